Context: an optimization exercise on an open-source flow, tuned for small area and a short achievable clock period. The choices shown serve that exercise and are no tape-out recipe. The RTL was checked by simulation tests, not by an equivalence proof against the original design. Runs are listed by start time; runs that overlapped did not see each other's results, and the first one shown may already differ from the original design. The series may have gaps, and a smaller design here may also do less where the tests do not look. Power is estimated from default activity; no workload was simulated.

<file path="run.sh">
#!/bin/bash
# synth_recipe.tcl (not shown) runs the flow's synth.tcl, then flattens the netlist and writes it again
# the make line also repeats each setting of config.mk as NAME=value (left out here)
make -C /OpenROAD-flow-scripts/flow DESIGN_CONFIG=/design/flow/config.mk WORK_HOME=/design/flow/orfs CLKGATE_MAP_FILE= SYNTH_SCRIPT=/design/flow/synth_recipe.tcl finish
</file>
<file path="config.mk">
export PLATFORM = sky130hd
export DESIGN_NAME = LEGLiteComputer
export DESIGN_NICKNAME = LEGLiteComputer
export VERILOG_FILES = /design/flow/design.v
export SDC_FILE = /design/flow/constraint.sdc
export NUM_CORES = 4
export LEC_CHECK = 0
export CAP_MARGIN = 20
export CORE_MARGIN = 2
export CORE_UTILIZATION = 40
export SLEW_MARGIN = 20
</file>
<file path="constraint.sdc">
create_clock -name core_clock -period 12.5 [get_ports {clock}]
set_input_delay 2.5000 -clock core_clock [delete_from_list [all_inputs] [get_ports {clock}]]
set_output_delay 2.5000 -clock core_clock [all_outputs]
set_load 0.01 [all_outputs]
</file>
<file path="design.v">
module DMemory_IO(
     output logic [15:0] rdata,   
     output logic [6:0] io_display,  
     input logic clock,   
     input logic [15:0] addr,    
     input logic [15:0] wdata,   
     input logic write,   
     input logic read,    
     input logic io_sw0,  
     input logic io_sw1   
     );
reg [15:0] memcell[0:127];  
always_comb
	begin
	if (read == 0) rdata = 0;
	else  
		begin
		if (addr >= 0 && addr < 256)
               rdata = memcell[addr[7:1]];
		else if (addr == 16'hfff0)
               rdata = {14'd0,io_sw1,io_sw0};
		else rdata = 0;  
		end
	end
always_ff @(posedge clock)
	if (write == 1 && addr == 16'hfffa)
         io_display <= wdata[6:0];
always_ff @(posedge clock)
     if (write == 1 && addr>= 0 && addr < 256)
          memcell[addr[7:1]] <= wdata;
endmodule
module RegFile(
     output logic [15:0] rdata1,   
     output logic [15:0] rdata2,   
     input logic clock,
     input logic [15:0] wdata,    
     input logic [2:0] waddr,    
     input logic [2:0] raddr1,   
     input logic [2:0] raddr2,   
     input logic write     
     );
reg [15:0] regcell[0:7];
always_ff @(posedge clock)
     if (write==1) regcell[waddr]<=wdata;
always_comb
     begin
     if (raddr1 == 7) 	rdata1 = 0;
     else rdata1 = regcell[raddr1];
     end
always_comb
     begin
     if (raddr2 == 7) 	rdata2 = 0;
     else rdata2 = regcell[raddr2];
     end
endmodule
module ALU(
     output logic [15:0] result,  
     output logic zero_result,  
     input logic [15:0] indata0,      
     input logic [15:0] indata1,      
     input logic [2:0] select        
     );
always_comb
	case(select)
	0: result = indata0 + indata1;
	1: result = indata0 - indata1;
	2: result = indata0;
	3: result = indata0 | indata1;
	4: result = indata0 & indata1;
	default: result = 0;
	endcase
always_comb  
	if (result == 0) 	zero_result = 1;
	else 			  	zero_result = 0;
endmodule
module MUX2(
     output logic [15:0] result,
     input logic [15:0] indata0,
     input logic [15:0] indata1,
     input logic select
     );
always_comb
	case(select)
	0: result = indata0;
	1: result = indata1;
	endcase
endmodule
module MUX4(
     output logic [15:0] result,
     input logic [15:0] indata0,
     input logic [15:0] indata1,
     input logic [15:0] indata2,
     input logic [15:0] indata3,
     input logic [1:0] select
     );
always_comb
	case(select)
	0: result = indata0;
	1: result = indata1;
	2: result = indata2;
	3: result = indata3;
	endcase
endmodule
module Control(
     output logic reg2loc,
     output logic uncondbranch,
     output logic branch,
     output logic memread,
     output logic memtoreg,
     output logic [2:0] alu_select,
     output logic memwrite,
     output logic alusrc,
     output logic regwrite,
     input logic [3:0] opcode
     );
always_comb
	case(opcode)
	0:			 
		begin
		reg2loc = 0;    
		branch = 0;     
    uncondbranch = 0;
		memread = 0;    
		memtoreg = 0;   
		alu_select = 0;  
		memwrite = 0;   
		alusrc = 0;     
		regwrite = 1;   
		end
	5:			 
		begin
		reg2loc = 0;    
		branch = 0;     
    uncondbranch = 0;
		memread = 1;    
		memtoreg = 1;   
		alu_select = 0;  
		memwrite = 0;   
		alusrc = 1;     
		regwrite = 1;   
		end
	6:			 
		begin
		reg2loc = 1;    
		branch = 0;     
    uncondbranch = 0;
		memread = 0;    
		memtoreg = 0;   
		alu_select = 0;  
		memwrite = 1;   
		alusrc = 1;     
		regwrite = 0;   
		end
	7:			 
		begin
		reg2loc = 1;    
		branch = 1;     
    uncondbranch = 0;
		memread = 0;    
		memtoreg = 0;   
		alu_select = 2;  
		memwrite = 0;   
		alusrc = 0;     
		regwrite = 0;   
		end
	8:			 
		begin
		reg2loc = 0;    
		branch = 0;     
    uncondbranch = 0;
		memread = 0;    
		memtoreg = 0;   
		alu_select = 0;  
		memwrite = 0;   
		alusrc = 1;     
		regwrite = 1;   
		end
	9:			 
		begin
		reg2loc = 0;    
		branch = 0;     
    uncondbranch = 0;
		memread = 0;    
		memtoreg = 0;   
		alu_select = 4;  
		memwrite = 0;   
		alusrc = 1;     
		regwrite = 1;   
		end
  default:
		begin
		reg2loc = 0;
		uncondbranch = 0;
		branch = 0;
		memread = 0;
		memtoreg = 0;
		alu_select = 0;
		memwrite = 0;
		alusrc = 0;
		regwrite = 0;
		end
	endcase
endmodule
module PCLogic(
     output logic [15:0] pc,   
     input logic clock,  
     input logic [15:0] signext,	 
     input logic uncondbranch,
     input logic branch,
     input logic alu_zero,
     input logic reset
     );
always_ff @(posedge clock)
	begin
	if (reset==1) pc <= 0;
  else if (branch == 1 && alu_zero == 1) pc <= pc + (signext << 1);
  else if(uncondbranch == 1) pc <= pc + (signext << 1);
	else pc <= pc+2;  
	end
endmodule
module LEGLiteSingle(
	iaddr,		 
	daddr,		 
	dwrite,		 
	dread,		 
	dwdata,		 
	alu_out,	 
	clock,
	idata,		 
	ddata,		 
	reset
	);
output [15:0] iaddr;
output [15:0] daddr;
output dwrite;
output dread;
output [15:0] dwdata;
output [15:0] alu_out;
input clock;
input [15:0] idata;  
input [15:0] ddata;
input reset;
wire reg2loc;
wire memread;
wire memtoreg;
wire[2:0] alu_select;
wire memwrite;
wire alusrc;
wire[15:0] pcout;  
wire[15:0] signext;
wire[15:0] alumuxout;
wire[15:0] iaddr;   
wire[15:0] readreg2;
wire[15:0] rdata1;
wire[15:0] rdata2;
wire[15:0] wdata;
wire[2:0] waddr;
assign alu_out = daddr;
assign dwdata = rdata2;
assign dwrite = memwrite;
assign dread = memread;
assign signext = {{10{idata[11]}}, idata[11:6]};
Control control(
	reg2loc,
	uncondbranch,
	branch,
	memread,
	memtoreg,
	alu_select,
	memwrite,
	alusrc,
	regwrite,
	{idata[15:12]}
	);
MUX2 regfilemux(
	readreg2,
	{{13'b0},idata [11:9]},
	{{13'b0},idata [2:0]},
	reg2loc
	);
RegFile regfile(
	rdata1,
	rdata2,
	clock,
	wdata,
	{idata[2:0]},
	{idata[5:3]},
	readreg2[2:0],
	regwrite
	);
MUX2 alumux(
	alumuxout,
	rdata2,
	signext,
	alusrc
	);
MUX2 datamux(
	wdata,
	daddr,
	ddata,
	memtoreg
	);
ALU alu(
	daddr,
	zero_result,
	rdata1,
	alumuxout,
	alu_select
	);
PCLogic PC(
	iaddr,
	clock,
	signext,
	uncondbranch,
	branch,
	zero_result,
	reset
	);
endmodule
module LEGLiteComputer(
	output logic [15:0] iaddr,       
	output logic [15:0] alu_out,     
	output logic [6:0]  io_display,  
	input  logic        clock,
	input  logic [15:0] idata,       
	input  logic        io_sw0,      
	input  logic        io_sw1,
	input  logic        reset
	);
wire [15:0] daddr;
wire [15:0] dwdata;
wire [15:0] drdata;
wire dwrite;
wire dread;
LEGLiteSingle cpu(
	iaddr,
	daddr,
	dwrite,
	dread,
	dwdata,
	alu_out,
	clock,
	idata,
	drdata,
	reset
	);
DMemory_IO DMemoryIO_Circ(
	drdata,
	io_display,
	clock,
	daddr,
	dwdata,
	dwrite,
	dread,
	io_sw0,
	io_sw1
	);
endmodule
</file>
==> results.txt, run 1 <==
* CP startpoint kind: input pin
* Via density at 6.34
* Later-pin clock latency in the skew report at 890 ps
* Final Instance Area at 100000 µm²
* Fmax at 84.3 MHz
* Routed via count at 58627
* Total GRT Usage at 28.3%
* Sequential area share after synthesis at 74.8%
* Die Width at 472 µm
* Worst Hold Path EP: cpu.PC.pc[1]
* VDD IR-drop max at 0.000355 V
* Top FF cell, synth: edfxtp_1
* Fin. Hold Viols at 0
* Syn Area/Cell at 14.7 µm²
* Final period util at 94.9%
* Minimum clock period at 11860 ps
* First-pass GRT wire length at 444000 µm
* R2R setup slack at 4200 ps
* Setup TNS at 0 ps
* RSZ-0062 raised after global routing: false
* Drt first pass iters at 8
* HP Start: cpu.PC.pc[1]
* Max-slew violations at 0
* Post-DP HPWL at 196000 µm
* CP Capture Type: primary output
* Layout area overhead at 14.3%
* Critical Path RT at 10000 ps
* Asr flop ratio synth at 0%
* Share of layout cells above drive strength 1 at 13.9%
* CTS Sinks at 2186
* Post-CTS setup buffer count at 0
* Synthesis-stage register bit count at 2186
* Initial Utilization at 40.3%
* Reg2reg start: cpu.regfile.regcell[0][1]
* IO Pins at 59
* # DRC at 0
* WHS at 599 ps
* Clock-pin slew on the worst setup and hold paths at 60 ps
* Area share of the largest cell type after synthesis at 74.4%
* Vias in the first global route at 54417
* CTS Root Cell: clkbuf_16
* Most common cell after layout, fill and taps aside: edfxtp_1
* Cell Area, Synth at 87600 µm²
* H-Tree Depth at 4
* Max clock buf depth at 3
* Placed inst area at 93200 µm²
* P_leak at 0.0324 µW
* Port Buffer Count at 57
* Final Non-Filler Cells at 9246
* FP Rows at 171
* Kind of critical path: in2out
* Routed wire length per instance at 34.8 µm
* Synth area leaders: edfxtp_1, nand2_1, o22ai_1, nor2_1, mux2i_1
* Placed Instances at 8829
* Worst EP arrival at 9360 ps
* Syn Inst Count at 5971
* Unique masters post-synth at 110
* Initial antenna violation count at 15
* CTS Hold Bufs at 0
* Worst reg-to-reg path cell count at 20
* Synthesis warning total at 10
* Remaining antenna violation count at 0
* Maxcap violations at 0
* CTS buffer count at 217
* Max_slew headroom at 3.35%
* Syn Nets at 6024
* Worst reg2reg path endpoint: cpu.regfile.regcell[1][1]
* Core area at 217000 µm²
* Dominant cell type by area after synthesis: edfxtp_1
* Post_cts resized at 0
* Placer Congestion at 0.977
* CTS tree: yes
* # nets final at 6249
* Finish-stage setup viols at 0
* Largest net degree at the start of global routing at 98
* Max FO, Critical Path at 20
* Count of flip-flops with a built-in enable after synthesis at 2171
* Slew at the pin with the worst max-slew slack at 1430 ps
* Die area at 223000 µm²
* Worst hold path type: reg2reg
* PD cells at 243 nW/µm²
* Drt total wl at 322000 µm
* Clock Skew at 49.7 ps
* Commonest cells after routing, fill and taps aside: edfxtp_1, nand2_1, nor2_1
* Hold path cells at 2
* Initial DRC count at 9513
* Grt ovf at 0
* Die Ht at 472 µm
* Status: timing/DRC/antenna clean
## cell usage after synthesis, drive strengths merged, types with 12 or more instances
cell     count
o31ai       16
nand2b      24
a21oi      207
dfxtp       15
o22a        20
a22oi       62
o32ai       28
xnor2       20
a32o        13
a31oi       49
and3        32
a2bb2oi     13
edfxtp    2171
o21ai      164
a32oi       16
buf        246
mux4        23
nand3      191
mux2i      155
ha          31
nor4        47
a221oi      42
o221ai      45
inv         42
clkbuf     133
nand4       17
nand2      667
a211oi      58
o211ai      56
xor2        12
or3         14
mux2        49
o22ai      386
nor3        92
nor2b       12
nor2       602
## layout make-up
| class | count | area, µm² |
|---|---|---|
| timing repair buffer | 385 | 3320 |
| multi-input combinational | 3363 | 20700 |
| clock buffer | 269 | 5690 |
| antenna | 9 | 22.5 |
| sequential | 2186 | 65500 |
| clock inverter | 137 | 1190 |
| inverter | 43 | 194 |
| tap | 2854 | 3570 |
| fill | 18881 | 117000 |
## critical path: stages
cell and delay [ps]:
clkdlybuf4s50_1 540, and3b_1 660, buf_4 280, o21ai_2 70, buf_4 260, a211oi_1 300
a21oi_1 120, and2_4 200, mux2i_1 290, ha_1 220, inv_1 60, nor3_1 280
and2_1 240, nand2_1 80, xor2_1 160, a21oi_1 190, ha_1 260, o21a_1 110
o21a_1 200, nand2b_1 180, a31oi_1 310, a21oi_1 170, nor2_1 110, o21ai_0 100
xnor3_1 480, nand2b_1 200, nand2_1 180, clkdlybuf4s50_1 580
## worst max path at each step
| stage | start | to | slack (ps) |
|---|---|---|---|
| after floorplan | idata[15] | cpu.PC.pc[14] | 450 |
| after global placement | idata[15] | cpu.PC.pc[14] | 440 |
| after detailed placement | idata[15] | cpu.PC.pc[14] | 620 |
| after CTS | idata[15] | alu_out[15] | 690 |
| after global routing | idata[15] | alu_out[15] | 180 |
| final | idata[15] | alu_out[15] | 640 |
## cells by family after synthesis
family / after synthesis / synth area share (%)
other cells: 1 / 0.00428
xor+xnor: 34 / 0.373
fa+ha+maj: 34 / 0.500
simple gates: 1756 / 8.98
buf+inv: 422 / 2.27
mux: 227 / 3.00
compound gates: 1311 / 10.1
flops: 2186 / 74.8
## routing by layer
| layer | track usage (%) | wire length (µm) | vias up |
|---|---|---|---|
| li1 | - | - | 23824 |
| met1 | 37.5 | 120000 | 29878 |
| met2 | 42.3 | 142000 | 4165 |
| met3 | 7.87 | 40200 | 752 |
| met4 | 14.8 | 19200 | 8 |
| met5 | 0 | 43 | - |
## stage by stage
step           util [%]  total power [µW]  setup WS, ps
2_1_floorplan         -             12800           452
3_3_place_gp       42.8             17600           444
3_5_place_dp       42.9             17700           623
4_1_cts            46.0             24000           688
5_1_grt            46.1             24700           183
6_report           46.1             24300           638
## where the power goes
part	switching, µW	internal (µW)
Clock	2850	3560
Sequential	7.91	8320
Combinational	7270	2320
Total	10100	14200
## registers in the layout, indices dropped and copies added, names as in the netlist
signal	count
DMemoryIO_Circ.memcell	2048
cpu.PC.pc	15
cpu.regfile.regcell	116
DMemoryIO_Circ.io_display	7
==> inputs of run 2 (changes only) <==
==> design.v (replaced) <==
module LEGLiteComputer(
	output logic [15:0] iaddr,       
	output logic [15:0] alu_out,     
	output logic [6:0]  io_display,  
	input  logic        clock,
	input  logic [15:0] idata,       
	input  logic        io_sw0,      
	input  logic        io_sw1,
	input  logic        reset
	);
wire [3:0]  op  = idata[15:12];
wire [2:0]  rm  = idata[11:9];
wire [2:0]  rn  = idata[5:3];
wire [2:0]  rd  = idata[2:0];
wire [15:0] imm = {{10{idata[11]}}, idata[11:6]};
wire is_ld   = (op == 4'd5);
wire is_st   = (op == 4'd6);
wire is_cbz  = (op == 4'd7);
wire is_addi = (op == 4'd8);
wire is_andi = (op == 4'd9);
wire use_imm = is_ld | is_st | is_addi | is_andi;
wire regwr   = (op == 4'd0) | is_ld | is_addi | is_andi;
logic [15:0] regs [0:6];
wire [15:0] ra = (rn == 3'd7) ? 16'd0 : regs[rn];
wire [15:0] rb = (rm == 3'd7) ? 16'd0 : regs[rm];
wire [15:0] rt = (rd == 3'd7) ? 16'd0 : regs[rd];
wire [15:0] opb = is_cbz ? 16'd0 : (use_imm ? imm : rb);
wire [15:0] sum = ra + opb;
wire [15:0] alu = is_andi ? (ra & imm) : sum;
assign alu_out = alu;
logic [15:1] pc;
wire         take = is_cbz & (ra == 16'd0);
wire [15:1]  pc_inc = pc + 15'd1;
wire [15:1]  pc_br  = pc + imm[14:0];
always_ff @(posedge clock)
	if (reset) pc <= 15'd0;
	else       pc <= take ? pc_br : pc_inc;
assign iaddr = {pc, 1'b0};
logic [15:0] mem [0:127];
logic [6:0]  disp;
wire in_range = (alu[15:8] == 8'd0);
wire [6:0] widx = alu[7:1];
wire is_sw   = (alu == 16'hfff0);
wire is_disp = (alu == 16'hfffa);
always_ff @(posedge clock)
	if (is_st & in_range) mem[widx] <= rt;
always_ff @(posedge clock)
	if (is_st & is_disp) disp <= rt[6:0];
assign io_display = disp;
wire [15:0] ld_data = in_range ? mem[widx] : (is_sw ? {14'd0, io_sw1, io_sw0} : 16'd0);
wire [15:0] wdata = is_ld ? ld_data : alu;
always_ff @(posedge clock)
	if (regwr && rd != 3'd7) regs[rd] <= wdata;
endmodule
==> results.txt, run 2 <==
* Count of flip-flops with a built-in enable after synthesis at 2167 (-0.18%)
* Total GRT Usage at 26.5% (-1.8 points)
* CTS buffer count at 217 (unchanged)
* Die Width at 462 µm (-2.1%)
* Setup TNS at 0 ps (unchanged)
* CP Capture Type: primary output
* # DRC at 0 (unchanged)
* Max FFs per register at 2048 (unchanged)
* Via density at 6.26 (-1.3%)
* Met1 Wirelength at 108000 µm (-10%)
* Routed wl met3 at 35100 µm (-13%)
* Fmax at 98.0 MHz (+16%)
* Final period util at 81.7% (-13 points)
* Synthesis-stage register bit count at 2182 (-0.18%)
* Initial antenna violation count at 24 (+9)
* Top Metal Used: met5
* PD cells at 194 nW/µm² (-20%)
* Grt ovf at 0 (unchanged)
* H-Tree Depth at 4 (unchanged)
* Max_slew headroom at 12.7% (+9.4 points)
* IO Pins at 59 (unchanged)
* Synth cell count leaders: edfxtp_1, nor2_1, o22ai_1
* Drt total wl at 286000 µm (-11%)
* Vias in the first global route at 50300 (-7.6%)
* Routed via count at 53266 (-9.1%)
* CTS Root Cell: clkbuf_16
* # nets final at 5558 (-11%)
* First-pass GRT wire length at 398000 µm (-10%)
* Layout area overhead at 15.2%
* Cell Area, Synth at 83900 µm² (-4.3%)
* Remaining antenna violation count at 0 (unchanged)
* Worst hold path type: reg2reg
* Synthesis warning total at 1 (-9)
* Max clock buf depth at 3 (unchanged)
* Area share of the largest cell type after synthesis at 77.6% (+3.2 points)
* CTS Sinks at 2182 (-0.18%)
* Asr flop ratio synth at 0% (unchanged)
* Synth area leaders: edfxtp_1, o22ai_1, nor2_1, o221ai_1, a21oi_1
* Initial DRC count at 7822 (-18%)
* Most common cell after layout, fill and taps aside: edfxtp_1
* Largest net degree at the start of global routing at 110 (+12%)
* Die area at 213000 µm² (-4.2%)
* Post-DP HPWL at 175000 µm (-11%)
* Worst EP arrival at 7710 ps (-1650 ps)
* Critical Path RT at 10000 ps (about the same)
* Later-pin clock latency in the skew report at 910 ps (+20 ps)
* Most common cell in the netlist: edfxtp_1
* Routed wire length per instance at 33.6 µm (-3.5%)
* Clock Skew at 66.7 ps (+17.0 ps)
* Max-slew violations at 0 (unchanged)
* Routed length on met2 at 127000 µm (-11%)
* Dominant cell type by area after synthesis: edfxtp_1
* Post-CTS setup buffer count at 0 (unchanged)
* Max FO, Critical Path at 12 (-40%)
* Status: timing/DRC/antenna clean
* VDD IR-drop max at 0.000145 V (-59%)
* Finish-stage setup viols at 0 (unchanged)
* Syn Area/Cell at 16.1 µm² (+9.5%)
* Die Ht at 462 µm (-2.1%)
* Share of layout cells above drive strength 1 at 13.9% (about the same)
* Kind of critical path: in2out
* Top FF cell, synth: edfxtp_1
* CTS tree: yes
* P_leak at 0.0306 µW (-5.3%)
* Syn Nets at 5271 (-13%)
* Port Buffer Count at 57 (unchanged)
* Overall power at 18800 µW (-23%)
* Post_cts resized at 0 (unchanged)
* Placer Congestion at 1.05 (+7.2%)
* CTS Hold Bufs at 0 (unchanged)
* Minimum clock period at 10210 ps (-1650 ps)
* Core area at 209000 µm² (-3.9%)
* Sequential area share after synthesis at 77.9% (+3.2 points)
* FP Rows at 168 (-1.8%)
* Syn Inst Count at 5220 (-13%)
* Maxcap violations at 0 (unchanged)
* Clock-pin slew on the worst setup and hold paths at 60 ps (about the same)
* Drt first pass iters at 8 (unchanged)
* Initial Utilization at 40.1% (-0.16 points)
* Commonest cells after routing, fill and taps aside: edfxtp_1, o22ai_1, nor2_1
* CP startpoint kind: input pin
* RSZ-0062 raised after global routing: false
* Slew at the pin with the worst max-slew slack at 1310 ps (-125 ps)
* Unique masters post-synth at 92 (-16%)
* Fin. Hold Viols at 0 (unchanged)
run 2: changes by cell type after synthesis, moves of 58 or more:
cell | previous run | this run
nand2_1 | 658 | 142
nand3_1 | 191 | 31
o22ai_1 | 386 | 529
mux2i_1 | 154 | 56
nor2_2 | 78 | 1
or3_1 | 13 | 81
o221ai_1 | 45 | 103
run 2: power by group:
part	internal, µW	switching (µW)
clock	3450	2840
combinational	1110	3150
sequential	8200	6.43
total	12800	5990
run 2: critical path: stages:
cell and delay, ps:
clkdlybuf4s50_1 930, buf_4 340, mux4_2 250, nor2_1 40, a21oi_1 390, ha_1 300, inv_1 80, fa_1 470
nor2b_1 190, o31a_1 230, o22ai_1 140, a31oi_1 230, nor3_1 70, o32ai_1 820, clkdlybuf4s50_1 710
run 2: worst paths after layout:
check / startpoint / to / slack [ps] / cells past startpoint
max: idata[3] / alu_out[12] / 2290 / 15
min: pc[1] / pc[1] / 640 / 2
max reg2reg: regs[0][1] / regs[6][11] / 4540 / 19
min reg2reg: pc[1] / pc[1] / 640 / 2
run 2: metal layers:
layer | vias up | track usage [%]
met4 | 10 | 13.4
met2 | 3585 | 39.6
met3 | 667 | 7.49
li1 | 21821 | -
met5 | - | 0.0226
met1 | 27183 | 35.3
run 2: final cells by class:
class,count,area (µm²)
antenna,14,35.0
clock buffer,264,5630
tap,2805,3510
fill,17998,112000
sequential,2182,65400
timing repair buffer,390,3350
clock inverter,140,1220
inverter,57,214
multi-input combinational,2659,17300
run 2: cell families after synthesis:
family / synth area share [%]
buf+inv: 2.00
mux: 1.95
compound gates: 11.4
xor+xnor: 0.177
other cells: 0.00447
simple gates: 6.08
flops: 77.9
fa+ha+maj: 0.480
run 2: through the flow:
step	std cells	setup slack, ps	hold slack, ps	instance area [µm²]	util [%]
finish	8511	2290	640	96600	46.2
global route	8501	2020	684	96600	46.2
CTS	8495	2330	651	96500	46.2
detailed placement	8091	1710	638	89700	42.9
global placement	8089	1220	579	89600	42.9
floorplan	5220	2530	629	83900	-
==> inputs of run 3 (changes only) <==
--- a/config.mk
+++ b/config.mk
@@ -8,4 +8,8 @@
 export CAP_MARGIN = 20
 export CORE_MARGIN = 2
 export CORE_UTILIZATION = 40
+export CTS_BUF_LIST = sky130_fd_sc_hd__clkbuf_4 sky130_fd_sc_hd__clkbuf_8
+export CTS_CLUSTER_DIAMETER = 45
+export CTS_CLUSTER_SIZE = 20
+export SETUP_SLACK_MARGIN = 5
 export SLEW_MARGIN = 20
==> results.txt, run 3 <==
* Commonest cells after routing, fill and taps aside: edfxtp_1, o22ai_1, nor2_1
* Critical Path RT at 10000 ps (about the same)
* Initial DRC count at 8541 (+9.2%)
* Maxcap violations at 0 (unchanged)
* Max-slew violations at 0 (unchanged)
* Worst EP arrival at 5590 ps (-2120 ps)
* Fin. Hold Viols at 0 (unchanged)
* Drt first pass iters at 6 (-2)
* Syn Area/Cell at 16.1 µm² (unchanged)
* Final period util at 64.7% (-17 points)
* Post-DP HPWL at 181000 µm (+3.4%)
* Grt ovf at 0 (unchanged)
* Routed wire length per instance at 33.9 µm (+0.85%)
* Worst path max stage delay at 330 ps (-600 ps)
* Worst hold path type: reg2reg
* Most common cell after layout, fill and taps aside: edfxtp_1
* Drt total wl at 293000 µm (+2.5%)
* Core area at 209000 µm² (unchanged)
* Max FFs per register at 2048 (unchanged)
* Crit-path leading delay family: simple AND/OR/NAND/NOR gates
* H-Tree Depth at 4 (unchanged)
* CP Capture Point: alu_out[15]
* First-pass GRT wire length at 403000 µm (+1.4%)
* Simple-gate share of the synthesized area at 6.08% (unchanged)
* Synth Area in Adders at 0.480% (unchanged)
* Status: timing/DRC/antenna clean
* Worst reg2reg path endpoint: regs[6][0]
* Total GRT Usage at 26.9% (+0.40 points)
* Mux share of post-synthesis cell area at 1.95% (unchanged)
* Synthesis-stage register bit count at 2182 (unchanged)
* Minimum clock period at 8090 ps (-2120 ps)
* Syn Nets at 5271 (unchanged)
* Die Ht at 462 µm (unchanged)
* Synth Area in XOR/XNOR at 0.177% (unchanged)
* CP startpoint kind: input pin
* CP bufs+invs at 4 (unchanged)
* Dominant cell type by area after synthesis: edfxtp_1
* CTS buffer count at 221 (+1.8%)
* Finish-stage setup viols at 0 (unchanged)
* Later-pin clock latency in the skew report at 1090 ps (+180 ps)
* Levels on crit path at 19 (+4)
* Sequential area share after synthesis at 77.9% (unchanged)
* Asr flop ratio synth at 0% (unchanged)
* Synth area leaders: edfxtp_1, o22ai_1, nor2_1, o221ai_1, a21oi_1
* Clock-pin slew on the worst setup and hold paths at 70 ps (about the same)
* Port Buffer Count at 57 (unchanged)
* Initial antenna violation count at 23 (-4.2%)
* Critical-path cell list: buf_8 > nor2b_4 > and3b_2 > nor2_4 > buf_8 > nand2_2 > nor2_1 > a21oi_1 > nor2_1 > ha_1 > and3_4 > a22oi_2 > buf_6 > a211o_4 > nand3_4 > and3_4 > nor3_4 > mux2_4 > buf_6
* RSZ-0062 raised after global routing: true
* Syn Inst Count at 5220 (unchanged)
* # DRC at 0 (unchanged)
* FP Rows at 168 (unchanged)
* Largest family of logic cells by synthesized area: compound AO/OA/AOI/OAI gates
* Unique masters post-synth at 92 (unchanged)
* Top FF cell, synth: edfxtp_1
* Highest-delay cell along the critical path: mux2_4
* # nets final at 5690 (+2.4%)
* Remaining antenna violation count at 0 (unchanged)
* Count of flip-flops with a built-in enable after synthesis at 2167 (unchanged)
* Compound-Gate Fraction of Synth Area at 11.4% (unchanged)
* Final Instance Area at 97800 µm² (+1.2%)
* IO Pins at 59 (unchanged)
* Kind of critical path: in2out
* CTS tree: yes
* CTS Sinks at 2182 (unchanged)
* Max_slew headroom at 19.4% (+6.6 points)
* Via density at 6.29 (+0.51%)
* Vias in the first global route at 50992 (+1.4%)
* Layout area overhead at 16.6%
* Largest net degree at the start of global routing at 93 (-15%)
* CP Capture Type: primary output
* P_leak at 0.0310 µW (+1.1%)
* Synth cell count leaders: edfxtp_1, nor2_1, o22ai_1
* Slew at the pin with the worst max-slew slack at 1200 ps (-106 ps)
* CTS Root Cell: clkbuf_8
* R2R setup slack at 6210 ps (+1670 ps)
* Routed via count at 54418 (+2.2%)
* CP startpoint: idata[14]
* Max FO, Critical Path at 5 (-7)
* PD cells at 185 nW/µm² (-4.5%)
* Clock Skew at 86.8 ps (+20.2 ps)
* Die area at 213000 µm² (unchanged)
* Synthesis warning total at 1 (unchanged)
* Worst reg-to-reg path cell count at 18 (-1)
* Placer Congestion at 1.02 (-2.3%)
* Share of layout cells above drive strength 1 at 21.1% (+7.2 points)
* Placed inst area at 89600 µm² (about the same)
* CTS Hold Bufs at 0 (unchanged)
* WHS at 623 ps (-16.8 ps)
* Setup TNS at 0 ps (unchanged)
* Initial Utilization at 40.1% (unchanged)
* Max clock buf depth at 3 (unchanged)
* Cell Area, Synth at 83900 µm² (unchanged)
* VDD IR-drop max at 0.000132 V (-8.8%)
* Area share of the largest cell type after synthesis at 77.6% (unchanged)
* Reg2reg start: regs[2][1]
* Fmax at 124 MHz (+26%)
* Die Width at 462 µm (unchanged)
* Most common cell in the netlist: edfxtp_1
run 3: through the flow:
stage | setup WS (ps) | power [µW] | util, % | std cells
after floorplan | 2720 | 10300 | - | 5220
after global placement | 1730 | 12400 | 42.8 | 8084
after detailed placement | 1810 | 12400 | 42.9 | 8088
after CTS | 4480 | 17800 | 46.3 | 8592
after global routing | 4300 | 18500 | 46.8 | 8643
final | 4410 | 18100 | 46.8 | 8651
run 3: metal layers:
layer	global-route usage (%)	part of all wire (%)	vias to the layer above
met4	14.5	6.1	10
met2	39.6	44	3842
met1	36.1	37	27792
li1	-	-	22066
met5	0	0.033	-
met3	7.46	13	708
run 3: what timing repair did:
item / 4_1_cts / 5_1_grt
gates resized for setup: 335 / 129
endpoints found under the setup margin: 2183 / 515
gates cloned: 7 / 4
pin swaps: 55 / 47
setup buffers: 77 / 42
run 3: layout make-up:
cell class	count	area [µm²]
fillers	17840	111000
flip-flops and latches	2182	65400
multi-input cells	2666	18500
repair buffers	511	4720
well taps	2805	3510
clock buffers	230	3110
clock inverters	190	2230
inverters	57	278
diodes	10	25.0
run 3: worst min path at each step:
stage / start / end / slack [ps] / depth (start not counted)
6_report: pc[1] / pc[1] / 620 / 2
5_1_grt: pc[1] / pc[1] / 650 / 2
4_1_cts: pc[1] / pc[1] / 620 / 2
3_5_place_dp: pc[1] / pc[1] / 600 / 2
3_3_place_gp: pc[1] / pc[1] / 580 / 2
2_1_floorplan: pc[1] / pc[1] / 630 / 2
run 3: report_power, final:
part	leakage [µW]	internal [µW]	switching, µW
Sequential	0.0197	8190	6.85
Clock	0.00266	2300	2960
Combinational	0.00869	1340	3330
Total	0.0310	11800	6300
run 3: worst reg2reg max path, delay by kind of cell, from the launching register on:
family | cells | cell delay (ps)
buffers and inverters | 2 | 830
muxes | 2 | 660
and+or+nand+nor | 8 | 1930
adders and majority gates | 1 | 320
AOI/OAI and AO/OA | 5 | 1800
DFF | 1 | 440
run 3: kinds of logic after synthesis:
family / after synthesis
flip-flops: 2182
AO/OA/AOI/OAI: 1385
AND/OR/NAND/NOR: 1107
buffers and inverters: 379
multiplexers: 118
adder cells (fa/ha/maj): 31
XOR/XNOR: 17
other: 1
==> inputs of run 4 (changes only) <==
==> design.v (replaced) <==
module LEGLiteComputer(
	output logic [15:0] iaddr,       
	output logic [15:0] alu_out,     
	output logic [6:0]  io_display,  
	input  logic        clock,
	input  logic [15:0] idata,       
	input  logic        io_sw0,      
	input  logic        io_sw1,
	input  logic        reset
	);
wire [3:0]  op  = idata[15:12];
wire [2:0]  rm  = idata[11:9];
wire [2:0]  rn  = idata[5:3];
wire [2:0]  rd  = idata[2:0];
wire [15:0] imm = {{10{idata[11]}}, idata[11:6]};
wire is_ld   = (op == 4'd5);
wire is_st   = (op == 4'd6);
wire is_cbz  = (op == 4'd7);
wire is_addi = (op == 4'd8);
wire is_andi = (op == 4'd9);
wire use_imm = is_ld | is_st | is_addi | is_andi;
wire regwr   = (op == 4'd0) | is_ld | is_addi | is_andi;
logic [15:0] regs [0:6];
wire use_rm = ~use_imm & ~is_cbz;
wire [6:0] asel, bsel;
for (genvar i = 0; i < 7; i++) begin : g_rsel
	assign asel[i] = (rn == 3'(i));
	assign bsel[i] = (rm == 3'(i)) & use_rm;
end
logic [15:0] ra, opb;
always_comb begin
	ra  = 16'd0;
	opb = imm & {16{use_imm}};
	for (int i = 0; i < 7; i++) begin
		ra  = ra  | (regs[i] & {16{asel[i]}});
		opb = opb | (regs[i] & {16{bsel[i]}});
	end
end
wire [6:0] tsel;
wire [15:0] rt;
genvar gi, gb, gk;
for (gi = 0; gi < 7; gi++) begin : g_tsel
	assign tsel[gi] = (rd == 3'(gi));
end
for (gb = 0; gb < 16; gb++) begin : g_rt
	wire y0, y1, y2;
	c_aoi222 u0(.a0(regs[0][gb]), .b0(tsel[0]), .a1(regs[1][gb]), .b1(tsel[1]),
	            .a2(regs[2][gb]), .b2(tsel[2]), .y(y0));
	c_aoi222 u1(.a0(regs[3][gb]), .b0(tsel[3]), .a1(regs[4][gb]), .b1(tsel[4]),
	            .a2(regs[5][gb]), .b2(tsel[5]), .y(y1));
	c_nand2  u2(.a(regs[6][gb]), .b(tsel[6]), .y(y2));
	c_nand3  u3(.a(y0), .b(y1), .c(y2), .y(rt[gb]));
end
wire [15:0] g0 = ra & opb;
wire [15:0] t0 = ra | opb;
wire [15:0] p0;
for (genvar i = 0; i < 16; i++) begin : g_p0
	c_xor2 x(.a(ra[i]), .b(opb[i]), .y(p0[i]));
end
logic [15:0] kg, kp;
always_comb begin
	kg = g0 & {16{~is_andi}};
	kp = t0;
	for (int d = 1; d < 16; d = d * 2)
		for (int i = 15; i >= d; i--) begin
			kg[i] = kg[i] | (kp[i] & kg[i-d]);
			kp[i] = kp[i] & kp[i-d];
		end
end
wire [15:0] half = is_andi ? g0 : p0;
wire [15:0] alu  = half ^ {kg[14:0], 1'b0};
wire [15:0] sum_i = alu;    
assign alu_out = alu;
logic [15:1] pc;
wire         take = is_cbz & (ra == 16'd0);
wire [15:1]  pc_inc = pc + 15'd1;
wire [15:1]  pc_br  = pc + imm[14:0];
always_ff @(posedge clock)
	if (reset) pc <= 15'd0;
	else       pc <= take ? pc_br : pc_inc;
assign iaddr = {pc, 1'b0};
wire in_range = (sum_i[15:8] == 8'd0);
wire is_sw    = (sum_i == 16'hfff0);
wire is_disp  = (sum_i == 16'hfffa);
wire [7:0]  lo;
wire [15:0] hi, whi;
for (gi = 0; gi < 8; gi++) begin : g_lo
	assign lo[gi] = (sum_i[3:1] == 3'(gi));
end
for (gi = 0; gi < 16; gi++) begin : g_hi
	assign hi[gi]  = (sum_i[7:4] == 4'(gi));
	assign whi[gi] = is_st & in_range & hi[gi];
end
wire [127:0] sel, wen;
for (gi = 0; gi < 128; gi++) begin : g_sel
	assign sel[gi] = lo[gi % 8] & hi[gi / 8];
	assign wen[gi] = lo[gi % 8] & whi[gi / 8];
end
logic [15:0] mem [0:127];
for (gi = 0; gi < 128; gi++) begin : g_mem
	always_ff @(posedge clock)
		if (wen[gi]) mem[gi] <= rt;
end
logic [6:0] disp;
always_ff @(posedge clock)
	if (is_st & is_disp) disp <= rt[6:0];
assign io_display = disp;
wire [15:0] mrd;
for (gb = 0; gb < 16; gb++) begin : g_rd
	wire [43:0] y;
	wire [10:0] z;
	wire [5:0]  u;
	wire [1:0]  v;
	for (gk = 0; gk < 42; gk++) begin : g_l1
		c_aoi222 a(.a0(mem[3*gk][gb]),   .b0(sel[3*gk]),
		           .a1(mem[3*gk+1][gb]), .b1(sel[3*gk+1]),
		           .a2(mem[3*gk+2][gb]), .b2(sel[3*gk+2]), .y(y[gk]));
	end
	c_nand2 n126(.a(mem[126][gb]), .b(sel[126]), .y(y[42]));
	c_nand2 n127(.a(mem[127][gb]), .b(sel[127]), .y(y[43]));
	for (gk = 0; gk < 11; gk++) begin : g_l2
		c_nand4 n(.a(y[4*gk]), .b(y[4*gk+1]), .c(y[4*gk+2]), .d(y[4*gk+3]), .y(z[gk]));
	end
	for (gk = 0; gk < 5; gk++) begin : g_l3
		c_nor2 n(.a(z[2*gk]), .b(z[2*gk+1]), .y(u[gk]));
	end
	c_inv i10(.a(z[10]), .y(u[5]));
	c_nand3 m0(.a(u[0]), .b(u[1]), .c(u[2]), .y(v[0]));
	c_nand3 m1(.a(u[3]), .b(u[4]), .c(u[5]), .y(v[1]));
	assign mrd[gb] = v[0] | v[1];
end
wire [15:0] ld_data = in_range ? mrd : (is_sw ? {14'd0, io_sw1, io_sw0} : 16'd0);
wire [15:0] wdata = is_ld ? ld_data : alu;
for (gi = 0; gi < 7; gi++) begin : g_regs
	always_ff @(posedge clock)
		if (regwr && rd == 3'(gi)) regs[gi] <= wdata;
end
endmodule
module c_aoi222(input a0, input b0, input a1, input b1, input a2, input b2, output y);
	assign y = ~((a0 & b0) | (a1 & b1) | (a2 & b2));
endmodule
module c_nand2(input a, input b, output y);
	assign y = ~(a & b);
endmodule
module c_nand3(input a, input b, input c, output y);
	assign y = ~(a & b & c);
endmodule
module c_nand4(input a, input b, input c, input d, output y);
	assign y = ~(a & b & c & d);
endmodule
module c_nor2(input a, input b, output y);
	assign y = ~(a | b);
endmodule
module c_inv(input a, output y);
	assign y = ~a;
endmodule
module c_xor2(input a, input b, output y);
	assign y = a ^ b;
endmodule
--- a/config.mk
+++ b/config.mk
@@ -13,3 +13,4 @@
 export CTS_CLUSTER_SIZE = 20
 export SETUP_SLACK_MARGIN = 5
 export SLEW_MARGIN = 20
+export SYNTH_HIERARCHICAL = 1
==> results.txt, run 4 <==
* Status: timing/DRC/antenna clean
* CTS tree: yes
* Largest net degree at the start of global routing at 99 (+6.5%)
* Critical-path cell list: buf_16 > bufbuf_16 > mux2i_1 > nor2_1 > a21oi_1 > o221ai_1 > maj3_2 > a21oi_2 > mux2i_2 > and2_4 > buf_6
* Initial DRC count at 9223 (+8.0%)
* Fin. Hold Viols at 0 (unchanged)
* Unique masters post-synth at 97 (+5.4%)
* Footprint of the multi-input gates at 16800 µm² (-9.3%)
* Grt ovf at 0 (unchanged)
* Most common cell in the netlist: edfxtp_1
* PD cells at 161 nW/µm² (-13%)
* Placed inst area at 87600 µm² (-2.3%)
* Highest-delay cell along the critical path: maj3_2
* CP startpoint kind: input pin
* Cell Area, Synth at 81000 µm² (-3.5%)
* Drt first pass iters at 13 (+7)
* Share of layout cells above drive strength 1 at 26.0% (+4.9 points)
* Fmax at 127 MHz (+3.0%)
* CP Capture Type: primary output
* Dpl ws at 1500 ps (-309 ps)
* Final Instance Area at 95400 µm² (-2.4%)
* CP bufs+invs at 3 (-1)
* Remaining antenna violation count at 0 (unchanged)
* Area share of the largest cell type after synthesis at 80.4% (+2.8 points)
* CTS Root Cell: clkbuf_8
* Clock-pin slew on the worst setup and hold paths at 100 ps (+30 ps)
* Kind of critical path: in2out
* Initial antenna violation count at 5 (-78%)
* Final period util at 62.9% (-1.9 points)
* RSZ-0062 raised after global routing: true
* Synthesis-stage register bit count at 2182 (unchanged)
* P_leak at 0.0303 µW (-2.4%)
* Synthesis warning total at 11 (+10)
* Routed wire length per instance at 30.8 µm (-9.2%)
* Vias in the first global route at 47105 (-7.6%)
* Initial Utilization at 40.1% (about the same)
* H-Tree Depth at 4 (unchanged)
* Worst hold path type: reg2reg
* Dominant cell type by area after synthesis: edfxtp_1
* Die area at 206000 µm² (-3.4%)
* Total GRT Usage at 22.7% (-4.2 points)
* Die Width at 454 µm (-1.7%)
* Top FF cell, synth: edfxtp_1
* Minimum clock period at 7860 ps (-233 ps)
* Routed via count at 49327 (-9.4%)
* Layout area overhead at 17.8%
* Port Buffer Count at 57 (unchanged)
* Sequential area share after synthesis at 80.7% (+2.8 points)
* First-pass GRT wire length at 339000 µm (-16%)
* Syn Nets at 4329 (-18%)
* CTS buffer count at 195 (-12%)
* Synth area leaders: edfxtp_1, a222oi_1, nand4_1, nor2_1, nor3_2
* # nets final at 4985 (-12%)
* Asr flop ratio synth at 0% (unchanged)
* Via density at 6.33 (+0.56%)
* IO Pins at 59 (unchanged)
* Max-slew violations at 0 (unchanged)
* Max_slew headroom at 24.1% (+4.7 points)
* Max FO, Critical Path at 12 (+7)
* Max FFs per register at 2048 (unchanged)
* CTS Sinks at 2182 (unchanged)
* FILL cells at 16597 (-7.0%)
* Post-DP HPWL at 147000 µm (-19%)
* Slew at the pin with the worst max-slew slack at 1140 ps (-61.6 ps)
* # DRC at 0 (unchanged)
* Finish-stage setup viols at 0 (unchanged)
* Overall power at 15300 µW (-15%)
* Most common cell after layout, fill and taps aside: edfxtp_1
* Synth cell count leaders: edfxtp_1, a222oi_1, nor2_1
* Core area at 202000 µm² (-3.5%)
* Syn Inst Count at 4294 (-18%)
* VDD IR-drop max at 0.000144 V (+8.9%)
* Worst path max stage delay at 500 ps (+170 ps)
* Die Ht at 454 µm (-1.7%)
* Worst EP arrival at 5360 ps (-230 ps)
* Maxcap violations at 0 (unchanged)
* Syn Area/Cell at 18.9 µm² (+17%)
* Register area at 65400 µm² (unchanged)
* Worst setup margin at 4640 ps (+233 ps)
* FP Rows at 165 (-1.8%)
* Later-pin clock latency in the skew report at 1030 ps (-60 ps)
* Clock Skew at 84.6 ps (-2.27 ps)
* Setup TNS at 0 ps (unchanged)
* Critical Path RT at 10000 ps (about the same)
* Max clock buf depth at 3 (unchanged)
* Commonest cells after routing, fill and taps aside: edfxtp_1, a222oi_1, buf_4
* Placer Congestion at 0.941 (-8.0%)
* Crit-path leading delay family: compound AO/OA/AOI/OAI gates
* Count of flip-flops with a built-in enable after synthesis at 2167 (unchanged)
* Drt total wl at 240000 µm (-18%)
* WHS at 603 ps (-20.8 ps)
## run 4: cell count changes after synthesis, moves of 62 or more
cell	before	now
a22oi_1	87	14
nor3_2	0	62
or3_1	81	4
a21oi_1	156	43
nor3_1	140	77
buf_2	138	17
nand4_1	18	186
nor2_1	544	277
o22ai_1	529	9
o221ai_1	103	5
clkbuf_1	125	49
a222oi_1	19	705
## run 4: modules after synthesis, one instance, submodules excluded
module | area [µm²] | copies in the design
LEGLiteComputer | 71900 | 1
c_nand4 | 6.26 | 176
c_nor2 | 3.75 | 80
c_nand3 | 5.00 | 48
c_inv | 3.75 | 16
c_xor2 | 8.76 | 16
c_aoi222 | 10.0 | 704
c_nand2 | 3.75 | 48
## run 4: final timing paths
path / start / end / slack [ps] / cells past startpoint
max: idata[5] / alu_out[15] / 4640 / 11
min: pc[1] / pc[1] / 600 / 2
max reg2reg: regs[5][2] / disp[3] / 5970 / 36
min reg2reg: pc[1] / pc[1] / 600 / 2
## run 4: layout make-up
class                   instances  area share, %
inverters                      60          0.268
clock inverters               164           1.98
multi-input cells            1956           17.6
repair buffers                555           5.18
flip-flops and latches       2182           68.5
diodes                          2        0.00525
well taps                    2672           3.50
clock buffers                 207           2.91
## run 4: through the flow
step           std cells  util [%]
6_report            7798      47.3
5_1_grt             7798      47.3
3_5_place_dp        7247      43.4
2_1_floorplan       4294         -
4_1_cts             7752      46.9
3_3_place_gp        7242      43.4
## run 4: logic make-up (layout without fill, tap and decap cells)
logic type                 count (synthesis)  after routing  share of synthesized area [%]
DFF                                     2182           2182                           80.7
AOI/OAI and AO/OA                        943            943                           10.8
and+or+nand+nor                          879            880                           5.75
buffers and inverters                    157            986                          0.926
muxes                                     70             70                          0.994
xor gates and xnor gates                  42             42                          0.473
adders and majority gates                 20             20                          0.307
other                                      1              3                        0.00463
## run 4: power breakdown
part | internal, µW | switching (µW) | leakage [µW]
Clock | 1950 | 2790 | 0.00232
Sequential | 8200 | 9.13 | 0.0198
Combinational | 642 | 1740 | 0.00817
Total | 10800 | 4530 | 0.0303
## run 4: layer usage
| layer | vias up | GRT usage (%) | share of wire, % |
|---|---|---|---|
| li1 | 20472 | - | - |
| met1 | 25230 | 31.3 | 39 |
| met2 | 3135 | 35.0 | 46 |
| met3 | 490 | 4.98 | 11 |
| met4 | 0 | 8.94 | 4.6 |
| met5 | - | 0 | 0 |
## run 4: tightest hold or removal path, stage by stage, from the launching register on
cell and delay, ps:
dfxtp_1 350, ha_1 120, nor2b_1 100
## run 4: repair_timing
action,in CTS,in global routing
gates resized for setup,364,136
gates cloned,12,2
pin swaps,74,52
hold buffers,0,0
endpoints found under the setup margin,1649,133
setup buffers,122,42
==> inputs of run 5 (changes only) <==
--- a/design.v
+++ b/design.v
@@ -27,15 +27,205 @@
 	assign asel[i] = (rn == 3'(i));
 	assign bsel[i] = (rm == 3'(i)) & use_rm;
 end
-logic [15:0] ra, opb;
-always_comb begin
-	ra  = 16'd0;
-	opb = imm & {16{use_imm}};
-	for (int i = 0; i < 7; i++) begin
-		ra  = ra  | (regs[i] & {16{asel[i]}});
-		opb = opb | (regs[i] & {16{bsel[i]}});
-	end
-end
+wire [15:0] ra, opb;
+for (genvar i = 0; i < 16; i++) begin : g_rd_ab
+	wire ya0, ya1, ya2, yb0, yb1, yb2;
+	c_aoi222 ua0(.a0(regs[0][i]), .b0(asel[0]), .a1(regs[1][i]), .b1(asel[1]), .a2(regs[2][i]), .b2(asel[2]), .y(ya0));
+	c_aoi222 ua1(.a0(regs[3][i]), .b0(asel[3]), .a1(regs[4][i]), .b1(asel[4]), .a2(regs[5][i]), .b2(asel[5]), .y(ya1));
+	c_nand2  ua2(.a(regs[6][i]), .b(asel[6]), .y(ya2));
+	c_nand3  ua3(.a(ya0), .b(ya1), .c(ya2), .y(ra[i]));
+	c_aoi222 ub0(.a0(regs[0][i]), .b0(bsel[0]), .a1(regs[1][i]), .b1(bsel[1]), .a2(regs[2][i]), .b2(bsel[2]), .y(yb0));
+	c_aoi222 ub1(.a0(regs[3][i]), .b0(bsel[3]), .a1(regs[4][i]), .b1(bsel[4]), .a2(regs[5][i]), .b2(bsel[5]), .y(yb1));
+	c_aoi22  ub2(.a0(regs[6][i]), .b0(bsel[6]), .a1(imm[i]), .b1(use_imm), .y(yb2));
+	c_nand3  ub3(.a(yb0), .b(yb1), .c(yb2), .y(opb[i]));
+end
+wire nandi = ~is_andi;
+wire [15:0] half;
+wire ng0_0, nt0_0;
+c_nand3 kg0_0(.a(ra[0]), .b(opb[0]), .c(nandi), .y(ng0_0));
+c_nor2  kt0_0(.a(ra[0]), .b(opb[0]), .y(nt0_0));
+wire na0; c_nand2 kn_0(.a(ra[0]), .b(opb[0]), .y(na0));
+c_half  kh_0(.ng(na0), .nt(nt0_0), .k(is_andi), .y(half[0]));
+wire ng0_1, nt0_1;
+c_nand3 kg0_1(.a(ra[1]), .b(opb[1]), .c(nandi), .y(ng0_1));
+c_nor2  kt0_1(.a(ra[1]), .b(opb[1]), .y(nt0_1));
+wire na1; c_nand2 kn_1(.a(ra[1]), .b(opb[1]), .y(na1));
+c_half  kh_1(.ng(na1), .nt(nt0_1), .k(is_andi), .y(half[1]));
+wire ng0_2, nt0_2;
+c_nand3 kg0_2(.a(ra[2]), .b(opb[2]), .c(nandi), .y(ng0_2));
+c_nor2  kt0_2(.a(ra[2]), .b(opb[2]), .y(nt0_2));
+wire na2; c_nand2 kn_2(.a(ra[2]), .b(opb[2]), .y(na2));
+c_half  kh_2(.ng(na2), .nt(nt0_2), .k(is_andi), .y(half[2]));
+wire ng0_3, nt0_3;
+c_nand3 kg0_3(.a(ra[3]), .b(opb[3]), .c(nandi), .y(ng0_3));
+c_nor2  kt0_3(.a(ra[3]), .b(opb[3]), .y(nt0_3));
+wire na3; c_nand2 kn_3(.a(ra[3]), .b(opb[3]), .y(na3));
+c_half  kh_3(.ng(na3), .nt(nt0_3), .k(is_andi), .y(half[3]));
+wire ng0_4, nt0_4;
+c_nand3 kg0_4(.a(ra[4]), .b(opb[4]), .c(nandi), .y(ng0_4));
+c_nor2  kt0_4(.a(ra[4]), .b(opb[4]), .y(nt0_4));
+wire na4; c_nand2 kn_4(.a(ra[4]), .b(opb[4]), .y(na4));
+c_half  kh_4(.ng(na4), .nt(nt0_4), .k(is_andi), .y(half[4]));
+wire ng0_5, nt0_5;
+c_nand3 kg0_5(.a(ra[5]), .b(opb[5]), .c(nandi), .y(ng0_5));
+c_nor2  kt0_5(.a(ra[5]), .b(opb[5]), .y(nt0_5));
+wire na5; c_nand2 kn_5(.a(ra[5]), .b(opb[5]), .y(na5));
+c_half  kh_5(.ng(na5), .nt(nt0_5), .k(is_andi), .y(half[5]));
+wire ng0_6, nt0_6;
+c_nand3 kg0_6(.a(ra[6]), .b(opb[6]), .c(nandi), .y(ng0_6));
+c_nor2  kt0_6(.a(ra[6]), .b(opb[6]), .y(nt0_6));
+wire na6; c_nand2 kn_6(.a(ra[6]), .b(opb[6]), .y(na6));
+c_half  kh_6(.ng(na6), .nt(nt0_6), .k(is_andi), .y(half[6]));
+wire ng0_7, nt0_7;
+c_nand3 kg0_7(.a(ra[7]), .b(opb[7]), .c(nandi), .y(ng0_7));
+c_nor2  kt0_7(.a(ra[7]), .b(opb[7]), .y(nt0_7));
+wire na7; c_nand2 kn_7(.a(ra[7]), .b(opb[7]), .y(na7));
+c_half  kh_7(.ng(na7), .nt(nt0_7), .k(is_andi), .y(half[7]));
+wire ng0_8, nt0_8;
+c_nand3 kg0_8(.a(ra[8]), .b(opb[8]), .c(nandi), .y(ng0_8));
+c_nor2  kt0_8(.a(ra[8]), .b(opb[8]), .y(nt0_8));
+wire na8; c_nand2 kn_8(.a(ra[8]), .b(opb[8]), .y(na8));
+c_half  kh_8(.ng(na8), .nt(nt0_8), .k(is_andi), .y(half[8]));
+wire ng0_9, nt0_9;
+c_nand3 kg0_9(.a(ra[9]), .b(opb[9]), .c(nandi), .y(ng0_9));
+c_nor2  kt0_9(.a(ra[9]), .b(opb[9]), .y(nt0_9));
+wire na9; c_nand2 kn_9(.a(ra[9]), .b(opb[9]), .y(na9));
+c_half  kh_9(.ng(na9), .nt(nt0_9), .k(is_andi), .y(half[9]));
+wire ng0_10, nt0_10;
+c_nand3 kg0_10(.a(ra[10]), .b(opb[10]), .c(nandi), .y(ng0_10));
+c_nor2  kt0_10(.a(ra[10]), .b(opb[10]), .y(nt0_10));
+wire na10; c_nand2 kn_10(.a(ra[10]), .b(opb[10]), .y(na10));
+c_half  kh_10(.ng(na10), .nt(nt0_10), .k(is_andi), .y(half[10]));
+wire ng0_11, nt0_11;
+c_nand3 kg0_11(.a(ra[11]), .b(opb[11]), .c(nandi), .y(ng0_11));
+c_nor2  kt0_11(.a(ra[11]), .b(opb[11]), .y(nt0_11));
+wire na11; c_nand2 kn_11(.a(ra[11]), .b(opb[11]), .y(na11));
+c_half  kh_11(.ng(na11), .nt(nt0_11), .k(is_andi), .y(half[11]));
+wire ng0_12, nt0_12;
+c_nand3 kg0_12(.a(ra[12]), .b(opb[12]), .c(nandi), .y(ng0_12));
+c_nor2  kt0_12(.a(ra[12]), .b(opb[12]), .y(nt0_12));
+wire na12; c_nand2 kn_12(.a(ra[12]), .b(opb[12]), .y(na12));
+c_half  kh_12(.ng(na12), .nt(nt0_12), .k(is_andi), .y(half[12]));
+wire ng0_13, nt0_13;
+c_nand3 kg0_13(.a(ra[13]), .b(opb[13]), .c(nandi), .y(ng0_13));
+c_nor2  kt0_13(.a(ra[13]), .b(opb[13]), .y(nt0_13));
+wire na13; c_nand2 kn_13(.a(ra[13]), .b(opb[13]), .y(na13));
+c_half  kh_13(.ng(na13), .nt(nt0_13), .k(is_andi), .y(half[13]));
+wire ng0_14, nt0_14;
+c_nand3 kg0_14(.a(ra[14]), .b(opb[14]), .c(nandi), .y(ng0_14));
+c_nor2  kt0_14(.a(ra[14]), .b(opb[14]), .y(nt0_14));
+wire na14; c_nand2 kn_14(.a(ra[14]), .b(opb[14]), .y(na14));
+c_half  kh_14(.ng(na14), .nt(nt0_14), .k(is_andi), .y(half[14]));
+wire ng0_15, nt0_15;
+c_nand3 kg0_15(.a(ra[15]), .b(opb[15]), .c(nandi), .y(ng0_15));
+c_nor2  kt0_15(.a(ra[15]), .b(opb[15]), .y(nt0_15));
+wire na15; c_nand2 kn_15(.a(ra[15]), .b(opb[15]), .y(na15));
+c_half  kh_15(.ng(na15), .nt(nt0_15), .k(is_andi), .y(half[15]));
+wire g1_15; c_oai21 ug1_15(.a1(nt0_15), .a2(ng0_14), .b(ng0_15), .y(g1_15));
+wire t1_15; c_nor2 ut1_15(.a(nt0_15), .b(nt0_14), .y(t1_15));
+wire g1_14; c_oai21 ug1_14(.a1(nt0_14), .a2(ng0_13), .b(ng0_14), .y(g1_14));
+wire t1_14; c_nor2 ut1_14(.a(nt0_14), .b(nt0_13), .y(t1_14));
+wire g1_13; c_oai21 ug1_13(.a1(nt0_13), .a2(ng0_12), .b(ng0_13), .y(g1_13));
+wire t1_13; c_nor2 ut1_13(.a(nt0_13), .b(nt0_12), .y(t1_13));
+wire g1_12; c_oai21 ug1_12(.a1(nt0_12), .a2(ng0_11), .b(ng0_12), .y(g1_12));
+wire t1_12; c_nor2 ut1_12(.a(nt0_12), .b(nt0_11), .y(t1_12));
+wire g1_11; c_oai21 ug1_11(.a1(nt0_11), .a2(ng0_10), .b(ng0_11), .y(g1_11));
+wire t1_11; c_nor2 ut1_11(.a(nt0_11), .b(nt0_10), .y(t1_11));
+wire g1_10; c_oai21 ug1_10(.a1(nt0_10), .a2(ng0_9), .b(ng0_10), .y(g1_10));
+wire t1_10; c_nor2 ut1_10(.a(nt0_10), .b(nt0_9), .y(t1_10));
+wire g1_9; c_oai21 ug1_9(.a1(nt0_9), .a2(ng0_8), .b(ng0_9), .y(g1_9));
+wire t1_9; c_nor2 ut1_9(.a(nt0_9), .b(nt0_8), .y(t1_9));
+wire g1_8; c_oai21 ug1_8(.a1(nt0_8), .a2(ng0_7), .b(ng0_8), .y(g1_8));
+wire t1_8; c_nor2 ut1_8(.a(nt0_8), .b(nt0_7), .y(t1_8));
+wire g1_7; c_oai21 ug1_7(.a1(nt0_7), .a2(ng0_6), .b(ng0_7), .y(g1_7));
+wire t1_7; c_nor2 ut1_7(.a(nt0_7), .b(nt0_6), .y(t1_7));
+wire g1_6; c_oai21 ug1_6(.a1(nt0_6), .a2(ng0_5), .b(ng0_6), .y(g1_6));
+wire t1_6; c_nor2 ut1_6(.a(nt0_6), .b(nt0_5), .y(t1_6));
+wire g1_5; c_oai21 ug1_5(.a1(nt0_5), .a2(ng0_4), .b(ng0_5), .y(g1_5));
+wire t1_5; c_nor2 ut1_5(.a(nt0_5), .b(nt0_4), .y(t1_5));
+wire g1_4; c_oai21 ug1_4(.a1(nt0_4), .a2(ng0_3), .b(ng0_4), .y(g1_4));
+wire t1_4; c_nor2 ut1_4(.a(nt0_4), .b(nt0_3), .y(t1_4));
+wire g1_3; c_oai21 ug1_3(.a1(nt0_3), .a2(ng0_2), .b(ng0_3), .y(g1_3));
+wire t1_3; c_nor2 ut1_3(.a(nt0_3), .b(nt0_2), .y(t1_3));
+wire g1_2; c_oai21 ug1_2(.a1(nt0_2), .a2(ng0_1), .b(ng0_2), .y(g1_2));
+wire t1_2; c_nor2 ut1_2(.a(nt0_2), .b(nt0_1), .y(t1_2));
+wire g1_1; c_oai21 ug1_1(.a1(nt0_1), .a2(ng0_0), .b(ng0_1), .y(g1_1));
+wire g2_15; c_aoi21 ug2_15(.a1(t1_15), .a2(g1_13), .b(g1_15), .y(g2_15));
+wire t2_15; c_nand2 ut2_15(.a(t1_15), .b(t1_13), .y(t2_15));
+wire g2_14; c_aoi21 ug2_14(.a1(t1_14), .a2(g1_12), .b(g1_14), .y(g2_14));
+wire t2_14; c_nand2 ut2_14(.a(t1_14), .b(t1_12), .y(t2_14));
+wire g2_13; c_aoi21 ug2_13(.a1(t1_13), .a2(g1_11), .b(g1_13), .y(g2_13));
+wire t2_13; c_nand2 ut2_13(.a(t1_13), .b(t1_11), .y(t2_13));
+wire g2_12; c_aoi21 ug2_12(.a1(t1_12), .a2(g1_10), .b(g1_12), .y(g2_12));
+wire t2_12; c_nand2 ut2_12(.a(t1_12), .b(t1_10), .y(t2_12));
+wire g2_11; c_aoi21 ug2_11(.a1(t1_11), .a2(g1_9), .b(g1_11), .y(g2_11));
+wire t2_11; c_nand2 ut2_11(.a(t1_11), .b(t1_9), .y(t2_11));
+wire g2_10; c_aoi21 ug2_10(.a1(t1_10), .a2(g1_8), .b(g1_10), .y(g2_10));
+wire t2_10; c_nand2 ut2_10(.a(t1_10), .b(t1_8), .y(t2_10));
+wire g2_9; c_aoi21 ug2_9(.a1(t1_9), .a2(g1_7), .b(g1_9), .y(g2_9));
+wire t2_9; c_nand2 ut2_9(.a(t1_9), .b(t1_7), .y(t2_9));
+wire g2_8; c_aoi21 ug2_8(.a1(t1_8), .a2(g1_6), .b(g1_8), .y(g2_8));
+wire t2_8; c_nand2 ut2_8(.a(t1_8), .b(t1_6), .y(t2_8));
+wire g2_7; c_aoi21 ug2_7(.a1(t1_7), .a2(g1_5), .b(g1_7), .y(g2_7));
+wire t2_7; c_nand2 ut2_7(.a(t1_7), .b(t1_5), .y(t2_7));
+wire g2_6; c_aoi21 ug2_6(.a1(t1_6), .a2(g1_4), .b(g1_6), .y(g2_6));
+wire t2_6; c_nand2 ut2_6(.a(t1_6), .b(t1_4), .y(t2_6));
+wire g2_5; c_aoi21 ug2_5(.a1(t1_5), .a2(g1_3), .b(g1_5), .y(g2_5));
+wire t2_5; c_nand2 ut2_5(.a(t1_5), .b(t1_3), .y(t2_5));
+wire g2_4; c_aoi21 ug2_4(.a1(t1_4), .a2(g1_2), .b(g1_4), .y(g2_4));
+wire t2_4; c_nand2 ut2_4(.a(t1_4), .b(t1_2), .y(t2_4));
+wire g2_3; c_aoi21 ug2_3(.a1(t1_3), .a2(g1_1), .b(g1_3), .y(g2_3));
+wire ki0; c_inv u_ki0(.a(ng0_0), .y(ki0));
+wire g2_2; c_aoi21 ug2_2(.a1(t1_2), .a2(ki0), .b(g1_2), .y(g2_2));
+wire g3_15; c_oai21 ug3_15(.a1(t2_15), .a2(g2_11), .b(g2_15), .y(g3_15));
+wire t3_15; c_nor2 ut3_15(.a(t2_15), .b(t2_11), .y(t3_15));
+wire g3_14; c_oai21 ug3_14(.a1(t2_14), .a2(g2_10), .b(g2_14), .y(g3_14));
+wire t3_14; c_nor2 ut3_14(.a(t2_14), .b(t2_10), .y(t3_14));
+wire g3_13; c_oai21 ug3_13(.a1(t2_13), .a2(g2_9), .b(g2_13), .y(g3_13));
+wire t3_13; c_nor2 ut3_13(.a(t2_13), .b(t2_9), .y(t3_13));
+wire g3_12; c_oai21 ug3_12(.a1(t2_12), .a2(g2_8), .b(g2_12), .y(g3_12));
+wire t3_12; c_nor2 ut3_12(.a(t2_12), .b(t2_8), .y(t3_12));
+wire g3_11; c_oai21 ug3_11(.a1(t2_11), .a2(g2_7), .b(g2_11), .y(g3_11));
+wire t3_11; c_nor2 ut3_11(.a(t2_11), .b(t2_7), .y(t3_11));
+wire g3_10; c_oai21 ug3_10(.a1(t2_10), .a2(g2_6), .b(g2_10), .y(g3_10));
+wire t3_10; c_nor2 ut3_10(.a(t2_10), .b(t2_6), .y(t3_10));
+wire g3_9; c_oai21 ug3_9(.a1(t2_9), .a2(g2_5), .b(g2_9), .y(g3_9));
+wire t3_9; c_nor2 ut3_9(.a(t2_9), .b(t2_5), .y(t3_9));
+wire g3_8; c_oai21 ug3_8(.a1(t2_8), .a2(g2_4), .b(g2_8), .y(g3_8));
+wire t3_8; c_nor2 ut3_8(.a(t2_8), .b(t2_4), .y(t3_8));
+wire g3_7; c_oai21 ug3_7(.a1(t2_7), .a2(g2_3), .b(g2_7), .y(g3_7));
+wire g3_6; c_oai21 ug3_6(.a1(t2_6), .a2(g2_2), .b(g2_6), .y(g3_6));
+wire ki1; c_inv u_ki1(.a(g1_1), .y(ki1));
+wire g3_5; c_oai21 ug3_5(.a1(t2_5), .a2(ki1), .b(g2_5), .y(g3_5));
+wire g3_4; c_oai21 ug3_4(.a1(t2_4), .a2(ng0_0), .b(g2_4), .y(g3_4));
+wire g4_15; c_aoi21 ug4_15(.a1(t3_15), .a2(g3_7), .b(g3_15), .y(g4_15));
+wire g4_14; c_aoi21 ug4_14(.a1(t3_14), .a2(g3_6), .b(g3_14), .y(g4_14));
+wire g4_13; c_aoi21 ug4_13(.a1(t3_13), .a2(g3_5), .b(g3_13), .y(g4_13));
+wire g4_12; c_aoi21 ug4_12(.a1(t3_12), .a2(g3_4), .b(g3_12), .y(g4_12));
+wire ki2; c_inv u_ki2(.a(g2_3), .y(ki2));
+wire g4_11; c_aoi21 ug4_11(.a1(t3_11), .a2(ki2), .b(g3_11), .y(g4_11));
+wire ki3; c_inv u_ki3(.a(g2_2), .y(ki3));
+wire g4_10; c_aoi21 ug4_10(.a1(t3_10), .a2(ki3), .b(g3_10), .y(g4_10));
+wire g4_9; c_aoi21 ug4_9(.a1(t3_9), .a2(g1_1), .b(g3_9), .y(g4_9));
+wire ki4; c_inv u_ki4(.a(ng0_0), .y(ki4));
+wire g4_8; c_aoi21 ug4_8(.a1(t3_8), .a2(ki4), .b(g3_8), .y(g4_8));
+wire [15:0] alu;
+assign alu[0] = half[0];
+c_xnor2 us_1(.a(half[1]), .b(ng0_0), .y(alu[1]));
+c_xor2  us_2(.a(half[2]), .b(g1_1), .y(alu[2]));
+c_xnor2 us_3(.a(half[3]), .b(g2_2), .y(alu[3]));
+c_xnor2 us_4(.a(half[4]), .b(g2_3), .y(alu[4]));
+c_xor2  us_5(.a(half[5]), .b(g3_4), .y(alu[5]));
+c_xor2  us_6(.a(half[6]), .b(g3_5), .y(alu[6]));
+c_xor2  us_7(.a(half[7]), .b(g3_6), .y(alu[7]));
+c_xor2  us_8(.a(half[8]), .b(g3_7), .y(alu[8]));
+c_xnor2 us_9(.a(half[9]), .b(g4_8), .y(alu[9]));
+c_xnor2 us_10(.a(half[10]), .b(g4_9), .y(alu[10]));
+c_xnor2 us_11(.a(half[11]), .b(g4_10), .y(alu[11]));
+c_xnor2 us_12(.a(half[12]), .b(g4_11), .y(alu[12]));
+c_xnor2 us_13(.a(half[13]), .b(g4_12), .y(alu[13]));
+c_xnor2 us_14(.a(half[14]), .b(g4_13), .y(alu[14]));
+c_xnor2 us_15(.a(half[15]), .b(g4_14), .y(alu[15]));
 wire [6:0] tsel;
 wire [15:0] rt;
 genvar gi, gb, gk;
@@ -51,25 +241,7 @@
 	c_nand2  u2(.a(regs[6][gb]), .b(tsel[6]), .y(y2));
 	c_nand3  u3(.a(y0), .b(y1), .c(y2), .y(rt[gb]));
 end
-wire [15:0] g0 = ra & opb;
-wire [15:0] t0 = ra | opb;
-wire [15:0] p0;
-for (genvar i = 0; i < 16; i++) begin : g_p0
-	c_xor2 x(.a(ra[i]), .b(opb[i]), .y(p0[i]));
-end
-logic [15:0] kg, kp;
-always_comb begin
-	kg = g0 & {16{~is_andi}};
-	kp = t0;
-	for (int d = 1; d < 16; d = d * 2)
-		for (int i = 15; i >= d; i--) begin
-			kg[i] = kg[i] | (kp[i] & kg[i-d]);
-			kp[i] = kp[i] & kp[i-d];
-		end
-end
-wire [15:0] half = is_andi ? g0 : p0;
-wire [15:0] alu  = half ^ {kg[14:0], 1'b0};
-wire [15:0] sum_i = alu;    
+wire [15:0] sum_i = ra + imm;    
 assign alu_out = alu;
 logic [15:1] pc;
 wire         take = is_cbz & (ra == 16'd0);
@@ -157,3 +329,18 @@
 module c_xor2(input a, input b, output y);
 	assign y = a ^ b;
 endmodule
+module c_aoi22(input a0, input b0, input a1, input b1, output y);
+	assign y = ~((a0 & b0) | (a1 & b1));
+endmodule
+module c_aoi21(input a1, input a2, input b, output y);
+	assign y = ~((a1 & a2) | b);
+endmodule
+module c_oai21(input a1, input a2, input b, output y);
+	assign y = ~((a1 | a2) & b);
+endmodule
+module c_xnor2(input a, input b, output y);
+	assign y = ~(a ^ b);
+endmodule
+module c_half(input ng, input nt, input k, output y);
+	assign y = ng ? ~(nt | k) : k;
+endmodule
--- a/config.mk
+++ b/config.mk
@@ -7,10 +7,11 @@
 export LEC_CHECK = 0
 export CAP_MARGIN = 20
 export CORE_MARGIN = 2
-export CORE_UTILIZATION = 40
+export CORE_UTILIZATION = 55
 export CTS_BUF_LIST = sky130_fd_sc_hd__clkbuf_4 sky130_fd_sc_hd__clkbuf_8
 export CTS_CLUSTER_DIAMETER = 45
 export CTS_CLUSTER_SIZE = 20
+export PLACE_DENSITY = 0.7
 export SETUP_SLACK_MARGIN = 5
 export SLEW_MARGIN = 20
 export SYNTH_HIERARCHICAL = 1
==> results.txt, run 5 <==
* Die Ht at 386 µm (-15%)
* CP Capture Type: primary output
* Total GRT Usage at 29.3% (+6.7 points)
* CTS Root Cell: clkbuf_8
* Syn Inst Count at 4257 (-0.86%)
* Via density at 7.17 (+13%)
* Setup TNS at 0 ps (unchanged)
* Critical-path cell list: buf_8 > nor2_4 > nand2_4 > nand3b_1 > buf_4 > nor3_4 > a222oi_1 > nand3_1 > nand3_4 > inv_2 > a21oi_4 > inv_1 > a21oi_4 > xnor2_4 > buf_6
* # nets final at 4817 (-3.4%)
* Remaining antenna violation count at 0 (unchanged)
* WHS at 659 ps (+56.7 ps)
* Initial Utilization at 55.2% (+15 points)
* Initial antenna violation count at 2 (-3)
* Highest-delay cell along the critical path: a222oi_1
* First-pass GRT wire length at 314000 µm (-7.4%)
* Status: timing/DRC/antenna clean
* Maxcap violations at 0 (unchanged)
* CTS buffer count at 172 (-12%)
* Later-pin clock latency in the skew report at 990 ps (-40 ps)
* Layout Utilization at 63.0% (+16 points)
* FP Rows at 140 (-15%)
* Grt ovf at 0 (unchanged)
* Worst path max stage delay at 690 ps (+190 ps)
* Crit-path leading delay family: compound AO/OA/AOI/OAI gates
* Sequential area share after synthesis at 81.6% (+0.84 points)
* PD cells at 157 nW/µm² (-2.2%)
* Routed wire length per instance at 32.6 µm (+6.0%)
* Commonest cells after routing, fill and taps aside: edfxtp_1, a222oi_1, buf_4
* Worst hold path type: reg2reg
* Kind of critical path: in2out
* P_leak at 0.0287 µW (-5.1%)
* Final period util at 62.4% (-0.51 points)
* CP bufs+invs at 5 (+2)
* Synthesis warning total at 11 (unchanged)
* Worst EP arrival at 5290 ps (-70 ps)
* Share of layout cells above drive strength 1 at 21.1% (-5.0 points)
* Vias in the first global route at 45459 (-3.5%)
* Fmax at 128 MHz (+0.82%)
* VDD IR-drop max at 0.000134 V (-6.8%)
* Syn Area/Cell at 18.8 µm² (-0.17%)
* Final Instance Area at 91500 µm² (-4.1%)
* Most common cell in the netlist: edfxtp_1
* H-Tree Depth at 4 (unchanged)
* CTS Hold Bufs at 0 (unchanged)
* Met3 GRT Util at 7.11% (+2.1 points)
* Die area at 149000 µm² (-28%)
* CP startpoint kind: input pin
* Dominant cell type by area after synthesis: edfxtp_1
* Largest net degree at the start of global routing at 81 (-18%)
* GRT met2 Usage at 43.2% (+8.2 points)
* Max FFs per register at 2048 (unchanged)
* Clock Skew at 62.9 ps (-21.7 ps)
* CP most frequent cell: a21oi_4
* Synthesis-stage register bit count at 2182 (unchanged)
* Initial DRC count at 11431 (+24%)
* GR peak layer: met2
* CTS tree: yes
* CTS Sinks at 2182 (unchanged)
* Drt first pass iters at 23 (+10)
* RSZ-0062 raised after global routing: true
* Finish-stage setup viols at 0 (unchanged)
* Most common cell after layout, fill and taps aside: edfxtp_1
* Placer Congestion at 0.951 (+1.1%)
* Cell Area, Synth at 80100 µm² (-1.0%)
* Max FO, Critical Path at 5 (-7)
* Max-slew violations at 0 (unchanged)
* Fin. Hold Viols at 0 (unchanged)
* Count of flip-flops with a built-in enable after synthesis at 2167 (unchanged)
* Clock-pin slew on the worst setup and hold paths at 90 ps (about the same)
* Port Buffer Count at 57 (unchanged)
* FILL cells at 9734 (-41%)
* Critical Path RT at 10000 ps (about the same)
* Drt total wl at 223000 µm (-7.3%)
* Asr flop ratio synth at 0% (unchanged)
* Post-DP HPWL at 135000 µm (-8.5%)
* Top FF cell, synth: edfxtp_1
* Met1 Use GR at 43.1% (+12 points)
* # DRC at 0 (unchanged)
* Synth cell count leaders: edfxtp_1, a222oi_1, nor2_1
* Core area at 145000 µm² (-28%)
* Slew at the pin with the worst max-slew slack at 1150 ps (+9.13 ps)
* Die Width at 386 µm (-15%)
* Area share of the largest cell type after synthesis at 81.2% (+0.84 points)
* Syn Nets at 4308 (-0.49%)
* Minimum clock period at 7790 ps (-63.6 ps)
* Synth area leaders: edfxtp_1, a222oi_1, nor2_1, nand4_1, nand3_1
* IO Pins at 59 (unchanged)
* Unique masters post-synth at 62 (-36%)
* Routed via count at 48910 (-0.85%)
* Placed inst area at 85000 µm² (-2.9%)
* Max_slew headroom at 23.4% (-0.69 points)
* Max clock buf depth at 3 (unchanged)
* Layout area overhead at 14.2%
[run 5: cell types whose count changed after synthesis, moves of 24 or more]
cell      delta
nor2_1     +155
inv_1       -24
a21oi_1     -25
mux2i_1     -39
nor3_2      -62
a222oi_1    +63
nor3_1      -62
o21ai_0     -45
nand3_1     +48
[run 5: where the power goes]
part / switching [µW] / internal [µW]
logic: 1430 / 494
registers: 9.05 / 8200
clock network: 2520 / 1710
[run 5: layout make-up]
class                           count  area, µm²  area share [%]
Tap cell                         1917       2400            2.62
Multi-Input combinational cell   1987      16400            17.9
Inverter                           33        130           0.142
Clock buffer                      183       2470            2.71
Clock inverter                    126       1400            1.53
Sequential cell                  2182      65400            71.5
Timing Repair inverter              1       7.51         0.00821
Antenna cell                        2       5.00         0.00547
Timing Repair Buffer              389       3290            3.59
[run 5: worst reg2reg max path: stages (launching register included)]
cell and delay, ps:
edfxtp_1 450, a222oi_1 510, nand3_2 210, buf_4 180, buf_4 140, ha_1 310
a21oi_4 230, nor2b_1 80, nor2_1 260, xor2_2 230, nand3_4 280, buf_8 340
nor2_4 190, a222oi_1 710, nand4_1 450, nor2_2 260, nand3_2 170, nor2_4 270
o31a_1 220, o21ai_1 220
[run 5: metal layers]
layer | share of wire (%) | vias up
met5 | 0.0049 | -
met4 | 4.0 | 2
met3 | 14 | 535
met2 | 45 | 3864
met1 | 37 | 24491
li1 | - | 20018
[run 5: final timing paths]
kind,endpoint,start,cells after the start,slack [ps]
setup / recovery,alu_out[11],idata[14],15,4710
hold / removal,pc[15],pc[15],3,660
setup reg to reg,regs[1][1],regs[0][1],19,6480
hold reg to reg,pc[15],pc[15],3,660
[run 5: logic make-up (layout without fill, tap and decap cells)]
family | after synthesis | in the layout | synth area share (%)
xor gates and xnor gates | 43 | 43 | 0.470
AOI/OAI and AO/OA | 919 | 919 | 11.0
adders and majority gates | 31 | 31 | 0.503
DFF | 2182 | 2182 | 81.6
and+or+nand+nor | 975 | 975 | 5.69
other | 1 | 3 | 0.00468
buffers and inverters | 88 | 732 | 0.481
muxes | 18 | 18 | 0.250
[run 5: stage by stage]
| step | worst slack, ps | cells | power, µW |
|---|---|---|---|
| final | 4710 | 6820 | 14400 |
| after floorplan | 4970 | 4257 | 9120 |
| after global routing | 4640 | 6819 | 14700 |
| after CTS | 4800 | 6778 | 14200 |
| after global placement | 2540 | 6419 | 9890 |
| after detailed placement | 2230 | 6422 | 9920 |
[run 5: repair_timing]
| action | in CTS | in global routing |
|---|---|---|
| gates resized for setup | 346 | 205 |
| cloned | 3 | 0 |
| pin swaps | 59 | 95 |
| setup buffers | 44 | 39 |
| endpoints found under the setup margin | 1914 | 1200 |
| endpoints found under the hold margin | 0 | 0 |
[run 5: per-module statistics from Yosys, one instance, submodules excluded, excerpt]
module / flip-flops and latches / copies in the design / area, µm²
c_nand3: 0 / 95 / 5.00
LEGLiteComputer: 2182 / 1 / 69100
c_aoi21: 0 / 20 / 8.76
c_xnor2: 0 / 10 / 8.76
c_half: 0 / 16 / 15.0
c_nand2: 0 / 91 / 3.75
c_nand4: 0 / 176 / 6.26
c_aoi222: 0 / 768 / 10.0
c_oai21: 0 / 25 / 5.00
c_inv: 0 / 21 / 3.75
c_aoi22: 0 / 16 / 12.5
==> inputs of run 6 (changes only) <==
--- a/design.v
+++ b/design.v
@@ -21,12 +21,36 @@
 wire use_imm = is_ld | is_st | is_addi | is_andi;
 wire regwr   = (op == 4'd0) | is_ld | is_addi | is_andi;
 logic [15:0] regs [0:6];
-wire use_rm = ~use_imm & ~is_cbz;
-wire [6:0] asel, bsel;
-for (genvar i = 0; i < 7; i++) begin : g_rsel
-	assign asel[i] = (rn == 3'(i));
-	assign bsel[i] = (rm == 3'(i)) & use_rm;
+wire [2:0] nrn, nrm;
+for (genvar b = 0; b < 3; b++) begin : g_ninv
+	c_inv uin(.a(rn[b]), .y(nrn[b]));
+	c_inv uim(.a(rm[b]), .y(nrm[b]));
 end
+wire nuse_rm, use_imm_s;
+c_op_nrm  uop0(.op(op), .y(nuse_rm));      
+c_op_imm  uop1(.op(op), .y(use_imm_s));    
+wire [6:0] asel, bsel, nbdec;
+c_nor3  uas0(.a(rn[0]), .b(rn[1]), .c(rn[2]), .y(asel[0]));
+c_nand3 ubd0(.a(nrm[0]), .b(nrm[1]), .c(nrm[2]), .y(nbdec[0]));
+c_nor2  ubs0(.a(nbdec[0]), .b(nuse_rm), .y(bsel[0]));
+c_nor3  uas1(.a(nrn[0]), .b(rn[1]), .c(rn[2]), .y(asel[1]));
+c_nand3 ubd1(.a(rm[0]), .b(nrm[1]), .c(nrm[2]), .y(nbdec[1]));
+c_nor2  ubs1(.a(nbdec[1]), .b(nuse_rm), .y(bsel[1]));
+c_nor3  uas2(.a(rn[0]), .b(nrn[1]), .c(rn[2]), .y(asel[2]));
+c_nand3 ubd2(.a(nrm[0]), .b(rm[1]), .c(nrm[2]), .y(nbdec[2]));
+c_nor2  ubs2(.a(nbdec[2]), .b(nuse_rm), .y(bsel[2]));
+c_nor3  uas3(.a(nrn[0]), .b(nrn[1]), .c(rn[2]), .y(asel[3]));
+c_nand3 ubd3(.a(rm[0]), .b(rm[1]), .c(nrm[2]), .y(nbdec[3]));
+c_nor2  ubs3(.a(nbdec[3]), .b(nuse_rm), .y(bsel[3]));
+c_nor3  uas4(.a(rn[0]), .b(rn[1]), .c(nrn[2]), .y(asel[4]));
+c_nand3 ubd4(.a(nrm[0]), .b(nrm[1]), .c(rm[2]), .y(nbdec[4]));
+c_nor2  ubs4(.a(nbdec[4]), .b(nuse_rm), .y(bsel[4]));
+c_nor3  uas5(.a(nrn[0]), .b(rn[1]), .c(nrn[2]), .y(asel[5]));
+c_nand3 ubd5(.a(rm[0]), .b(nrm[1]), .c(rm[2]), .y(nbdec[5]));
+c_nor2  ubs5(.a(nbdec[5]), .b(nuse_rm), .y(bsel[5]));
+c_nor3  uas6(.a(rn[0]), .b(nrn[1]), .c(nrn[2]), .y(asel[6]));
+c_nand3 ubd6(.a(nrm[0]), .b(rm[1]), .c(rm[2]), .y(nbdec[6]));
+c_nor2  ubs6(.a(nbdec[6]), .b(nuse_rm), .y(bsel[6]));
 wire [15:0] ra, opb;
 for (genvar i = 0; i < 16; i++) begin : g_rd_ab
 	wire ya0, ya1, ya2, yb0, yb1, yb2;
@@ -36,7 +60,7 @@
 	c_nand3  ua3(.a(ya0), .b(ya1), .c(ya2), .y(ra[i]));
 	c_aoi222 ub0(.a0(regs[0][i]), .b0(bsel[0]), .a1(regs[1][i]), .b1(bsel[1]), .a2(regs[2][i]), .b2(bsel[2]), .y(yb0));
 	c_aoi222 ub1(.a0(regs[3][i]), .b0(bsel[3]), .a1(regs[4][i]), .b1(bsel[4]), .a2(regs[5][i]), .b2(bsel[5]), .y(yb1));
-	c_aoi22  ub2(.a0(regs[6][i]), .b0(bsel[6]), .a1(imm[i]), .b1(use_imm), .y(yb2));
+	c_aoi22  ub2(.a0(regs[6][i]), .b0(bsel[6]), .a1(imm[i]), .b1(use_imm_s), .y(yb2));
 	c_nand3  ub3(.a(yb0), .b(yb1), .c(yb2), .y(opb[i]));
 end
 wire nandi = ~is_andi;
@@ -263,15 +287,22 @@
 	assign hi[gi]  = (sum_i[7:4] == 4'(gi));
 	assign whi[gi] = is_st & in_range & hi[gi];
 end
-wire [127:0] sel, wen;
+wire [7:0]  nlo = ~lo;
+wire [15:0] nhi = ~hi, nwhi = ~whi;
+wire [127:0] sel, wen, nwen;
 for (gi = 0; gi < 128; gi++) begin : g_sel
-	assign sel[gi] = lo[gi % 8] & hi[gi / 8];
-	assign wen[gi] = lo[gi % 8] & whi[gi / 8];
+	c_nor2  us(.a(nlo[gi % 8]), .b(nhi[gi / 8]),  .y(sel[gi]));
+	c_nor2  uw(.a(nlo[gi % 8]), .b(nwhi[gi / 8]), .y(wen[gi]));
+	c_nand2 un(.a(lo[gi % 8]),  .b(whi[gi / 8]),  .y(nwen[gi]));
 end
 logic [15:0] mem [0:127];
 for (gi = 0; gi < 128; gi++) begin : g_mem
+	wire [15:0] d;
+	for (gb = 0; gb < 16; gb++) begin : g_b
+		c_ao22 u(.a0(wen[gi]), .b0(rt[gb]), .a1(nwen[gi]), .b1(mem[gi][gb]), .y(d[gb]));
+	end
 	always_ff @(posedge clock)
-		if (wen[gi]) mem[gi] <= rt;
+		mem[gi] <= d;
 end
 logic [6:0] disp;
 always_ff @(posedge clock)
@@ -344,3 +375,15 @@
 module c_half(input ng, input nt, input k, output y);
 	assign y = ng ? ~(nt | k) : k;
 endmodule
+module c_ao22(input a0, input b0, input a1, input b1, output y);
+	assign y = (a0 & b0) | (a1 & b1);
+endmodule
+module c_nor3(input a, input b, input c, output y);
+	assign y = ~(a | b | c);
+endmodule
+module c_op_nrm(input [3:0] op, output y);
+	assign y = (~op[3] & op[2] & (op[1] | op[0])) | (op[3] & ~op[2] & ~op[1]);
+endmodule
+module c_op_imm(input [3:0] op, output y);
+	assign y = (~op[3] & op[2] & (op[1] ^ op[0])) | (op[3] & ~op[2] & ~op[1]);
+endmodule
--- a/config.mk
+++ b/config.mk
@@ -10,7 +10,7 @@
 export CORE_UTILIZATION = 55
 export CTS_BUF_LIST = sky130_fd_sc_hd__clkbuf_4 sky130_fd_sc_hd__clkbuf_8
 export CTS_CLUSTER_DIAMETER = 45
-export CTS_CLUSTER_SIZE = 20
+export CTS_CLUSTER_SIZE = 16
 export PLACE_DENSITY = 0.7
 export SETUP_SLACK_MARGIN = 5
 export SLEW_MARGIN = 20
==> results.txt, run 6 <==
* Kind of critical path: in2out
* Syn Area/Cell at 12.1 µm² (-36%)
* Max-slew violations at 0 (unchanged)
* CTS tree: yes
* Initial Utilization at 55.3% (+0.15 points)
* Minimum clock period at 7830 ps (+40.0 ps)
* Simple-gate share of the synthesized area at 6.67% (+0.97 points)
* Area share of the largest cell type after synthesis at 52.8% (-28 points)
* Initial DRC count at 14718 (+29%)
* Remaining antenna violation count at 0 (unchanged)
* Unique masters post-synth at 67 (+8.1%)
* Synthesis-stage register bit count at 2182 (unchanged)
* Port Buffer Count at 57 (unchanged)
* P_leak at 0.0330 µW (+15%)
* Fmax at 128 MHz (-0.51%)
* Slew at the pin with the worst max-slew slack at 1180 ps (+34.7 ps)
* Drt total wl at 292000 µm (+31%)
* Final Instance Area at 90500 µm² (-1.1%)
* CTS buffer count at 189 (+9.9%)
* Later-pin clock latency in the skew report at 990 ps (about the same)
* Post-DP HPWL at 179000 µm (+33%)
* Routed via count at 68856 (+41%)
* Asr flop ratio synth at 0% (unchanged)
* Drt first pass iters at 15 (-35%)
* Synthesis warning total at 11 (unchanged)
* Most common cell after layout, fill and taps aside: dfxtp_1
* Clock-pin slew on the worst setup and hold paths at 80 ps (about the same)
* Top FF cell, synth: dfxtp_1
* Count of flip-flops with a built-in enable after synthesis at 119 (-95%)
* # DRC at 0 (unchanged)
* Max clock buf depth at 3 (unchanged)
* First-pass GRT wire length at 426000 µm (+36%)
* Mux share of post-synthesis cell area at 0.256% (+0.0064 points)
* # nets final at 7042 (+46%)
* Clock Skew at 53.4 ps (-9.52 ps)
* Compound-Gate Fraction of Synth Area at 34.3% (+23 points)
* Total GRT Usage at 38.0% (+8.7 points)
* Placer Congestion at 1.00 (+5.2%)
* Placed inst area at 82800 µm² (-2.7%)
* IO Pins at 59 (unchanged)
* Cell Area, Synth at 78100 µm² (-2.5%)
* Synth Area in XOR/XNOR at 0.538% (+0.068 points)
* Overall power at 13200 µW (-8.0%)
* CP most frequent cell: a21oi_2
* Share of layout cells above drive strength 1 at 16.2% (-4.9 points)
* Layout area overhead at 15.8%
* Synth cell count leaders: dfxtp_1, a22o_1, a222oi_1
* Max FO, Critical Path at 16 (+11)
* Max_slew headroom at 21.2% (-2.2 points)
* Status: timing/DRC/antenna clean
* RSZ-0062 raised after global routing: true
* Syn Nets at 6497 (+51%)
* Final Non-Filler Cells at 9030 (+32%)
* Maxcap violations at 0 (unchanged)
* CP Capture Type: primary output
* Max FFs per register at 2048 (unchanged)
* Finish-stage setup viols at 0 (unchanged)
* Synth area leaders: dfxtp_1, a22o_1, a222oi_1, edfxtp_1, nor2_1
* H-Tree Depth at 4 (unchanged)
* Placed Instances at 8547 (+33%)
* Core area at 141000 µm² (-2.7%)
* Worst path max stage delay at 540 ps (-150 ps)
* Via density at 7.63 (+6.3%)
* Most common cell in the netlist: dfxtp_1
* FP Rows at 138 (-1.4%)
* Worst setup margin at 4670 ps (-40.0 ps)
* Syn Inst Count at 6446 (+51%)
* CP startpoint kind: input pin
* Critical-path cell list: clkdlybuf4s15_2 > inv_2 > nor3_2 > buf_4 > a222oi_1 > nand3_2 > nor2_2 > nor2_1 > a21oi_2 > o21ai_1 > a21oi_2 > xnor2_2 > buf_2
* Synth Area in Adders at 0.516% (+0.013 points)
* CTS Root Cell: clkbuf_8
* Die Width at 381 µm (-1.2%)
* Die area at 145000 µm² (-2.5%)
* Sequential area share after synthesis at 57.4% (-24 points)
* Fin. Hold Viols at 0 (unchanged)
* VDD IR-drop max at 0.000133 V (-0.58%)
* Critical Path RT at 10000 ps (about the same)
* Vias in the first global route at 63578 (+40%)
* Commonest cells after routing, fill and taps aside: dfxtp_1, a22o_1, a222oi_1
* Dpl ws at 2190 ps (-44.2 ps)
* Initial antenna violation count at 4 (+2)
* PD cells at 146 nW/µm² (-7.0%)
* Grt ovf at 0 (unchanged)
* Highest-delay cell along the critical path: a222oi_1
* Worst EP arrival at 5330 ps (+40 ps)
* Worst hold path type: reg2reg
* Largest family of logic cells by synthesized area: compound AO/OA/AOI/OAI gates
* Die Ht at 381 µm (-1.2%)
* CTS Sinks at 2182 (unchanged)
* Setup TNS at 0 ps (unchanged)
* Largest net degree at the start of global routing at 130 (+60%)
* Dominant cell type by area after synthesis: dfxtp_1
* Routed wire length per instance at 32.3 µm (-0.94%)
* Final period util at 62.7% (+0.32 points)
-- run 6: cell count changes in the layout (fill, tap and decap cells not counted), moves of 35 or more --
cell	before	now
buf_4	299	259
a22o_1	1	2048
dfxtp_1	15	2063
clkbuf_8	176	211
edfxtp_1	2167	119
nor2_2	69	129
nor2_1	297	197
nand2_1	124	249
nor2_4	86	136
-- run 6: path summary, 6_finish.rpt --
| kind | start | to | slack (ps) | cells past startpoint |
|---|---|---|---|---|
| setup / recovery | idata[4] | alu_out[13] | 4670 | 13 |
| hold / removal | mem[30][4] | mem[30][4] | 480 | 1 |
| setup reg to reg | regs[0][0] | regs[3][1] | 6430 | 20 |
| hold reg to reg | mem[30][4] | mem[30][4] | 480 | 1 |
-- run 6: timing repair --
item | CTS | global route
setup buffers | 76 | 51
hold buffers | 0 | 0
pin swaps | 92 | 97
resized for setup | 386 | 215
cloned | 11 | 0
endpoints found under the setup margin | 2007 | 1204
-- run 6: logic make-up (layout without fill, tap and decap cells) --
group                    count (synthesis)  in the layout
adder cells (fa/ha/maj)                 31             31
XOR/XNOR                                45             45
other                                    1              5
buffers and inverters                   67            749
AND/OR/NAND/NOR                       1134           1142
flip-flops                            2182           2182
multiplexers                            18             18
AO/OA/AOI/OAI                         2968           2968
-- run 6: critical path, delay by kind of cell --
kind            cells  cell delay [ps]
xor+xnor            1              140
simple gates        4              890
buf+inv             4              720
compound gates      4             1060
-- run 6: where the power goes --
part | internal, µW | switching, µW | leakage (µW)
Combinational | 370 | 1150 | 0.0132
Clock | 2050 | 2570 | 0.00218
Sequential | 7060 | 10.3 | 0.0177
Total | 9480 | 3730 | 0.0330
-- run 6: per-module statistics from Yosys (local to each module, per instance), a selection --
module           cell area (µm²)  copies in the design
c_aoi22                     12.5                    16
c_xor2                      8.76                     5
c_op_imm                    28.8                     1
c_aoi222                    10.0                   768
c_oai21                     5.00                    25
c_nand2                     3.75                   219
c_nor3                      10.0                     7
LEGLiteComputer            47600                     1
c_nand4                     6.26                   176
c_nor2                      3.75                   379
c_inv                       3.75                    27
c_aoi21                     8.76                    20
-- run 6: layer usage --
| layer | part of all wire, % | vias to the layer above | GRT usage, % |
|---|---|---|---|
| li1 | - | 28891 | - |
| met1 | 39 | 33807 | 53.8 |
| met2 | 42 | 5237 | 54.1 |
| met3 | 13 | 915 | 9.08 |
| met4 | 5.6 | 6 | 19.0 |
| met5 | 0.022 | - | 0 |
-- run 6: cell type report --
class	instances	area, µm²
clock inverters	110	1280
clock buffers	226	3020
repair inverters	1	7.51
flip-flops and latches	2182	44900
repair buffers	359	3140
diodes	4	10.0
inverters	53	206
fillers	10995	50700
multi-input cells	4205	35600
well taps	1890	2360
-- run 6: stage by stage --
stage / hold WS, ps / util, %
finish: 477 / 64.1
global route: 486 / 64.1
CTS: 479 / 62.9
detailed placement: 452 / 58.6
global placement: 451 / 58.4
floorplan: 439 / -
==> inputs of run 7 (changes only) <==
--- a/design.v
+++ b/design.v
@@ -21,129 +21,121 @@
 wire use_imm = is_ld | is_st | is_addi | is_andi;
 wire regwr   = (op == 4'd0) | is_ld | is_addi | is_andi;
 logic [15:0] regs [0:6];
-wire [2:0] nrn, nrm;
-for (genvar b = 0; b < 3; b++) begin : g_ninv
-	c_inv uin(.a(rn[b]), .y(nrn[b]));
-	c_inv uim(.a(rm[b]), .y(nrm[b]));
-end
-wire nuse_rm, use_imm_s;
-c_op_nrm  uop0(.op(op), .y(nuse_rm));      
+wire use_rm_s, use_imm_s;
+c_op_rm   uop0(.op(op), .y(use_rm_s));     
 c_op_imm  uop1(.op(op), .y(use_imm_s));    
-wire [6:0] asel, bsel, nbdec;
+wire [6:0] asel, bsel;
 c_nor3  uas0(.a(rn[0]), .b(rn[1]), .c(rn[2]), .y(asel[0]));
-c_nand3 ubd0(.a(nrm[0]), .b(nrm[1]), .c(nrm[2]), .y(nbdec[0]));
-c_nor2  ubs0(.a(nbdec[0]), .b(nuse_rm), .y(bsel[0]));
-c_nor3  uas1(.a(nrn[0]), .b(rn[1]), .c(rn[2]), .y(asel[1]));
-c_nand3 ubd1(.a(rm[0]), .b(nrm[1]), .c(nrm[2]), .y(nbdec[1]));
-c_nor2  ubs1(.a(nbdec[1]), .b(nuse_rm), .y(bsel[1]));
-c_nor3  uas2(.a(rn[0]), .b(nrn[1]), .c(rn[2]), .y(asel[2]));
-c_nand3 ubd2(.a(nrm[0]), .b(rm[1]), .c(nrm[2]), .y(nbdec[2]));
-c_nor2  ubs2(.a(nbdec[2]), .b(nuse_rm), .y(bsel[2]));
-c_nor3  uas3(.a(nrn[0]), .b(nrn[1]), .c(rn[2]), .y(asel[3]));
-c_nand3 ubd3(.a(rm[0]), .b(rm[1]), .c(nrm[2]), .y(nbdec[3]));
-c_nor2  ubs3(.a(nbdec[3]), .b(nuse_rm), .y(bsel[3]));
-c_nor3  uas4(.a(rn[0]), .b(rn[1]), .c(nrn[2]), .y(asel[4]));
-c_nand3 ubd4(.a(nrm[0]), .b(nrm[1]), .c(rm[2]), .y(nbdec[4]));
-c_nor2  ubs4(.a(nbdec[4]), .b(nuse_rm), .y(bsel[4]));
-c_nor3  uas5(.a(nrn[0]), .b(rn[1]), .c(nrn[2]), .y(asel[5]));
-c_nand3 ubd5(.a(rm[0]), .b(nrm[1]), .c(rm[2]), .y(nbdec[5]));
-c_nor2  ubs5(.a(nbdec[5]), .b(nuse_rm), .y(bsel[5]));
-c_nor3  uas6(.a(rn[0]), .b(nrn[1]), .c(nrn[2]), .y(asel[6]));
-c_nand3 ubd6(.a(nrm[0]), .b(rm[1]), .c(rm[2]), .y(nbdec[6]));
-c_nor2  ubs6(.a(nbdec[6]), .b(nuse_rm), .y(bsel[6]));
-wire [15:0] ra, opb;
+c_nor3  ubs0(.a(rm[0]), .b(rm[1]), .c(rm[2]), .y(bsel[0]));
+c_nor3b uas1(.a(rn[1]), .b(rn[2]), .cn(rn[0]), .y(asel[1]));
+c_nor3b ubs1(.a(rm[1]), .b(rm[2]), .cn(rm[0]), .y(bsel[1]));
+c_nor3b uas2(.a(rn[0]), .b(rn[2]), .cn(rn[1]), .y(asel[2]));
+c_nor3b ubs2(.a(rm[0]), .b(rm[2]), .cn(rm[1]), .y(bsel[2]));
+c_and3b uas3(.an(rn[2]), .b(rn[0]), .c(rn[1]), .y(asel[3]));
+c_and3b ubs3(.an(rm[2]), .b(rm[0]), .c(rm[1]), .y(bsel[3]));
+c_nor3b uas4(.a(rn[0]), .b(rn[1]), .cn(rn[2]), .y(asel[4]));
+c_nor3b ubs4(.a(rm[0]), .b(rm[1]), .cn(rm[2]), .y(bsel[4]));
+c_and3b uas5(.an(rn[1]), .b(rn[0]), .c(rn[2]), .y(asel[5]));
+c_and3b ubs5(.an(rm[1]), .b(rm[0]), .c(rm[2]), .y(bsel[5]));
+c_and3b uas6(.an(rn[0]), .b(rn[1]), .c(rn[2]), .y(asel[6]));
+c_and3b ubs6(.an(rm[0]), .b(rm[1]), .c(rm[2]), .y(bsel[6]));
+wire [15:0] ra, nopb;   
 for (genvar i = 0; i < 16; i++) begin : g_rd_ab
-	wire ya0, ya1, ya2, yb0, yb1, yb2;
-	c_aoi222 ua0(.a0(regs[0][i]), .b0(asel[0]), .a1(regs[1][i]), .b1(asel[1]), .a2(regs[2][i]), .b2(asel[2]), .y(ya0));
-	c_aoi222 ua1(.a0(regs[3][i]), .b0(asel[3]), .a1(regs[4][i]), .b1(asel[4]), .a2(regs[5][i]), .b2(asel[5]), .y(ya1));
-	c_nand2  ua2(.a(regs[6][i]), .b(asel[6]), .y(ya2));
-	c_nand3  ua3(.a(ya0), .b(ya1), .c(ya2), .y(ra[i]));
-	c_aoi222 ub0(.a0(regs[0][i]), .b0(bsel[0]), .a1(regs[1][i]), .b1(bsel[1]), .a2(regs[2][i]), .b2(bsel[2]), .y(yb0));
-	c_aoi222 ub1(.a0(regs[3][i]), .b0(bsel[3]), .a1(regs[4][i]), .b1(bsel[4]), .a2(regs[5][i]), .b2(bsel[5]), .y(yb1));
-	c_aoi22  ub2(.a0(regs[6][i]), .b0(bsel[6]), .a1(imm[i]), .b1(use_imm_s), .y(yb2));
-	c_nand3  ub3(.a(yb0), .b(yb1), .c(yb2), .y(opb[i]));
+	wire ya0, ya1, ya2, ya3, yb0, yb1, yb2, yb3;
+	c_aoi22  ua0(.a0(regs[0][i]), .b0(asel[0]), .a1(regs[1][i]), .b1(asel[1]), .y(ya0));
+	c_aoi22  ua1(.a0(regs[2][i]), .b0(asel[2]), .a1(regs[3][i]), .b1(asel[3]), .y(ya1));
+	c_aoi22  ua2(.a0(regs[4][i]), .b0(asel[4]), .a1(regs[5][i]), .b1(asel[5]), .y(ya2));
+	c_nand2  ua3(.a(regs[6][i]), .b(asel[6]), .y(ya3));
+	c_nand4  ua4(.a(ya0), .b(ya1), .c(ya2), .d(ya3), .y(ra[i]));
+	wire rb;
+	c_aoi22  ub0(.a0(regs[0][i]), .b0(bsel[0]), .a1(regs[1][i]), .b1(bsel[1]), .y(yb0));
+	c_aoi22  ub1(.a0(regs[2][i]), .b0(bsel[2]), .a1(regs[3][i]), .b1(bsel[3]), .y(yb1));
+	c_aoi22  ub2(.a0(regs[4][i]), .b0(bsel[4]), .a1(regs[5][i]), .b1(bsel[5]), .y(yb2));
+	c_nand2  ub3(.a(regs[6][i]), .b(bsel[6]), .y(yb3));
+	c_nand4  ub4(.a(yb0), .b(yb1), .c(yb2), .d(yb3), .y(rb));
+	c_aoi22  ub5(.a0(rb), .b0(use_rm_s), .a1(imm[i]), .b1(use_imm_s), .y(nopb[i]));
 end
 wire nandi = ~is_andi;
 wire [15:0] half;
 wire ng0_0, nt0_0;
-c_nand3 kg0_0(.a(ra[0]), .b(opb[0]), .c(nandi), .y(ng0_0));
-c_nor2  kt0_0(.a(ra[0]), .b(opb[0]), .y(nt0_0));
-wire na0; c_nand2 kn_0(.a(ra[0]), .b(opb[0]), .y(na0));
+c_nand3b kg0_0(.an(nopb[0]), .b(ra[0]), .c(nandi), .y(ng0_0));
+c_nor2b  kt0_0(.a(ra[0]), .bn(nopb[0]), .y(nt0_0));
+wire na0; c_nand2b kn_0(.an(nopb[0]), .b(ra[0]), .y(na0));
 c_half  kh_0(.ng(na0), .nt(nt0_0), .k(is_andi), .y(half[0]));
 wire ng0_1, nt0_1;
-c_nand3 kg0_1(.a(ra[1]), .b(opb[1]), .c(nandi), .y(ng0_1));
-c_nor2  kt0_1(.a(ra[1]), .b(opb[1]), .y(nt0_1));
-wire na1; c_nand2 kn_1(.a(ra[1]), .b(opb[1]), .y(na1));
+c_nand3b kg0_1(.an(nopb[1]), .b(ra[1]), .c(nandi), .y(ng0_1));
+c_nor2b  kt0_1(.a(ra[1]), .bn(nopb[1]), .y(nt0_1));
+wire na1; c_nand2b kn_1(.an(nopb[1]), .b(ra[1]), .y(na1));
 c_half  kh_1(.ng(na1), .nt(nt0_1), .k(is_andi), .y(half[1]));
 wire ng0_2, nt0_2;
-c_nand3 kg0_2(.a(ra[2]), .b(opb[2]), .c(nandi), .y(ng0_2));
-c_nor2  kt0_2(.a(ra[2]), .b(opb[2]), .y(nt0_2));
-wire na2; c_nand2 kn_2(.a(ra[2]), .b(opb[2]), .y(na2));
+c_nand3b kg0_2(.an(nopb[2]), .b(ra[2]), .c(nandi), .y(ng0_2));
+c_nor2b  kt0_2(.a(ra[2]), .bn(nopb[2]), .y(nt0_2));
+wire na2; c_nand2b kn_2(.an(nopb[2]), .b(ra[2]), .y(na2));
 c_half  kh_2(.ng(na2), .nt(nt0_2), .k(is_andi), .y(half[2]));
 wire ng0_3, nt0_3;
-c_nand3 kg0_3(.a(ra[3]), .b(opb[3]), .c(nandi), .y(ng0_3));
-c_nor2  kt0_3(.a(ra[3]), .b(opb[3]), .y(nt0_3));
-wire na3; c_nand2 kn_3(.a(ra[3]), .b(opb[3]), .y(na3));
+c_nand3b kg0_3(.an(nopb[3]), .b(ra[3]), .c(nandi), .y(ng0_3));
+c_nor2b  kt0_3(.a(ra[3]), .bn(nopb[3]), .y(nt0_3));
+wire na3; c_nand2b kn_3(.an(nopb[3]), .b(ra[3]), .y(na3));
 c_half  kh_3(.ng(na3), .nt(nt0_3), .k(is_andi), .y(half[3]));
 wire ng0_4, nt0_4;
-c_nand3 kg0_4(.a(ra[4]), .b(opb[4]), .c(nandi), .y(ng0_4));
-c_nor2  kt0_4(.a(ra[4]), .b(opb[4]), .y(nt0_4));
-wire na4; c_nand2 kn_4(.a(ra[4]), .b(opb[4]), .y(na4));
+c_nand3b kg0_4(.an(nopb[4]), .b(ra[4]), .c(nandi), .y(ng0_4));
+c_nor2b  kt0_4(.a(ra[4]), .bn(nopb[4]), .y(nt0_4));
+wire na4; c_nand2b kn_4(.an(nopb[4]), .b(ra[4]), .y(na4));
 c_half  kh_4(.ng(na4), .nt(nt0_4), .k(is_andi), .y(half[4]));
 wire ng0_5, nt0_5;
-c_nand3 kg0_5(.a(ra[5]), .b(opb[5]), .c(nandi), .y(ng0_5));
-c_nor2  kt0_5(.a(ra[5]), .b(opb[5]), .y(nt0_5));
-wire na5; c_nand2 kn_5(.a(ra[5]), .b(opb[5]), .y(na5));
+c_nand3b kg0_5(.an(nopb[5]), .b(ra[5]), .c(nandi), .y(ng0_5));
+c_nor2b  kt0_5(.a(ra[5]), .bn(nopb[5]), .y(nt0_5));
+wire na5; c_nand2b kn_5(.an(nopb[5]), .b(ra[5]), .y(na5));
 c_half  kh_5(.ng(na5), .nt(nt0_5), .k(is_andi), .y(half[5]));
 wire ng0_6, nt0_6;
-c_nand3 kg0_6(.a(ra[6]), .b(opb[6]), .c(nandi), .y(ng0_6));
-c_nor2  kt0_6(.a(ra[6]), .b(opb[6]), .y(nt0_6));
-wire na6; c_nand2 kn_6(.a(ra[6]), .b(opb[6]), .y(na6));
+c_nand3b kg0_6(.an(nopb[6]), .b(ra[6]), .c(nandi), .y(ng0_6));
+c_nor2b  kt0_6(.a(ra[6]), .bn(nopb[6]), .y(nt0_6));
+wire na6; c_nand2b kn_6(.an(nopb[6]), .b(ra[6]), .y(na6));
 c_half  kh_6(.ng(na6), .nt(nt0_6), .k(is_andi), .y(half[6]));
 wire ng0_7, nt0_7;
-c_nand3 kg0_7(.a(ra[7]), .b(opb[7]), .c(nandi), .y(ng0_7));
-c_nor2  kt0_7(.a(ra[7]), .b(opb[7]), .y(nt0_7));
-wire na7; c_nand2 kn_7(.a(ra[7]), .b(opb[7]), .y(na7));
+c_nand3b kg0_7(.an(nopb[7]), .b(ra[7]), .c(nandi), .y(ng0_7));
+c_nor2b  kt0_7(.a(ra[7]), .bn(nopb[7]), .y(nt0_7));
+wire na7; c_nand2b kn_7(.an(nopb[7]), .b(ra[7]), .y(na7));
 c_half  kh_7(.ng(na7), .nt(nt0_7), .k(is_andi), .y(half[7]));
 wire ng0_8, nt0_8;
-c_nand3 kg0_8(.a(ra[8]), .b(opb[8]), .c(nandi), .y(ng0_8));
-c_nor2  kt0_8(.a(ra[8]), .b(opb[8]), .y(nt0_8));
-wire na8; c_nand2 kn_8(.a(ra[8]), .b(opb[8]), .y(na8));
+c_nand3b kg0_8(.an(nopb[8]), .b(ra[8]), .c(nandi), .y(ng0_8));
+c_nor2b  kt0_8(.a(ra[8]), .bn(nopb[8]), .y(nt0_8));
+wire na8; c_nand2b kn_8(.an(nopb[8]), .b(ra[8]), .y(na8));
 c_half  kh_8(.ng(na8), .nt(nt0_8), .k(is_andi), .y(half[8]));
 wire ng0_9, nt0_9;
-c_nand3 kg0_9(.a(ra[9]), .b(opb[9]), .c(nandi), .y(ng0_9));
-c_nor2  kt0_9(.a(ra[9]), .b(opb[9]), .y(nt0_9));
-wire na9; c_nand2 kn_9(.a(ra[9]), .b(opb[9]), .y(na9));
+c_nand3b kg0_9(.an(nopb[9]), .b(ra[9]), .c(nandi), .y(ng0_9));
+c_nor2b  kt0_9(.a(ra[9]), .bn(nopb[9]), .y(nt0_9));
+wire na9; c_nand2b kn_9(.an(nopb[9]), .b(ra[9]), .y(na9));
 c_half  kh_9(.ng(na9), .nt(nt0_9), .k(is_andi), .y(half[9]));
 wire ng0_10, nt0_10;
-c_nand3 kg0_10(.a(ra[10]), .b(opb[10]), .c(nandi), .y(ng0_10));
-c_nor2  kt0_10(.a(ra[10]), .b(opb[10]), .y(nt0_10));
-wire na10; c_nand2 kn_10(.a(ra[10]), .b(opb[10]), .y(na10));
+c_nand3b kg0_10(.an(nopb[10]), .b(ra[10]), .c(nandi), .y(ng0_10));
+c_nor2b  kt0_10(.a(ra[10]), .bn(nopb[10]), .y(nt0_10));
+wire na10; c_nand2b kn_10(.an(nopb[10]), .b(ra[10]), .y(na10));
 c_half  kh_10(.ng(na10), .nt(nt0_10), .k(is_andi), .y(half[10]));
 wire ng0_11, nt0_11;
-c_nand3 kg0_11(.a(ra[11]), .b(opb[11]), .c(nandi), .y(ng0_11));
-c_nor2  kt0_11(.a(ra[11]), .b(opb[11]), .y(nt0_11));
-wire na11; c_nand2 kn_11(.a(ra[11]), .b(opb[11]), .y(na11));
+c_nand3b kg0_11(.an(nopb[11]), .b(ra[11]), .c(nandi), .y(ng0_11));
+c_nor2b  kt0_11(.a(ra[11]), .bn(nopb[11]), .y(nt0_11));
+wire na11; c_nand2b kn_11(.an(nopb[11]), .b(ra[11]), .y(na11));
 c_half  kh_11(.ng(na11), .nt(nt0_11), .k(is_andi), .y(half[11]));
 wire ng0_12, nt0_12;
-c_nand3 kg0_12(.a(ra[12]), .b(opb[12]), .c(nandi), .y(ng0_12));
-c_nor2  kt0_12(.a(ra[12]), .b(opb[12]), .y(nt0_12));
-wire na12; c_nand2 kn_12(.a(ra[12]), .b(opb[12]), .y(na12));
+c_nand3b kg0_12(.an(nopb[12]), .b(ra[12]), .c(nandi), .y(ng0_12));
+c_nor2b  kt0_12(.a(ra[12]), .bn(nopb[12]), .y(nt0_12));
+wire na12; c_nand2b kn_12(.an(nopb[12]), .b(ra[12]), .y(na12));
 c_half  kh_12(.ng(na12), .nt(nt0_12), .k(is_andi), .y(half[12]));
 wire ng0_13, nt0_13;
-c_nand3 kg0_13(.a(ra[13]), .b(opb[13]), .c(nandi), .y(ng0_13));
-c_nor2  kt0_13(.a(ra[13]), .b(opb[13]), .y(nt0_13));
-wire na13; c_nand2 kn_13(.a(ra[13]), .b(opb[13]), .y(na13));
+c_nand3b kg0_13(.an(nopb[13]), .b(ra[13]), .c(nandi), .y(ng0_13));
+c_nor2b  kt0_13(.a(ra[13]), .bn(nopb[13]), .y(nt0_13));
+wire na13; c_nand2b kn_13(.an(nopb[13]), .b(ra[13]), .y(na13));
 c_half  kh_13(.ng(na13), .nt(nt0_13), .k(is_andi), .y(half[13]));
 wire ng0_14, nt0_14;
-c_nand3 kg0_14(.a(ra[14]), .b(opb[14]), .c(nandi), .y(ng0_14));
-c_nor2  kt0_14(.a(ra[14]), .b(opb[14]), .y(nt0_14));
-wire na14; c_nand2 kn_14(.a(ra[14]), .b(opb[14]), .y(na14));
+c_nand3b kg0_14(.an(nopb[14]), .b(ra[14]), .c(nandi), .y(ng0_14));
+c_nor2b  kt0_14(.a(ra[14]), .bn(nopb[14]), .y(nt0_14));
+wire na14; c_nand2b kn_14(.an(nopb[14]), .b(ra[14]), .y(na14));
 c_half  kh_14(.ng(na14), .nt(nt0_14), .k(is_andi), .y(half[14]));
 wire ng0_15, nt0_15;
-c_nand3 kg0_15(.a(ra[15]), .b(opb[15]), .c(nandi), .y(ng0_15));
-c_nor2  kt0_15(.a(ra[15]), .b(opb[15]), .y(nt0_15));
-wire na15; c_nand2 kn_15(.a(ra[15]), .b(opb[15]), .y(na15));
+c_nand3b kg0_15(.an(nopb[15]), .b(ra[15]), .c(nandi), .y(ng0_15));
+c_nor2b  kt0_15(.a(ra[15]), .bn(nopb[15]), .y(nt0_15));
+wire na15; c_nand2b kn_15(.an(nopb[15]), .b(ra[15]), .y(na15));
 c_half  kh_15(.ng(na15), .nt(nt0_15), .k(is_andi), .y(half[15]));
 wire g1_15; c_oai21 ug1_15(.a1(nt0_15), .a2(ng0_14), .b(ng0_15), .y(g1_15));
 wire t1_15; c_nor2 ut1_15(.a(nt0_15), .b(nt0_14), .y(t1_15));
@@ -381,9 +373,24 @@
 module c_nor3(input a, input b, input c, output y);
 	assign y = ~(a | b | c);
 endmodule
-module c_op_nrm(input [3:0] op, output y);
-	assign y = (~op[3] & op[2] & (op[1] | op[0])) | (op[3] & ~op[2] & ~op[1]);
+module c_op_rm(input [3:0] op, output y);
+	assign y = ~((~op[3] & op[2] & (op[1] | op[0])) | (op[3] & ~op[2] & ~op[1]));
 endmodule
 module c_op_imm(input [3:0] op, output y);
 	assign y = (~op[3] & op[2] & (op[1] ^ op[0])) | (op[3] & ~op[2] & ~op[1]);
 endmodule
+module c_nand3b(input an, input b, input c, output y);
+	assign y = ~(~an & b & c);
+endmodule
+module c_nand2b(input an, input b, output y);
+	assign y = ~(~an & b);
+endmodule
+module c_nor2b(input a, input bn, output y);
+	assign y = ~(a | ~bn);
+endmodule
+module c_nor3b(input a, input b, input cn, output y);
+	assign y = ~(a | b | ~cn);
+endmodule
+module c_and3b(input an, input b, input c, output y);
+	assign y = ~an & b & c;
+endmodule
==> results.txt, run 7 <==
* P_leak at 0.0330 µW (-0.16%)
* WHS at 477 ps (-0.287 ps)
* Total GRT Usage at 38.4% (+0.39 points)
* Routed via count at 69035 (+0.26%)
* # nets final at 7060 (+0.26%)
* Most common cell in the netlist: dfxtp_1
* Asr flop ratio synth at 0% (unchanged)
* Unique masters post-synth at 68 (+1.5%)
* Synth area leaders: dfxtp_1, a22o_1, a222oi_1, edfxtp_1, nor2_1
* Maxcap violations at 0 (unchanged)
* Compound-Gate Fraction of Synth Area at 34.6% (+0.38 points)
* Clock-pin slew on the worst setup and hold paths at 80 ps (about the same)
* Final Instance Area at 90700 µm² (+0.25%)
* Via density at 7.61 (-0.16%)
* Layout area overhead at 14.8%
* RSZ-0062 raised after global routing: true
* CTS Sinks at 2182 (unchanged)
* Sequential area share after synthesis at 56.8% (-0.62 points)
* Syn Nets at 6547 (+0.77%)
* Slew at the pin with the worst max-slew slack at 1210 ps (+32.6 ps)
* Status: timing/DRC/antenna clean
* Synth cell count leaders: dfxtp_1, a22o_1, a222oi_1
* Max clock buf depth at 3 (unchanged)
* Max_slew headroom at 19.0% (-2.2 points)
* Drt first pass iters at 14 (-1)
* Worst hold path type: reg2reg
* Placed Instances at 8624 (+0.90%)
* Die Width at 383 µm (+0.54%)
* VDD IR-drop max at 0.000119 V (-11%)
* PD cells at 146 nW/µm² (+0.29%)
* CTS Hold Bufs at 0 (unchanged)
* Die area at 147000 µm² (+1.1%)
* Routed wire length per instance at 32.6 µm (+0.76%)
* Cell Area, Synth at 79000 µm² (+1.1%)
* Finish-stage setup viols at 0 (unchanged)
* First-pass GRT wire length at 432000 µm (+1.3%)
* Most common cell after layout, fill and taps aside: dfxtp_1
* Fmax at 131 MHz (+2.7%)
* Drt total wl at 295000 µm (+1.2%)
* CTS tree: yes
* Max-slew violations at 0 (unchanged)
* Routed wl met3 at 35200 µm (-9.1%)
* Initial Utilization at 55.2% (-0.13 points)
* Initial DRC count at 12398 (-16%)
* Synthesis-stage register bit count at 2182 (unchanged)
* Mux share of post-synthesis cell area at 0.242% (-0.014 points)
* CTS buffer count at 194 (+2.6%)
* Synthesis warning total at 11 (unchanged)
* Initial antenna violation count at 7 (+3)
* Largest net degree at the start of global routing at 73 (-44%)
* Dominant cell type by area after synthesis: dfxtp_1
* Port Buffer Count at 57 (unchanged)
* Simple-gate share of the synthesized area at 6.95% (+0.28 points)
* Count of flip-flops with a built-in enable after synthesis at 119 (unchanged)
* Critical Path RT at 13130 ps (+3130 ps)
* Syn Area/Cell at 12.2 µm² (+0.32%)
* Placer Congestion at 0.944 (-5.6%)
* Fin. Hold Viols at 0 (unchanged)
* Setup TNS at 0 ps (unchanged)
* Post-DP HPWL at 181000 µm (+1.3%)
* Commonest cells after routing, fill and taps aside: dfxtp_1, a22o_1, a222oi_1
* Syn Inst Count at 6496 (+0.78%)
* Synth Area in XOR/XNOR at 0.477% (-0.061 points)
* Max FFs per register at 2048 (unchanged)
* Routed length on met2 at 127000 µm (+3.5%)
* Grt ovf at 0 (unchanged)
* Final period util at 61.0% (-1.6 points)
* Minimum clock period at 7630 ps (-204 ps)
* H-Tree Depth at 4 (unchanged)
* Met1 Wirelength at 116000 µm (+1.9%)
* CP Capture Type: flop
* FP Rows at 139 (+0.72%)
* CP startpoint kind: input pin
* Clock Skew at 48.9 ps (-4.48 ps)
* Final Non-Filler Cells at 9068 (+0.42%)
* CTS Root Cell: clkbuf_8
* Later-pin clock latency in the skew report at 970 ps (-20 ps)
* Layout Utilization at 63.4% (-0.69 points)
* Synth Area in Adders at 0.510% (-0.0056 points)
* Vias in the first global route at 64240 (+1.0%)
* Die Ht at 383 µm (+0.54%)
* Core area at 143000 µm² (+1.3%)
* Remaining antenna violation count at 0 (unchanged)
* Largest family of logic cells by synthesized area: compound AO/OA/AOI/OAI gates
* Area share of the largest cell type after synthesis at 52.3% (-0.57 points)
* FILL cells at 11146 (+1.4%)
* Max FO, Critical Path at 16 (unchanged)
* Kind of critical path: in2reg
* Top FF cell, synth: dfxtp_1
* Share of layout cells above drive strength 1 at 16.1% (-0.054 points)
* IO Pins at 59 (unchanged)
* Worst EP arrival at 8260 ps (+2930 ps)
* # DRC at 0 (unchanged)
* Placed inst area at 83800 µm² (+1.2%)
* Top Metal Used: met5
## run 7: cell types whose count changed after synthesis, sizes merged, moves of 15 or more
| cell | delta |
|---|---|
| a22oi | +96 |
| a222oi | -64 |
| nand3 | -36 |
| nand4 | +34 |
| nor2 | -20 |
| o21ai | +20 |
| nand3b | +17 |
| o31ai | -16 |
| nor2b | +15 |
## run 7: area by class of cell
cell class              instances  area, µm²  share of cell area, %
repair inverters                1       7.51                0.00828
flip-flops and latches       2182      44900                   49.5
clock buffers                 226       3000                   3.31
multi-input cells            4246      35900                   39.5
repair buffers                340       2950                   3.25
well taps                    1903       2380                   2.62
clock inverters               121       1470                   1.62
diodes                          5       12.5                 0.0138
inverters                      44        171                  0.189
## run 7: worst max-delay path, stage by stage
cell and delay [ps]:
buf_2 170, nor3b_4 180, buf_12 150, buf_4 180, a22oi_2 150, nand4_1 220, buf_4 210, buf_4 140
ha_2 390, o21ai_1 140, o21ai_1 180, mux2_2 390, nand2_1 140, nor2_1 100, buf_4 240, nand2_8 210
nor2_4 130, a222oi_1 850, nand4_1 450, nor2_4 340, nand3_4 180, nor2_4 330, o221ai_4 210
## run 7: layer usage
metal,global-route usage [%],vias up
met4,19.8,2
li1,-,28911
met1,53.0,34278
met3,8.72,891
met5,0,-
met2,56.3,4953
## run 7: Yosys stat by module (local to each module, per instance), a selection
module | flops+latches | cells inside | cell area [µm²] | copies in the design
c_op_imm | 0 | 4 | 28.8 | 1
c_xnor2 | 0 | 1 | 8.76 | 10
c_nor3 | 0 | 1 | 10.0 | 2
c_half | 0 | 2 | 15.0 | 16
c_nand2b | 0 | 1 | 6.26 | 16
c_aoi21 | 0 | 1 | 8.76 | 20
c_xor2 | 0 | 1 | 8.76 | 5
c_nand4 | 0 | 1 | 6.26 | 208
c_inv | 0 | 1 | 3.75 | 21
c_nor3b | 0 | 1 | 12.5 | 6
c_nor2b | 0 | 1 | 13.8 | 16
c_aoi222 | 0 | 1 | 10.0 | 704
LEGLiteComputer | 2182 | 2620 | 47500 | 1
## run 7: cell families after synthesis
| logic type | after synthesis |
|---|---|
| other | 1 |
| AO/OA/AOI/OAI | 3011 |
| flip-flops | 2182 |
| adder cells (fa/ha/maj) | 31 |
| XOR/XNOR | 43 |
| multiplexers | 17 |
| buffers and inverters | 68 |
| AND/OR/NAND/NOR | 1143 |
## run 7: per-stage QoR
stage	power, µW	setup WS [ps]
after floorplan	7790	5000
after global placement	8420	2120
after detailed placement	8440	2070
after CTS	13100	4810
after global routing	13600	4830
final	13300	4870
## run 7: path summary, 6_finish.rpt
kind                from     endpoint  slack [ps]  cells after the start
min          mem[11][10]  mem[11][10]         480                      1
max reg2reg   regs[0][3]   regs[4][1]        6570                     19
max             idata[4]   regs[4][1]        4870                     23
min reg2reg  mem[11][10]  mem[11][10]         480                      1
## run 7: where the power goes
group,total [µW],internal [µW],switching [µW]
Sequential,7070,7060,12.0
Clock,4750,2150,2590
Combinational,1470,341,1130
Total,13300,9550,3740
## run 7: timing repair
| item | in CTS | in global routing |
|---|---|---|
| cloned | 2 | 1 |
| pin swaps | 72 | 79 |
| gates resized for setup | 330 | 153 |
| buffers inserted | 50 | 37 |
| endpoints found under the setup margin | 1954 | 186 |
==> inputs of run 8 (changes only) <==
==> config.mk (replaced) <==
export PLATFORM = sky130hd
export DESIGN_NAME = LEGLiteComputer
export DESIGN_NICKNAME = LEGLiteComputer
export VERILOG_FILES = /design/flow/design.v
export SDC_FILE = /design/flow/constraint.sdc
export NUM_CORES = 4
export LEC_CHECK = 0
export CAP_MARGIN = 20
export CORE_MARGIN = 2
export CORE_UTILIZATION = 60
export CTS_BUF_LIST = sky130_fd_sc_hd__clkbuf_8
export CTS_CLUSTER_DIAMETER = 50
export CTS_CLUSTER_SIZE = 18
export PLACE_DENSITY = 0.75
export SETUP_SLACK_MARGIN = 5
export SLEW_MARGIN = 20
export SYNTH_HIERARCHICAL = 1
==> results.txt, run 8 <==
* IO Pins at 59 (unchanged)
* CP most frequent cell: a211oi_1
* Most common cell after layout, fill and taps aside: dfxtp_1
* Max_slew headroom at 19.3% (+0.27 points)
* Layout area overhead at 12.9%
* P_leak at 0.0322 µW (-2.2%)
* Crit-path leading delay family: simple AND/OR/NAND/NOR gates
* Total GRT Usage at 40.8% (+2.4 points)
* Sw power at 3700 µW (-0.92%)
* Worst path max stage delay at 920 ps (+70 ps)
* CTS tree: yes
* Mux share of post-synthesis cell area at 0.242% (unchanged)
* Routed via count at 69037 (+0.0029%)
* Fmax at 131 MHz (-0.38%)
* Status: timing/DRC/antenna clean
* Clock-pin slew on the worst setup and hold paths at 100 ps (+20 ps)
* PD cells at 143 nW/µm² (-2.4%)
* CP Capture Type: flop
* Initial Utilization at 60.2% (+5.1 points)
* Clock power frac at 33.1% (-2.6 points)
* FP Rows at 133 (-4.3%)
* Area share of the largest cell type after synthesis at 52.3% (unchanged)
* Synth Area in XOR/XNOR at 0.477% (unchanged)
* Kind of critical path: in2reg
* P_int at 9050 µW (-5.2%)
* Syn Area/Cell at 12.2 µm² (unchanged)
* Grt ovf at 0 (unchanged)
* CTS Sinks at 2182 (unchanged)
* Remaining antenna violation count at 0 (unchanged)
* Synthesis-stage register bit count at 2182 (unchanged)
* Later-pin clock latency in the skew report at 1000 ps (+30 ps)
* CP startpoint kind: input pin
* Syn Nets at 6547 (unchanged)
* Port Buffer Count at 57 (unchanged)
* Max clock buf depth at 3 (unchanged)
* Largest net degree at the start of global routing at 73 (unchanged)
* # DRC at 0 (unchanged)
* Finish-stage setup viols at 0 (unchanged)
* Die area at 135000 µm² (-8.2%)
* Dominant cell type by area after synthesis: dfxtp_1
* Max FFs per register at 2048 (unchanged)
* Cell Area, Synth at 79000 µm² (unchanged)
* Most common cell in the netlist: dfxtp_1
* Highest-delay cell along the critical path: nor2_2
* Setup TNS at 0 ps (unchanged)
* Vias in the first global route at 63182 (-1.6%)
* Worst hold path type: reg2reg
* Worst EP arrival at 8560 ps (+300 ps)
* Maxcap violations at 0 (unchanged)
* Simple-gate share of the synthesized area at 6.95% (unchanged)
* Compound-Gate Fraction of Synth Area at 34.6% (unchanged)
* Post-DP HPWL at 177000 µm (-2.2%)
* Unique masters post-synth at 68 (unchanged)
* CTS Root Cell: clkbuf_8
* Synth Area in Adders at 0.510% (unchanged)
* # nets final at 6964 (-1.4%)
* Critical Path RT at 13400 ps (+270 ps)
* Via density at 7.85 (+3.1%)
* Synth cell count leaders: dfxtp_1, a22o_1, a222oi_1
* Critical-path cell list: clkdlybuf4s15_2 > and3b_1 > buf_8 > a22oi_2 > nand4_1 > ha_2 > inv_1 > fa_1 > and2b_1 > o21ai_2 > a211oi_1 > a211oi_1 > nor4_1 > and3_1 > and3_2 > buf_4 > nand3_1 > nor2_2 > a22o_1
* H-Tree Depth at 4 (unchanged)
* Synth area leaders: dfxtp_1, a22o_1, a222oi_1, edfxtp_1, nor2_1
* Share of layout cells above drive strength 1 at 15.1% (-0.99 points)
* RSZ-0062 raised after global routing: true
* Drt first pass iters at 17 (+3)
* Initial DRC count at 14129 (+14%)
* Synthesis warning total at 11 (unchanged)
* Initial antenna violation count at 5 (-2)
* Core area at 131000 µm² (-8.4%)
* Count of flip-flops with a built-in enable after synthesis at 119 (unchanged)
* CP bufs+invs at 4 (-2)
* Slew at the pin with the worst max-slew slack at 1210 ps (-4.04 ps)
* Clock Skew at 68.1 ps (+19.2 ps)
* Largest family of logic cells by synthesized area: compound AO/OA/AOI/OAI gates
* First-pass GRT wire length at 423000 µm (-2.0%)
* CTS buffer count at 171 (-12%)
* CTS Hold Bufs at 0 (unchanged)
* Reg power frac at 55.4% (+2.2 points)
* Routed wire length per instance at 32.7 µm (+0.48%)
* WHS at 479 ps (+2.13 ps)
* Max FO, Critical Path at 32 (+16)
* Sw Share at 29.0% (+0.91 points)
* Top FF cell, synth: dfxtp_1
* Commonest cells after routing, fill and taps aside: dfxtp_1, a22o_1, a222oi_1
* Die Width at 367 µm (-4.2%)
* Syn Inst Count at 6496 (unchanged)
* Die Ht at 367 µm (-4.2%)
* Placer Congestion at 1.03 (+8.8%)
* Max-slew violations at 0 (unchanged)
* Combinational power share at 11.5% (+0.4 points)
* Final period util at 61.3% (+0.23 points)
* Minimum clock period at 7660 ps (+29.2 ps)
* Sequential area share after synthesis at 56.8% (unchanged)
* Drt total wl at 288000 µm (-2.6%)
* Asr flop ratio synth at 0% (unchanged)
* VDD IR-drop max at 0.000143 V (+21%)
* Fin. Hold Viols at 0 (unchanged)
==> run 8: cell counts after synthesis <==
Identical to the previous run, type by type.
==> run 8: Yosys stat by module, one instance, submodules excluded, a selection <==
module	times used	cells inside	area, µm²
c_nor2	356	1	3.75
c_nand3	48	1	5.00
c_oai21	25	1	5.00
c_aoi222	704	1	10.0
c_xnor2	10	1	8.76
c_nand4	208	1	6.26
==> run 8: what timing repair did <==
action	4_1_cts	5_1_grt
buffers inserted	47	22
endpoints found under the setup margin	2176	315
gates resized for setup	313	200
pin swaps	50	83
cloned	3	0
==> run 8: power groups by stage <==
stage / registers (µW) / logic [µW] / clock network, µW
CTS: 7070 / 1300 / 4240
detailed placement: 7230 / 1210 / 0
global placement: 7230 / 1200 / 0
finish: 7070 / 1470 / 4220
global route: 7070 / 1470 / 4500
floorplan: 7230 / 563 / 0
==> run 8: path summary, 6_finish.rpt <==
kind                                  start     endpoint  slack (ps)  cells after the start
worst max-delay path               idata[3]  mem[52][14]        4840                     19
worst min-delay path            mem[39][13]  mem[39][13]         480                      1
worst max register to register   regs[2][0]  mem[52][14]        6610                     16
worst min register to register  mem[39][13]  mem[39][13]         480                      1
==> run 8: worst reg2reg max path, cell delays in order, from the launching register on <==
cell and delay (ps):
edfxtp_1 470, a22oi_2 210, nand4_1 280, ha_2 310, inv_1 70, fa_1 300
and2b_1 250, o21ai_2 310, a21oi_1 150, xor2_1 180, nor4_1 300, and3_1 240
and3_2 190, buf_4 510, nand3_1 860, nor2_2 930, a22o_1 270
==> run 8: cells by family (layout without fill, tap and decap cells) <==
family / after synthesis / after routing
AO/OA/AOI/OAI: 3011 / 3011
multiplexers: 17 / 17
flip-flops: 2182 / 2182
AND/OR/NAND/NOR: 1143 / 1143
buffers and inverters: 68 / 606
adder cells (fa/ha/maj): 31 / 31
other: 1 / 6
XOR/XNOR: 43 / 43
==> run 8: layer usage <==
metal	wire [µm]	up-vias	part of all wire [%]	global-route usage (%)
met2	121000	5435	42	58.0
met3	39900	906	14	10.9
met1	110000	33978	38	57.1
li1	-	28714	-	-
met4	16200	4	5.6	20.4
met5	22	-	0.0076	0
==> run 8: cell type report <==
class                   instances  area (µm²)
repair inverters                1        7.51
well taps                    1755        2200
multi-input cells            4246       35900
clock buffers                 184        2530
flip-flops and latches       2182       44900
repair buffers                267        2370
inverters                      44         169
diodes                          5        12.5
fillers                      9842       41900
clock inverters               110        1180
==> run 8: through the flow <==
step	total power, µW	instances	setup WS [ps]	instance area [µm²]	util (%)
6_report	12800	8794	4840	89200	68.0
5_1_grt	13000	8792	4870	89200	68.0
4_1_cts	12600	8760	4890	88000	67.1
3_5_place_dp	8440	8416	2330	83100	63.4
3_3_place_gp	8420	8409	2370	82900	63.2
2_1_floorplan	7790	6496	5000	79000	-

-- re-timing with driven ports --
No port has a modelled driver above. Below, the same layouts with a new extraction and two added sets of constraints. Step 1 assumes that a clkbuf_16 drives the clock port and a buf_2 every other input. Step 2 adds t to the input delays and takes it off the output delays; t is the mean of the earliest and latest rising clock arrival at the registers after step 1. Input paths then give back, and output paths get back, about the clock's delay inside the block. Slacks: ideal ports / drivers / drivers and shift; pairs: ideal ports / drivers.
run	t (ns)	slack for setup (ns)	hold slack, ns	worst setup path after step 2	worst register clock-pin slew, ns
run 1	0.968	0.638 / 0.605 / 0.484	0.599 / 0.599 / 0.599	input to register	0.07 / 0.07
run 2	0.964	2.291 / 2.260 / 1.456	0.640 / 0.640 / 0.640	input to register	0.07 / 0.07
run 3	1.123	4.410 / 4.266 / 3.717	0.623 / 0.623 / 0.623	input to register	0.12 / 0.12
run 4	1.073	4.642 / 4.460 / 3.487	0.603 / 0.603 / 0.603	input to register	0.12 / 0.12
run 5	1.028	4.706 / 4.658 / 3.771	0.659 / 0.659 / 0.659	input to register	0.12 / 0.12
run 6	1.034	4.666 / 4.632 / 3.765	0.477 / 0.477 / 0.477	input to register	0.11 / 0.11
run 7	1.026	4.869 / 4.879 / 3.895	0.477 / 0.477 / 0.477	input to register	0.10 / 0.10
run 8	1.048	4.840 / 4.870 / 3.850	0.479 / 0.479 / 0.479	input to register	0.12 / 0.12
After both steps every run listed still meets setup and hold. For run 4, which loses most, drivers alone change the setup slack by -0.182 ns; drivers and shift together by -1.155 ns.
